This is an optimization exercise on Yosys and OpenROAD, whose aim is small area, a short achievable clock period and few clock cycles, not a production implementation. At most, simulation tests tie the RTL to the original design; equivalence was not proved. The runs stand in the order in which they began. Some may have run side by side, so a run need not build on the results above it, and the first need not be the original design. Not every run is shown, and edits may drop behaviour that the tests do not exercise. The RTL of runs 2 to 4 and 6 was laid out without a check of its function. Power and IR drop assume default switching activity.

==> design.v <==
module alu(
    input logic [31:0] reg1, reg2,
    input logic [4:0] alu_op,
    output logic [31:0] result
);   
localparam ADD = 5'd0,
           SUB = 5'd1,
           AND = 5'd2,
           OR  = 5'd3,
           XOR = 5'd4,
           SLOG = 5'd5,
           SARI = 5'd6,
           ILTU = 5'd7,
           ILT = 5'd8,  
           EQ  = 5'd9,
           NEQ = 5'd10,
           ADDI= 5'd11,
           ANDI= 5'd12,
           ORI = 5'd13,
           XORI= 5'd14,
           SLOGI= 5'd15,
           SARII= 5'd16,
           ILTUI= 5'd17,
           ILTI = 5'd18,
           EQI = 5'd19,
           NEQI= 5'd20,
           LW = 5'd21,
           SW = 5'd22,
           BT = 5'd23,
           BF = 5'd24,
           JAL = 5'd25,
           JALR = 5'd26,
           LI = 5'd27,
           LUI = 5'd28,
           AUITPC = 5'd29,
           ECALL = 5'd30,
           EBREAK = 5'd31;
    always_comb begin 
            case(alu_op)
                ADD, ADDI,JALR: result = reg1 + reg2;
                SUB: result = reg1 - reg2;
                AND, ANDI: result = reg1 & reg2;
                OR, ORI: result = reg1 | reg2;
                XOR, XORI: result = reg1 ^ reg2;
                SLOG, SLOGI: result = $signed(reg2) > 0 ? $signed(reg1) >> reg2 : $signed(reg1) << ($signed(reg2)*-1);
                SARI, SARII: result = $signed(reg2) > 0 ? $signed(reg1) >>> reg2 : $signed(reg1) <<< ($signed(reg2)*-1);
                ILTU, ILTUI: result = {31'b0, reg1 < reg2};
                ILT, ILTI: result = {31'b0, $signed(reg1) < $signed(reg2)};
                EQI, EQ, BF: result = {31'b0, reg1 == reg2};
                NEQI, NEQ, BT: result = {31'b0, reg1 != reg2};
                default: result = reg1;
            endcase
    end
endmodule
module reg_file (
    input logic clk,
    input logic reset,
    input logic [4:0] rd1_addr,
    input logic [4:0] rd2_addr,
    input logic [4:0] wr_addr,
    input logic [31:0] wr_data,
    input logic write_en,
    output logic [31:0] rd1_data,
    output logic [31:0] rd2_data
);
assign rd1_data = rd1_addr == 0 ? 32'b0 : rd1_addr == wr_addr & write_en ? wr_data : registers[rd1_addr];
assign rd2_data = rd2_addr == 0 ? 32'b0 : rd2_addr == wr_addr & write_en ? wr_data : registers[rd2_addr];
logic [31:0] registers [31:0];
always_ff @(posedge clk or posedge reset) begin
    if (reset) begin
        for (int i = 0; i < 32; i++) begin
            registers[i] <= 32'b0;
        end
    end else if (write_en) begin
        registers[wr_addr] <= wr_data;
    end
end
endmodule
module Branch_Prediction_Unit(
    input logic clk,
    input logic stall,
    input logic halted,
    input logic [4:0] opcode,
    input logic [16:0] branch_target,
    output logic [16:0] predicted_offset,
    output logic [16:0] not_predicted_offset
);
localparam ADD = 5'd0,
           SUB = 5'd1,
           AND = 5'd2,
           OR  = 5'd3,
           XOR = 5'd4,
           SLOG = 5'd5,
           SARI = 5'd6,
           ILTU = 5'd7,
           ILT = 5'd8,  
           EQ  = 5'd9,
           NEQ = 5'd10,
           ADDI= 5'd11,
           ANDI= 5'd12,
           ORI = 5'd13,
           XORI= 5'd14,
           SLOGI= 5'd15,
           SARII= 5'd16,
           ILTUI= 5'd17,
           ILTI = 5'd18,
           EQI = 5'd19,
           NEQI= 5'd20,
           LW = 5'd21,
           SW = 5'd22,
           BT = 5'd23,
           BF = 5'd24,
           JAL = 5'd25,
           JALR = 5'd26,
           LI = 5'd27,
           LUI = 5'd28,
           AUITPC = 5'd29,
           ECALL = 5'd30,
           EBREAK = 5'd31;
logic [16:0] not_predicted_offset_ID;
    always_ff @(posedge clk) begin  
    if (stall | halted) begin
        not_predicted_offset <= not_predicted_offset;
    end else begin
        if (opcode == JAL) begin  
            not_predicted_offset <= not_predicted_offset_ID - branch_target + 17'd1;
        end else begin
            not_predicted_offset <= not_predicted_offset_ID;
        end
    end
end
always_comb begin
    if (opcode == BT || opcode == BF) begin
        if ($signed(branch_target) >= 0) begin  
            predicted_offset = 17'd1;
            not_predicted_offset_ID = branch_target - 17'd2;
        end else begin
            predicted_offset = branch_target;
            not_predicted_offset_ID = 17'd0 - branch_target;
        end
    end else if (opcode == JAL) begin
        predicted_offset = branch_target;
        not_predicted_offset_ID = 17'd0;
    end else begin
        predicted_offset = 17'd1;
        not_predicted_offset_ID = 17'd0;
    end
end
endmodule
module Execute_To_Memory(
    input logic clk,
    input logic reset,
    input logic halted,
    input logic [31:0] alu_result_in,
    input logic [16:0] memaddr_in,
    input logic [4:0] rd_in,
    input logic [4:0] alu_op_in,
    output logic [31:0] alu_result_out,
    output logic [16:0] memaddr_out,
    output logic [4:0] rd_out,
    output logic [4:0] alu_op_out
);
    always_ff @(posedge clk, posedge reset) begin
        if (reset) begin
            alu_result_out <= 32'b0;
            memaddr_out <= 17'b0;
            rd_out <= 5'b0;
            alu_op_out <= 5'b0;
        end else if (!halted) begin
            alu_result_out <= alu_result_in;
            memaddr_out <= memaddr_in;
            rd_out <= rd_in;
            alu_op_out <= alu_op_in;
        end else begin
            alu_result_out <= alu_result_out;
            memaddr_out <= memaddr_out;
            rd_out <= rd_out;
            alu_op_out <= alu_op_out;
        end
    end
endmodule
module Decode_To_Execute(
    input logic clk,
    input logic reset,
    input logic stall,
    input logic flush,
    input logic halted,
    input logic [31:0] operand1_in,
    input logic [31:0] operand2_in,
    input logic [4:0] rd_in,
    input logic [4:0] alu_op_in,
    output logic [31:0] operand1_out,
    output logic [31:0] operand2_out,
    output logic [4:0] alu_op_out,
    output logic [4:0] rd_out
);
    always_ff @(posedge clk,posedge reset) begin
        if (reset) begin
            operand1_out <= 32'b0;
            operand2_out <= 32'b0;
            alu_op_out <= 5'b0;
            rd_out <= 5'b0;
        end else if (flush) begin
            operand1_out <= 32'b0;
            operand2_out <= 32'b0;
            alu_op_out <= 5'b0;
            rd_out <= 5'b0;
        end else if (halted) begin
            operand1_out <= operand1_out;
            operand2_out <= operand2_out;
            alu_op_out <= alu_op_out;
            rd_out <= rd_out;
        end else if (!stall) begin
            operand1_out <= operand1_in;
            operand2_out <= operand2_in;
            alu_op_out <= alu_op_in;
            rd_out <= rd_in;
        end else begin
            operand1_out <= 32'b0;
            operand2_out <= 32'b0;
            alu_op_out <= 5'b0;
            rd_out <= 5'b0;
        end
    end
endmodule
module Hazard_unit(
    input logic clk,
    input logic [4:0] decode_reg1,
    input logic [4:0] decode_reg2,
    input logic [4:0] execute_reg_check,  
    input logic [4:0] memory_reg,
    input logic [4:0] writeback_reg,
    input logic [31:0] memory_data,
    input logic [31:0] writeback_data,
    input logic [4:0] opcode,
    input logic halted,
    output logic hazard1,
    output logic hazard2,
    output logic [31:0] forward_data1,
    output logic [31:0] forward_data2,
    output logic stall
);
localparam ADD = 5'd0,
           SUB = 5'd1,
           AND = 5'd2,
           OR  = 5'd3,
           XOR = 5'd4,
           SLOG = 5'd5,
           SARI = 5'd6,
           ILTU = 5'd7,
           ILT = 5'd8,  
           EQ  = 5'd9,
           NEQ = 5'd10,
           ADDI= 5'd11,
           ANDI= 5'd12,
           ORI = 5'd13,
           XORI= 5'd14,
           SLOGI= 5'd15,
           SARII= 5'd16,
           ILTUI= 5'd17,
           ILTI = 5'd18,
           EQI = 5'd19,
           NEQI= 5'd20,
           LW = 5'd21,
           SW = 5'd22,
           BT = 5'd23,
           BF = 5'd24,
           JAL = 5'd25,
           JALR = 5'd26,
           LI = 5'd27,
           LUI = 5'd28,
           AUITPC = 5'd29,
           ECALL = 5'd30,
           EBREAK = 5'd31;
    logic [4:0] execute_reg1;
    logic [4:0] execute_reg2;
    logic [4:0] mem_opcode;
    logic [4:0] wb_opcode;
    always_ff @(posedge clk) begin
        if(halted) begin
        execute_reg1 <= execute_reg1;
        execute_reg2 <= execute_reg2;
        mem_opcode <= mem_opcode;
        wb_opcode <= wb_opcode;
        end else if(!stall) begin
        execute_reg1 <= decode_reg1;
        execute_reg2 <= decode_reg2;
        mem_opcode <= opcode;
        wb_opcode <= mem_opcode;
        end else begin
        execute_reg1 <= execute_reg1;
        execute_reg2 <= execute_reg2;
        mem_opcode <= opcode;
        wb_opcode <= mem_opcode;
        end
    end
    always_comb begin
        if (memory_reg != 0 && memory_reg == execute_reg1 && mem_opcode != SW && mem_opcode != BT && mem_opcode != BF && mem_opcode != EBREAK) begin
            forward_data1 = memory_data;
            hazard1 = 1'b1;
        end else if (writeback_reg != 0 && writeback_reg == execute_reg1 && wb_opcode != SW && wb_opcode != BT && wb_opcode != BF && wb_opcode != EBREAK) begin
            forward_data1 = writeback_data;
            hazard1 = 1'b1;
        end else begin
            forward_data1 = 32'b0;
            hazard1 = 1'b0;
        end
        if(memory_reg != 0 && memory_reg == execute_reg2 && mem_opcode != SW && mem_opcode != BT && mem_opcode != BF && mem_opcode != EBREAK) begin
            forward_data2 = memory_data;
            hazard2 = 1'b1;
        end else if (writeback_reg != 0 && writeback_reg == execute_reg2 && wb_opcode != SW && wb_opcode != BT && wb_opcode != BF && wb_opcode != EBREAK) begin
            forward_data2 = writeback_data;
            hazard2 = 1'b1;
        end else begin
            forward_data2 = 32'b0;
            hazard2 = 1'b0;
        end
        if(((opcode == LW) | (opcode == LI) | (opcode == LUI)) & 
           ((execute_reg_check == decode_reg1) | (execute_reg_check == decode_reg2))) begin
            stall = 1'b1;
        end else begin
            stall = 1'b0;
        end
    end
endmodule
module pc_mem (
    input logic clk,
    input logic reset,
    input logic flush,
    input logic halted,
    input logic stall,
    input logic [31:0] mem_data,  
    output logic [31:0] read_data
);
    always_ff @(posedge clk or posedge reset) begin
        if (reset) begin
            read_data <= 32'h0000;
        end else if (flush) begin
            read_data <= 32'h0000;
        end else if (!stall & !halted) begin
            read_data <= mem_data;
        end else begin
            read_data <= read_data;
        end
    end
endmodule
module cpu(
    input logic clk,
    input logic reset,
    output logic [12:0] imem_addr,
    input logic [31:0] imem_rdata,
    output logic [16:0] dmem_addr,
    output logic dmem_we,
    output logic [31:0] dmem_wdata,
    input logic [31:0] dmem_rdata,
    output logic halted
);
localparam START_OF_PROGRAM = 13'h0000;
localparam RAM_SIZE = 131072;
localparam PC_SIZE = 8192;   
localparam ADD = 5'd0,
           SUB = 5'd1,
           AND = 5'd2,
           OR  = 5'd3,
           XOR = 5'd4,
           SLOG = 5'd5,
           SARI = 5'd6,
           ILTU = 5'd7,
           ILT = 5'd8,  
           EQ  = 5'd9,
           NEQ = 5'd10,
           ADDI= 5'd11,
           ANDI= 5'd12,
           ORI = 5'd13,
           XORI= 5'd14,
           SLOGI= 5'd15,
           SARII= 5'd16,
           ILTUI= 5'd17,
           ILTI = 5'd18,
           EQI = 5'd19,
           NEQI= 5'd20,
           LW = 5'd21,
           SW = 5'd22,
           BT = 5'd23,
           BF = 5'd24,
           JAL = 5'd25,
           JALR = 5'd26,
           LI = 5'd27,
           LUI = 5'd28,
           AUITPC = 5'd29,
           ECALL = 5'd30,
           EBREAK = 5'd31;
localparam R_TYPE = 5'd10;
logic [12:0] pc;
logic [31:0] instruction;
logic [31:0] operand1;
logic [31:0] operand2;
logic [4:0] alu_op;
logic [4:0] rd;
logic [31:0] alu_result;
logic [16:0] memaddr;
logic [31:0] memdata;
logic [31:0] writeback_data;
logic [31:0] writeback_data_in;
logic [4:0] writeback_regaddr;
logic [4:0] writeback_regaddr_in;
logic [31:0] reg_read_addr1;
logic [31:0] reg_read_addr2;
logic [31:0] reg_read_addr3;
logic write_en_in;
logic write_en;
logic [31:0] operand1_in;
logic [31:0] operand2_in;
logic hazard1;
logic hazard2;
logic [31:0] forward_data1;
logic [31:0] forward_data2;
logic [4:0] mem_alu_op;
logic [31:0] decode_result1;
logic [31:0] decode_result2;
logic stall;
logic flush;
logic [16:0] predicted_offset;
logic [16:0] not_predicted_offset;
logic [12:0] pc_ID;
logic [12:0] pc_EX;
logic debug;
logic [12:0] addr;
logic [31:0] RAM_read_data;
logic [31:0] mem_data_out;
logic [4:0] writeback_op;
    assign addr = flush ? (alu_op == JALR ? alu_result[12:0] : pc - 1 + not_predicted_offset ): pc - 1 + predicted_offset;  
alu alu_inst(
    .reg1(operand1),
    .reg2(operand2),
    .alu_op(alu_op),
    .result(alu_result)
);
reg_file reg_file_inst(
    .clk(clk),
    .reset(reset),
    .write_en(write_en),
    .wr_addr(writeback_regaddr), 
    .wr_data(writeback_data), 
    .rd1_addr(instruction[4:0] != SW  ? instruction[14:10] : instruction[9:5]),  
    .rd2_addr(instruction[19:15]),
    .rd1_data(reg_read_addr1),
    .rd2_data(reg_read_addr2)
);
Hazard_unit hazard_unit_inst(
    .clk(clk),
    .decode_reg1(instruction[4:0] != SW ?instruction[14:10] : instruction[9:5]),  
    .decode_reg2(instruction[4:0] <= R_TYPE ? instruction[19:15] : 5'b0),  
    .execute_reg_check(rd),
    .memory_reg(writeback_regaddr_in),
    .writeback_reg(writeback_regaddr),
    .memory_data(memdata),
    .writeback_data(writeback_data),
    .hazard1(hazard1),
    .hazard2(hazard2),
    .forward_data1(forward_data1),
    .forward_data2(forward_data2),
    .opcode(alu_op),
    .stall(stall),
    .halted(halted)
);
Branch_Prediction_Unit branch_prediction_unit_inst(
    .clk(clk),
    .stall(stall),
    .opcode(instruction[4:0]),
    .branch_target(instruction[31:15]),
    .predicted_offset(predicted_offset),
    .not_predicted_offset(not_predicted_offset),
    .halted(halted)
);
assign imem_addr = addr;
pc_mem pc_mem_inst(
    .clk(clk),
    .reset(reset),
    .flush(flush),
    .halted(halted),
    .stall(stall),
    .mem_data(imem_rdata),
    .read_data(instruction)
);
Decode_To_Execute decode_to_execute_inst(
    .clk(clk),
    .reset(reset),
    .stall(stall),
    .flush(flush),
    .operand1_in(operand1_in), 
    .operand2_in(operand2_in), 
    .rd_in(instruction[9:5]),
    .alu_op_in(instruction[4:0]),  
    .operand1_out(decode_result1),
    .operand2_out(decode_result2),
    .alu_op_out(alu_op),   
    .rd_out(rd),
    .halted(halted)
);
Execute_To_Memory execute_to_memory_inst(
    .clk(clk),
    .reset(reset),
    .alu_result_in(alu_op != JAL && alu_op != JALR ? alu_result : pc_EX), 
    .rd_in(rd),
    .memaddr_in(operand2[16:0]),
    .alu_op_in(alu_op),
    .alu_result_out(memdata), 
    .memaddr_out(memaddr),         
    .rd_out(writeback_regaddr_in),
    .alu_op_out(mem_alu_op),
    .halted(halted)
);
always_ff @(posedge clk, posedge reset) begin
    if (reset) begin
        pc <= START_OF_PROGRAM;
    end else if (flush) begin
        if(alu_op == JALR) begin
            pc <= alu_result[12:0];
        end else begin
            pc <= pc + not_predicted_offset;
        end
    end else if (stall | halted) begin
        pc <= pc;
    end else begin
        pc <= pc + predicted_offset;
    end
end
always_ff @(posedge clk) begin
    if (!stall & !halted) begin
        pc_ID <= addr + 1;  
        pc_EX <= pc_ID;
    end else begin
        pc_ID <= pc_ID;
        pc_EX <= pc_EX;
    end
end
always_comb begin   
    operand2_in = (instruction[4:0] <= R_TYPE ? reg_read_addr2 : (instruction[4:0] == ADDI | instruction[4:0] == ILT | instruction[4:0] == ILTI | instruction[4:0] == SLOG | instruction[4:0] == SLOGI | instruction[4:0] == SARI | instruction[4:0] == SARII | instruction[4:0] == BT | instruction[4:0] == BF | instruction[4:0] == JALR) & instruction[31] == 1 ? {{15{1'b1}},instruction[31:15]} : {{15{1'b0}},instruction[31:15]});
    operand1_in = reg_read_addr1;
end
assign operand1 = hazard1 ? forward_data1 : decode_result1;
assign operand2 = (alu_op == BT | alu_op == BF) ? 32'b0 : hazard2 ? forward_data2 : decode_result2;
always_comb begin
    if(alu_op == JALR) begin
        flush = 1'b1;
    end else if((alu_op == BT | alu_op == BF)) begin
        if(decode_result2[31] ^ alu_result[0]) begin  
            flush = 1'b1;
        end else begin
            flush = 1'b0;
        end
    end else begin
        flush = 1'b0;
    end
end
always_ff @(posedge clk or posedge reset) begin
    if(reset) begin
        debug <= 1'b0;
    end else if (alu_op == EBREAK) begin
        debug <= 1'b1;
    end else begin
        debug <= debug;
    end
end
always_ff @(posedge clk) begin
    writeback_op <= mem_alu_op;
    if(!halted) begin
        write_en <= (mem_alu_op == SW | mem_alu_op == BT | mem_alu_op == BF | mem_alu_op == EBREAK) ? 1'b0 : 1'b1;
        writeback_regaddr <= writeback_regaddr_in;
        if (mem_alu_op == SW) begin
            mem_data_out <= 32'b0;
        end else if(mem_alu_op == LI) begin
            mem_data_out <= {{15{1'b0}},memaddr};
        end else if(mem_alu_op == LUI) begin
            mem_data_out <= {memaddr[14:0],17'b0};
        end else begin
            mem_data_out <= memdata;
        end
    end
    else begin
        write_en <= write_en;
        writeback_regaddr <= writeback_regaddr;
        mem_data_out <= mem_data_out;
        writeback_op <= writeback_op;
    end
end
assign RAM_read_data = dmem_rdata;
assign dmem_addr = memaddr;
assign dmem_wdata = memdata;
assign dmem_we = (mem_alu_op == SW) & !halted;
assign writeback_data = (writeback_op == LW) ? RAM_read_data : mem_data_out;
assign halted = debug;
endmodule
==> run.sh <==
#!/bin/bash
# synth_recipe.tcl (not shown) runs the flow's synth.tcl, then flattens the netlist and writes it again
# the make line also repeats each setting of config.mk as NAME=value (left out here)
make -C /OpenROAD-flow-scripts/flow DESIGN_CONFIG=/design/flow/config.mk WORK_HOME=/design/flow/orfs CLKGATE_MAP_FILE= SYNTH_SCRIPT=/design/flow/synth_recipe.tcl finish
==> config.mk <==
export PLATFORM = sky130hd
export DESIGN_NAME = cpu
export DESIGN_NICKNAME = cpu
export VERILOG_FILES = /design/flow/design.v
export SDC_FILE = /design/flow/constraint.sdc
export NUM_CORES = 4
export LEC_CHECK = 0
export CAP_MARGIN = 20
export CORE_MARGIN = 2
export CORE_UTILIZATION = 30
export PLACE_DENSITY = 0.5
export SLEW_MARGIN = 20
==> constraint.sdc <==
create_clock -name core_clock -period 14.0 [get_ports {clk}]
set_input_delay 2.8000 -clock core_clock [delete_from_list [all_inputs] [get_ports {clk}]]
set_output_delay 2.8000 -clock core_clock [all_outputs]
set_load 0.01 [all_outputs]
==> impl_metrics.tcl, run 1 <==
set metrics [dict create \
    status "finished clean" \
    grt_overflow 0 \
    synth_flop_cell "dfrtp_1" \
    initial_utilization_pct 30.13 \
    wl_met1_mm 168.4 \
    cts_resized 0 \
    clkTransAtPathRegs_ps 60 \
    place_ws_ps 1373 \
    rows 182 \
    portBuffers 129 \
    grt_setup_unrepaired "no" \
    drive_gt1_share_pct 9.960 \
    h-tree-depth 4 \
    ys.warnings.count 9 \
    final_cell_mix "dfrtp_1 (1,169), a21oi_1 (1,027), nor2_1 (911), nand2_1 (843), o21ai_0 (706)" \
    critPathLaunchType "input port" \
    drtAntennaViolNets 0 \
    die_h_um 500.5 \
    relSlewSlack_pct 10.54 \
    worstSkewPairLatency_ps 880 \
    endpoint_kind "output pin" \
    critPathRequiredTime_ps 11200 \
    layout_commonest_cell "dfrtp_1" \
    synth_edf_count 102 \
    drcViolationCount 0 \
    drv_slew 0 \
    crit_type "in2out" \
    wl_met2_mm 167.8 \
    fmax_ghz 0.07840 \
    fp.coreArea_um2 245500 \
    cts_root_buf "clkbuf_16" \
    post_cts_buffers 0 \
    critical_path_arrival_ps 9950 \
    fillers 25140 \
    wl_met3_mm 54.67 \
    finalHoldViolations 0 \
    setup_ws_ps 1245 \
    startpoint "dmem_rdata[0]" \
    fin_skew_ps 54.56 \
    yosysSeqAreaShare_pct 43.76 \
    finalSetupViolCount 0 \
    synth_cell_types 100 \
    cp_num_buf_inv 3 \
    netlist_area_um2 73970 \
    antenna_found_initial 40 \
    grt_usage_pct 32.25 \
    utilization_pct 34.76 \
    critPathMaxStageDelay_ps 640 \
    synth.avg_cell_area_um2 8.710 \
    path_max_fanout 34 \
    cts_hold_buf 0 \
    gp_congestion 0.9606 \
    cp_common_cell "a21oi_1" \
    dieArea_um2 250500 \
    die_w_um 500.5 \
    clock-sinks 1273 \
    period_share_pct 91.11 \
    hold_start "pc_ID[7]$_DFFE_PP_" \
    dr_total_vias 76030 \
    grt_pass1_vias 70930 \
    hold_path_class "reg2reg" \
    cts_buffers 147 \
    crit_family "compound AO/OA/AOI/OAI gates" \
    drtIter0Drc 13030 \
    wirelength_mm 417.1 \
    wire_per_inst_um 35.69 \
    tightest_slew_ps 1339 \
    cts_tree "built" \
    min_period_ps 12750 \
    first_pass_iters 10 \
    synthCells 8492 \
    syn_to_final_growth_pct 15.37 \
    maxCapViolations 0 \
    ys_ff_latch 1273 \
    highest_layer "met5" \
    via_per_inst 6.505 \
    ios 130 \
    grt_max_degree 160 \
    async_flop_share_pct 91.99 \
    cts_buffer_depth 3 \
    grt_first_pass_wirelength_mm 575.2 \
    reg2reg_from "writeback_op[3]$_DFFE_PN_" \
    dp_hpwl_mm 259.3 \
    slowest_stage "clkdlybuf4s50_1" \
    nNetsFinal 8583 \
]
area by class of cell:
type | count | area, µm² | area share [%]
Antenna cell | 24 | 60.06 | 0.07038
Tap cell | 3220 | 4029 | 4.721
Sequential cell | 1273 | 32370 | 37.93
Inverter | 178 | 678.2 | 0.7947
Clock inverter | 59 | 818.3 | 0.9589
Multi-Input combinational cell | 6278 | 39250 | 45.99
Timing Repair Buffer | 455 | 3968 | 4.649
Clock buffer | 201 | 4165 | 4.881
registers in the layout (all words and copies together), names as in the netlist, 17 cells and up:
name and cells:
decode_to_execute_inst.operand1_out 32, reg_file_inst.registers 992, mem_data_out 32, decode_to_execute_inst.operand2_out 32, execute_to_memory_inst.memaddr_out 17, pc_mem_inst.read_data 32, execute_to_memory_inst.alu_result_out 32
per-stage QoR:
step | cell area, µm² | TNS [ps] | instances | hold WS, ps
after floorplan | 73970 | -5819990 | 8492 | 400.3
after global routing | 85280 | 0 | 11670 | 423.0
final | 85340 | 0 | 11690 | 418.3
after detailed placement | 80090 | 0 | 11400 | 406.6
after CTS | 85070 | 0 | 11660 | 419.7
after global placement | 80040 | 0 | 11390 | 402.4
per-layer routing:
| layer | vias up | global-route usage, % |
|---|---|---|
| met5 | - | 0.2894 |
| met4 | 40 | 17.29 |
| met3 | 1421 | 11.20 |
| met2 | 6066 | 44.65 |
| met1 | 37500 | 43.67 |
| li1 | 31000 | - |
synth_stat cells, types with 28 or more instances:
| master | n | area, µm² |
|---|---|---|
| nor2_1 | 985 | 3697 |
| o211ai_1 | 58 | 435.4 |
| xor2_1 | 44 | 385.4 |
| xnor2_1 | 102 | 893.4 |
| buf_1 | 65 | 244.0 |
| o21bai_1 | 41 | 307.8 |
| a22oi_1 | 369 | 2770 |
| a21o_1 | 58 | 435.4 |
| nand2_1 | 853 | 3202 |
| a211oi_1 | 41 | 307.8 |
| a2111oi_0 | 41 | 359.1 |
| dfrtp_1 | 1171 | 29300 |
| ha_1 | 177 | 2215 |
| o31ai_1 | 45 | 337.8 |
| a221oi_1 | 308 | 2698 |
| or3_1 | 31 | 193.9 |
| nand3_1 | 131 | 655.6 |
| mux2_2 | 70 | 788.3 |
| and3_1 | 38 | 237.7 |
| inv_1 | 166 | 623.1 |
| a22o_1 | 225 | 1971 |
| a31oi_1 | 40 | 250.2 |
| clkbuf_1 | 664 | 2492 |
| o22ai_1 | 50 | 312.8 |
| a21oi_1 | 1027 | 5140 |
| o21ai_0 | 707 | 3538 |
| nand4_1 | 158 | 988.5 |
| nor4_1 | 28 | 175.2 |
| nor3_1 | 109 | 545.5 |
| a222oi_1 | 32 | 320.3 |
| edfxtp_1 | 102 | 3063 |
| mux2i_1 | 186 | 1862 |
| nand2b_1 | 28 | 175.2 |
worst paths after layout:
kind                                                                  endpoint  slack, ps  depth (start not counted)
max                                                              imem_addr[12]       1250                         27
min                                                         pc_EX[7]$_DFFE_PP_        420                          0
max reg2reg                decode_to_execute_inst.operand2_out[23]$_DFFE_PP0P_       3930                         26
min reg2reg                                                 pc_EX[7]$_DFFE_PP_        420                          0
max in group asynchronous   execute_to_memory_inst.memaddr_out[12]$_DFFE_PP0N_       8860                          5
min in group asynchronous          reg_file_inst.registers[16][20]$_DFFE_PP0P_       2430                          2
cell families after synthesis:
family / Yosys count / synth area share [%]
AND/OR/NAND/NOR: 2457 / 14.35
multiplexers: 262 / 3.765
AO/OA/AOI/OAI: 3228 / 28.30
buffers and inverters: 941 / 4.907
flip-flops: 1273 / 43.76
adder cells (fa/ha/maj): 184 / 3.184
other: 1 / 0.005070
XOR/XNOR: 146 / 1.729
Testbench counts, summed over its fixed seeds: cycles 54,533.
Power of run 1 is not shown: the default activity estimate is doubtful for this run.
==> run 2: changes to the inputs <==
==> design.v (replaced) <==
module alu (
    input  logic [31:0] a,
    input  logic [31:0] b,
    input  logic        sub,
    input  logic [3:0]  tt,
    input  logic        arith,
    input  logic [1:0]  cmp,
    input  logic [3:0]  fsel,    
    output logic [31:0] result
);
    logic [32:0] s;
    assign s = {1'b0, a} + {1'b0, b ^ {32{sub}}} + {32'b0, sub};
    wire ltu = ~s[32];
    wire lt  = (a[31] ^ b[31]) ? a[31] : s[31];
    wire eq  = (a == b);
    logic cbit;
    always_comb
        case (cmp)
            2'd0: cbit = ltu;
            2'd1: cbit = lt;
            2'd2: cbit = eq;
            default: cbit = ~eq;
        endcase
    logic [31:0] lg;
    always_comb
        for (int i = 0; i < 32; i++) lg[i] = tt[{a[i], b[i]}];
    wire        dl  = b[31];
    wire [4:0]  n   = b[4:0] ^ {5{dl}};            
    wire        big = dl ? ~&b[30:5] : |b[30:5];
    wire        fill = arith & a[31] & ~dl;
    logic [31:0] ar, x, y, yr;
    logic [32:0] y33;
    always_comb
        for (int i = 0; i < 32; i++) ar[i] = a[31 - i];
    assign x = dl ? {1'b0, ar[31:1]} : a;
    assign y33 = $signed({fill, x}) >>> n;
    assign y = y33[31:0];
    always_comb
        for (int i = 0; i < 32; i++) yr[i] = y[31 - i];
    wire [31:0] sh = big ? {32{fill}} : (dl ? yr : y);
    assign result = ({32{fsel[0]}} & s[31:0])
                  | ({32{fsel[1]}} & lg)
                  | ({32{fsel[2]}} & sh)
                  | {31'b0, fsel[3] & cbit};
endmodule
module reg_file (
    input  logic        clk,
    input  logic        reset,
    input  logic [4:0]  ra,
    input  logic [4:0]  rb,
    input  logic [4:0]  wa,
    input  logic [31:0] wd,
    input  logic        we,      
    output logic [31:0] rda,
    output logic [31:0] rdb
);
    logic [31:1][31:0] regs;
    logic [31:1]       vld;
    for (genvar i = 1; i < 32; i++) begin : g_reg
        always_ff @(posedge clk)
            if (we && wa == i) regs[i] <= wd;
        always_ff @(posedge clk or posedge reset)
            if (reset) vld[i] <= 1'b0;
            else if (we && wa == i) vld[i] <= 1'b1;
    end
    wire [31:0][31:0] rr = {regs, 32'b0};
    wire [31:0]       rv = {vld, 1'b0};
    wire hit_a = we && (wa == ra);
    wire hit_b = we && (wa == rb);
    assign rda = hit_a ? wd : (rr[ra] & {32{rv[ra]}});
    assign rdb = hit_b ? wd : (rr[rb] & {32{rv[rb]}});
endmodule
module cpu(
    input  logic        clk,
    input  logic        reset,
    output logic [12:0] imem_addr,
    input  logic [31:0] imem_rdata,
    output logic [16:0] dmem_addr,
    output logic        dmem_we,
    output logic [31:0] dmem_wdata,
    input  logic [31:0] dmem_rdata,
    output logic        halted
);
    localparam logic [4:0] ADD = 5'd0, SUB = 5'd1, AND = 5'd2, OR = 5'd3, XOR = 5'd4,
        SLOG = 5'd5, SARI = 5'd6, ILTU = 5'd7, ILT = 5'd8, EQ = 5'd9, NEQ = 5'd10,
        ADDI = 5'd11, ANDI = 5'd12, ORI = 5'd13, XORI = 5'd14, SLOGI = 5'd15, SARII = 5'd16,
        ILTUI = 5'd17, ILTI = 5'd18, EQI = 5'd19, NEQI = 5'd20, LW = 5'd21, SW = 5'd22,
        BT = 5'd23, BF = 5'd24, JAL = 5'd25, JALR = 5'd26, LI = 5'd27, LUI = 5'd28,
        AUIPC = 5'd29, ECALL = 5'd30, EBREAK = 5'd31;
    logic [12:0] pc;                  
    logic        d_valid;
    logic [31:0] d_ir;
    logic [12:0] d_pc;
    logic [4:0]  d_rb;                
    logic        d_ldok;              
    logic        e_wr;                
    logic        e_br;                
    logic        e_pt;                
    logic        e_bf;                
    logic [12:0] e_alt;               
    logic [4:0]  e_rd;
    logic        e_ld;
    logic        e_fa, e_fb;          
    logic [31:0] e_a, e_b;
    logic        e_sub, e_arith;
    logic [3:0]  e_tt;
    logic [1:0]  e_cmp;
    logic [3:0]  e_fsel;
    logic        w_wr;
    logic [4:0]  w_rd;
    logic [31:0] w_res;
    logic [16:0] ma;
    logic        mwe;
    logic [31:0] mwd;
    logic        halt_r;
    assign imem_addr  = pc;
    assign dmem_addr  = ma;
    assign dmem_we    = mwe;
    assign dmem_wdata = mwd;
    assign halted     = halt_r;
    localparam logic [4:0] R_LAST = NEQ;
    wire [4:0] f_rb = (imem_rdata[4:0] <= R_LAST) ? imem_rdata[19:15] : imem_rdata[9:5];
    wire [4:0]  op   = d_ir[4:0];
    wire [4:0]  rd   = d_ir[9:5];
    wire [4:0]  ra   = d_ir[14:10];
    wire [16:0] imm  = d_ir[31:15];
    wire rtype  = op <= R_LAST;
    wire is_sw  = op == SW;
    wire is_lw  = op == LW;
    wire is_bt  = op == BT;
    wire is_br  = op == BT || op == BF;
    wire is_jal = op == JAL;
    wire is_jr  = op == JALR;
    wire is_eb  = op == EBREAK;
    wire uses_a = op <= NEQI || is_br || is_jr || op == AUIPC || op == ECALL;
    wire writes = op <= LW || (op >= JAL && op <= ECALL);
    wire simm_op = op == ADDI || op == SLOGI || op == SARII || op == ILTI;
    logic [31:0] rda, rdb;
    reg_file rf (
        .clk(clk), .reset(reset),
        .ra(ra), .rb(d_rb),
        .wa(w_rd), .wd(w_res), .we(w_wr),
        .rda(rda), .rdb(rdb)
    );
    wire hz_a = e_wr && e_rd == ra;      
    wire hz_b = e_wr && e_rd == d_rb;    
    wire flush = e_br && (((|w_res) ^ e_bf) ^ e_pt);
    wire neg     = imm[16];
    wire cond_d  = (rda == 32'b0) ^ is_bt;
    wire br_tk   = is_br && (hz_a ? neg : cond_d);
    wire [12:0] tgt_pc = d_pc + imm[12:0];
    wire [12:0] tgt_jr = rda[12:0] + imm[12:0];
    wire [12:0] tgt    = is_jr ? tgt_jr : tgt_pc;
    wire stall = d_valid && (is_eb || (is_jr && hz_a) || (is_sw && hz_b) || (is_lw && !d_ldok));
    wire redir = d_valid && (is_jal || (is_jr && !hz_a) || br_tk);
    wire adv   = d_valid && !stall && !flush;
    logic [31:0] bval;
    always_comb begin
        if (rtype)                    bval = rdb;
        else if (op == LUI)           bval = {imm[14:0], 17'b0};
        else if (is_jal || is_jr)     bval = {19'b0, pc};           
        else if (simm_op)             bval = {{15{imm[16]}}, imm};
        else                          bval = {15'b0, imm};
    end
    logic       c_sub, c_arith;
    logic [3:0] c_tt;
    logic [1:0] c_cmp;
    logic [3:0] c_fsel;
    always_comb begin
        c_sub = 1'b0; c_arith = 1'b0; c_tt = 4'b1010; c_cmp = 2'd0; c_fsel = 4'b0010;
        case (op)
            ADD, ADDI:        c_fsel = 4'b0001;
            SUB:              begin c_fsel = 4'b0001; c_sub = 1'b1; end
            AND, ANDI:        c_tt = 4'b1000;
            OR, ORI:          c_tt = 4'b1110;
            XOR, XORI:        c_tt = 4'b0110;
            SLOG, SLOGI:      c_fsel = 4'b0100;
            SARI, SARII:      begin c_fsel = 4'b0100; c_arith = 1'b1; end
            ILTU, ILTUI:      begin c_fsel = 4'b1000; c_sub = 1'b1; c_cmp = 2'd0; end
            ILT, ILTI:        begin c_fsel = 4'b1000; c_sub = 1'b1; c_cmp = 2'd1; end
            EQ, EQI:          begin c_fsel = 4'b1000; c_cmp = 2'd2; end
            NEQ, NEQI:        begin c_fsel = 4'b1000; c_cmp = 2'd3; end
            LW:               c_fsel = 4'b0000;
            AUIPC, ECALL:     c_tt = 4'b1100;
            default:          c_tt = 4'b1010;    
        endcase
    end
    always_ff @(posedge clk or posedge reset) begin
        if (reset) begin
            pc      <= 13'd0;
            d_valid <= 1'b0;
        end else if (flush) begin
            pc      <= e_alt;
            d_valid <= 1'b0;
        end else if (!stall) begin
            pc      <= redir ? tgt : pc + 13'd1;
            d_valid <= !redir;
        end
    end
    always_ff @(posedge clk) begin
        if (!stall) begin
            d_ir <= imem_rdata;
            d_pc <= pc;
            d_rb <= f_rb;
        end
    end
    wire sel_d = d_valid && (is_sw || (is_lw && !d_ldok));
    always_ff @(posedge clk) begin
        ma     <= sel_d ? imm : imem_rdata[31:15];
        d_ldok <= !sel_d || (d_valid && is_lw);
        mwd    <= rdb;
    end
    always_ff @(posedge clk or posedge reset) begin
        if (reset) begin
            e_wr   <= 1'b0;
            e_br   <= 1'b0;
            mwe    <= 1'b0;
            halt_r <= 1'b0;
        end else begin
            e_wr   <= adv && writes && rd != 5'd0;
            e_br   <= adv && is_br && hz_a;
            mwe    <= adv && is_sw;
            halt_r <= halt_r || (d_valid && is_eb && !flush);
        end
    end
    always_ff @(posedge clk) begin
        e_pt    <= neg;
        e_bf    <= !is_bt;
        e_alt   <= neg ? pc : tgt_pc;
        e_rd    <= rd;
        e_ld    <= is_lw;
        e_fa    <= uses_a && hz_a;
        e_fb    <= rtype && hz_b;
        e_a     <= rda;
        e_b     <= bval;
        e_sub   <= c_sub;
        e_arith <= c_arith;
        e_tt    <= c_tt;
        e_cmp   <= c_cmp;
        e_fsel  <= c_fsel;
    end
    wire [31:0] xa = e_fa ? w_res : e_a;
    wire [31:0] xb = e_fb ? w_res : e_b;
    logic [31:0] alu_res;
    alu alu_i (
        .a(xa), .b(xb), .sub(e_sub), .tt(e_tt), .arith(e_arith), .cmp(e_cmp),
        .fsel(e_fsel), .result(alu_res)
    );
    always_ff @(posedge clk or posedge reset) begin
        if (reset) w_wr <= 1'b0;
        else       w_wr <= e_wr;
    end
    always_ff @(posedge clk) begin
        w_rd  <= e_rd;
        w_res <= e_ld ? dmem_rdata : alu_res;
    end
endmodule
==> run 2 against run 1 <==
  * Still clean
  * Wire length down 42%
  * Via count down 43%
  * Setup slack better by 5800 ps
  * Global-route usage down 10 points
  * Clock skew down 13 ps
  * Critical path depth down 13
  * Fmax up 84%
  * Clock-buffer cell count down 24
  * Non-clock buffer count down 158
==> impl_metrics.tcl, run 2 <==
set metrics [dict create \
    final_cell_mix "edfxtp_1 (1,042), mux4_2 (510), nand2_1 (265), mux2i_1 (258), o21ai_0 (189)" \
    r2r_end "pc[2]$_DFFE_PP0P_" \
    dr_total_vias 43450 \
    post_cts_buffers 0 \
    drtAntennaViolNets 0 \
    synth_edf_count 1042 \
    cts_resized 0 \
    place_ws_ps 7045 \
    synth.avg_cell_area_um2 14.95 \
    yosysSeqAreaShare_pct 56.17 \
    min_period_ps 6928 \
    ys_ff_latch 1277 \
    synth_top_family_by_area "multiplexers" \
    wirelength_mm 243.6 \
    synthMuxAreaShare_pct 24.46 \
    hold_slack_ps 374.8 \
    hold_end "e_rd[0]$_DFF_P_" \
    p_total_mw 11.92 \
    synth_common_cells "edfxtp_1 (1,042), mux4_2 (510), nand2_1 (266)" \
    cp_common_cell "buf_12" \
    grt_setup_unrepaired "no" \
    status "finished clean" \
    ios 130 \
    synth_flop_cell "edfxtp_1" \
    finalSetupViolCount 0 \
    cts_hold_buf 0 \
    hold_start "d_ir[5]$_DFFE_PN_" \
    grt.met1_usage_pct 30.33 \
    cts_buffers 145 \
    tightest_slew_ps 1200 \
    critPathMaxStageDelay_ps 810 \
    cts_buffer_depth 3 \
    synth_cell_types 86 \
    synthXorXnorAreaFrac_pct 1.788 \
    clock-sinks 1277 \
    ys.warnings.count 3 \
    grt_pass1_vias 42460 \
    crit_type "reg2reg" \
    ir_drop_mv 0.1379 \
    p_per_area_nw_per_um2 160.0 \
    period_share_pct 49.49 \
    h-tree-depth 4 \
    syn_to_final_growth_pct 15.42 \
    wire_per_inst_um 32.86 \
    dieArea_um2 218800 \
    cts_root_buf "clkbuf_16" \
    synth_top_area_share_pct 48.49 \
    rows 170 \
    yosys.area_share.simple_pct 5.435 \
    drcViolationCount 0 \
    largest_reg_flops 992 \
    path_cells "buf_12 -> buf_12 -> buf_4 -> mux4_2 -> a22oi_1 -> a21oi_1 -> a31o_2 -> nor4_1 -> o2111ai_1 -> nor4_2 -> o311a_2 -> nand2_1 -> a2111oi_1 -> a311oi_1" \
    critPathRequiredTime_ps 14640 \
    finalHoldViolations 0 \
    synthCells 4317 \
    first_pass_iters 9 \
    synth_compound_area_share_pct 8.370 \
    slowest_stage "nor4_2" \
    path_max_fanout 108 \
    gp_congestion 0.8952 \
    grt_overflow 0 \
    fin_skew_ps 41.20 \
    synthAdderAreaFrac_pct 1.276 \
    maxCapViolations 0 \
    grt_max_degree 128 \
    yosysMostFrequentCell "edfxtp_1" \
    via_per_inst 5.860 \
    fillers 20380 \
    async_flop_share_pct 3.915 \
    reg2reg_depth 14 \
    yosysTopAreaCell "edfxtp_1" \
    dp_hpwl_mm 148.8 \
    initial_utilization_pct 30.13 \
    relSlewSlack_pct 19.46 \
    hold_path_class "reg2reg" \
    fin_setup_tns_ps 0 \
    layout_commonest_cell "edfxtp_1" \
    clkTransAtPathRegs_ps 60 \
    fp.coreArea_um2 214200 \
    grt_util_met2_pct 33.74 \
    regMostFlops "rf.regs" \
    critical_path_arrival_ps 7570 \
    rrSetupSlack_ps 7070 \
    synth.area.top_cells "edfxtp_1 (48%), mux4_2 (18%), dfxtp_1 (5.7%)" \
    use_met3_pct 4.264 \
    fmax_ghz 0.1443 \
    worstSkewPairLatency_ps 830 \
    p_leak_nw 24.89 \
    endpoint_kind "flop" \
    cts_tree "built" \
    critPathLaunchType "flop" \
    grt_first_pass_wirelength_mm 339.4 \
    grt_usage_pct 21.86 \
    antenna_found_initial 18 \
    die_w_um 467.8 \
    regArea_um2 36250 \
    portBuffers 129 \
    die_h_um 467.8 \
    setup_ws_ps 7072 \
    top_usage_layer "met2" \
    netlist_area_um2 64530 \
    nNetsFinal 4579 \
    hold-path-cell-count 0 \
    drv_slew 0 \
    drive_gt1_share_pct 25.52 \
    reg2reg_from "d_ir[10]$_DFFE_PN_" \
    drtIter0Drc 6081 \
    multi_input_area_um2 27010 \
]
[run 2: cell types whose count changed after synthesis, moves of 262 or more]
cell,delta
nor2_1,-797
edfxtp_1,+940
a21oi_1,-874
o21ai_0,-512
a221oi_1,-262
clkbuf_1,-471
nand2_1,-587
dfrtp_1,-1121
mux4_2,+504
a22oi_1,-312
[run 2: cells by family after synthesis]
logic type      count (synthesis)
xor+xnor                      130
flops                        1277
fa+ha+maj                      64
compound gates                801
buf+inv                       369
mux                           920
simple gates                  756
[run 2: worst max-delay path, delay by kind of cell (launching register included)]
kind	cells	cell delay (ps)
mux	1	580
simple gates	3	1650
compound gates	7	1900
buf+inv	3	1850
flops	1	460
[run 2: power by group]
| part | total (mW) | switching (mW) | internal, mW |
|---|---|---|---|
| Combinational | 3.24 | 2.02 | 1.22 |
| Sequential | 4.83 | 0.248 | 4.58 |
| Clock | 3.85 | 1.68 | 2.17 |
| Total | 11.9 | 3.95 | 7.97 |
[run 2: how the worst max path moves through the flow]
stage | startpoint | to | slack, ps | cells past startpoint
3_5_place_dp | d_ir[10]$_DFFE_PN_ | pc[2]$_DFFE_PP0P_ | 7040 | 14
6_report | d_ir[10]$_DFFE_PN_ | pc[2]$_DFFE_PP0P_ | 7070 | 14
2_1_floorplan | d_ir[10]$_DFFE_PN_ | pc[12]$_DFFE_PP0P_ | 9230 | 22
5_1_grt | d_ir[10]$_DFFE_PN_ | pc[2]$_DFFE_PP0P_ | 6650 | 14
3_3_place_gp | d_ir[10]$_DFFE_PN_ | pc[9]$_DFFE_PP0P_ | 7120 | 14
4_1_cts | d_ir[10]$_DFFE_PN_ | pc[2]$_DFFE_PP0P_ | 6990 | 14
[run 2: routing by layer]
metal / part of all wire, % / routed length [µm]
met2: 46 / 111100
met3: 8.4 / 20370
met4: 4.0 / 9818
met1: 42 / 102300
met5: 0.011 / 28
[run 2: final cells by class]
cell class | instances | share of cell area, %
clock inverter | 90 | 1.294
inverter | 57 | 0.2873
antenna | 7 | 0.02352
tap | 2838 | 4.768
timing repair buffer | 297 | 3.545
clock buffer | 177 | 5.144
sequential | 1277 | 48.68
multi-input combinational | 2671 | 36.26
[run 2: per-stage QoR]
stage	instances	cell area (µm²)	util, %
floorplan	4317	64530	-
global placement	7140	69670	32.53
detailed placement	7140	69670	32.53
CTS	7407	74460	34.76
global route	7410	74470	34.77
finish	7414	74480	34.77
==> run 3: changes to the inputs <==
--- a/design.v
+++ b/design.v
@@ -9,7 +9,7 @@
     output logic [31:0] result
 );
     logic [32:0] s;
-    assign s = {1'b0, a} + {1'b0, b ^ {32{sub}}} + {32'b0, sub};
+    ks_add #(.W(32)) add_i (.a(a), .b(b ^ {32{sub}}), .ci(sub), .s(s[31:0]), .co(s[32]));
     wire ltu = ~s[32];
     wire lt  = (a[31] ^ b[31]) ? a[31] : s[31];
     wire eq  = (a == b);
@@ -43,32 +43,88 @@
                   | ({32{fsel[2]}} & sh)
                   | {31'b0, fsel[3] & cbit};
 endmodule
+module ks_add #(parameter int W = 13) (
+    input  logic [W-1:0] a,
+    input  logic [W-1:0] b,
+    input  logic         ci,
+    output logic [W-1:0] s,
+    output logic         co
+);
+    localparam int L = $clog2(W + 1);
+    logic [W:0] g [0:L];
+    logic [W:0] p [0:L];
+    assign g[0][0] = ci;
+    assign p[0][0] = 1'b0;
+    assign g[0][W:1] = a & b;
+    assign p[0][W:1] = a ^ b;
+    for (genvar k = 0; k < L; k++) begin : g_lvl
+        for (genvar i = 0; i <= W; i++) begin : g_bit
+            if (i >= (1 << k)) begin : g_op
+                assign g[k+1][i] = g[k][i] | (p[k][i] & g[k][i - (1 << k)]);
+                assign p[k+1][i] = p[k][i] & p[k][i - (1 << k)];
+            end else begin : g_pass
+                assign g[k+1][i] = g[k][i];
+                assign p[k+1][i] = p[k][i];
+            end
+        end
+    end
+    assign s  = p[0][W:1] ^ g[L][W-1:0];
+    assign co = g[L][W];
+endmodule
 module reg_file (
     input  logic        clk,
     input  logic        reset,
-    input  logic [4:0]  ra,
+    input  logic        hold,    
+    input  logic [4:0]  ra,      
     input  logic [4:0]  rb,
-    input  logic [4:0]  wa,
+    input  logic [4:0]  fra,     
+    input  logic [4:0]  frb0,    
+    input  logic [4:0]  frb1,
+    input  logic        frb_sel,
+    input  logic        pwe,     
+    input  logic [4:0]  pwa,
+    input  logic [4:0]  wa,      
     input  logic [31:0] wd,
-    input  logic        we,      
+    input  logic        we,
     output logic [31:0] rda,
     output logic [31:0] rdb
 );
     logic [31:1][31:0] regs;
     logic [31:1]       vld;
+    logic [31:1]       sa, sb;
+    logic              ha, hb;
     for (genvar i = 1; i < 32; i++) begin : g_reg
+        wire wi = we && wa == i;
         always_ff @(posedge clk)
-            if (we && wa == i) regs[i] <= wd;
+            if (wi) regs[i] <= wd;
         always_ff @(posedge clk or posedge reset)
             if (reset) vld[i] <= 1'b0;
-            else if (we && wa == i) vld[i] <= 1'b1;
-    end
-    wire [31:0][31:0] rr = {regs, 32'b0};
-    wire [31:0]       rv = {vld, 1'b0};
-    wire hit_a = we && (wa == ra);
-    wire hit_b = we && (wa == rb);
-    assign rda = hit_a ? wd : (rr[ra] & {32{rv[ra]}});
-    assign rdb = hit_b ? wd : (rr[rb] & {32{rv[rb]}});
+            else if (wi) vld[i] <= 1'b1;
+        wire ra_i = ra == i, fra_i = fra == i;
+        wire rb_i = rb == i, fb0_i = frb0 == i, fb1_i = frb1 == i;
+        wire fb_i = frb_sel ? fb0_i : fb1_i;
+        always_ff @(posedge clk) begin
+            sa[i] <= (hold ? ra_i : fra_i) && (vld[i] || wi);
+            sb[i] <= (hold ? rb_i : fb_i) && (vld[i] || wi);
+        end
+    end
+    wire ha_d = pwe && pwa == ra, ha_f = pwe && pwa == fra;
+    wire hb_d = pwe && pwa == rb, hb_0 = pwe && pwa == frb0, hb_1 = pwe && pwa == frb1;
+    always_ff @(posedge clk) begin
+        ha <= hold ? ha_d : ha_f;
+        hb <= hold ? hb_d : (frb_sel ? hb_0 : hb_1);
+    end
+    logic [31:0] ora, orb;
+    always_comb begin
+        ora = 32'b0;
+        orb = 32'b0;
+        for (int i = 1; i < 32; i++) begin
+            ora = ora | (regs[i] & {32{sa[i]}});
+            orb = orb | (regs[i] & {32{sb[i]}});
+        end
+    end
+    assign rda = ha ? wd : ora;
+    assign rdb = hb ? wd : orb;
 endmodule
 module cpu(
     input  logic        clk,
@@ -91,6 +147,7 @@
     logic        d_valid;
     logic [31:0] d_ir;
     logic [12:0] d_pc;
+    logic [12:0] d_link;              
     logic [4:0]  d_rb;                
     logic        d_ldok;              
     logic        e_wr;                
@@ -119,7 +176,13 @@
     assign dmem_wdata = mwd;
     assign halted     = halt_r;
     localparam logic [4:0] R_LAST = NEQ;
-    wire [4:0] f_rb = (imem_rdata[4:0] <= R_LAST) ? imem_rdata[19:15] : imem_rdata[9:5];
+    wire       f_rtype = imem_rdata[4:0] <= R_LAST;
+    wire [4:0] f_rb = f_rtype ? imem_rdata[19:15] : imem_rdata[9:5];
+    wire [4:0]  f_op   = imem_rdata[4:0];
+    wire        f_jump = f_op == JAL || ((f_op == BT || f_op == BF) && imem_rdata[31]);
+    logic [12:0] f_tgt;
+    ks_add #(.W(13)) add_f (.a(pc), .b(imem_rdata[27:15]), .ci(1'b0), .s(f_tgt), .co());
+    wire [12:0] pc_inc = pc + 13'd1;
     wire [4:0]  op   = d_ir[4:0];
     wire [4:0]  rd   = d_ir[9:5];
     wire [4:0]  ra   = d_ir[14:10];
@@ -138,7 +201,10 @@
     logic [31:0] rda, rdb;
     reg_file rf (
         .clk(clk), .reset(reset),
-        .ra(ra), .rb(d_rb),
+        .hold(stall), .ra(ra), .rb(d_rb),
+        .fra(imem_rdata[14:10]), .frb0(imem_rdata[19:15]), .frb1(imem_rdata[9:5]),
+        .frb_sel(f_rtype),
+        .pwe(e_wr), .pwa(e_rd),
         .wa(w_rd), .wd(w_res), .we(w_wr),
         .rda(rda), .rdb(rdb)
     );
@@ -147,18 +213,19 @@
     wire flush = e_br && (((|w_res) ^ e_bf) ^ e_pt);
     wire neg     = imm[16];
     wire cond_d  = (rda == 32'b0) ^ is_bt;
-    wire br_tk   = is_br && (hz_a ? neg : cond_d);
-    wire [12:0] tgt_pc = d_pc + imm[12:0];
-    wire [12:0] tgt_jr = rda[12:0] + imm[12:0];
-    wire [12:0] tgt    = is_jr ? tgt_jr : tgt_pc;
+    wire br_fix  = is_br && !hz_a && (cond_d ^ neg);
+    logic [12:0] tgt_pc, tgt_jr;
+    ks_add #(.W(13)) add_p (.a(d_pc), .b(imm[12:0]), .ci(1'b0), .s(tgt_pc), .co());
+    ks_add #(.W(13)) add_j (.a(rda[12:0]), .b(imm[12:0]), .ci(1'b0), .s(tgt_jr), .co());
+    wire [12:0] tgt    = is_jr ? tgt_jr : (neg ? d_link : tgt_pc);
     wire stall = d_valid && (is_eb || (is_jr && hz_a) || (is_sw && hz_b) || (is_lw && !d_ldok));
-    wire redir = d_valid && (is_jal || (is_jr && !hz_a) || br_tk);
+    wire redir = d_valid && ((is_jr && !hz_a) || br_fix);
     wire adv   = d_valid && !stall && !flush;
     logic [31:0] bval;
     always_comb begin
         if (rtype)                    bval = rdb;
         else if (op == LUI)           bval = {imm[14:0], 17'b0};
-        else if (is_jal || is_jr)     bval = {19'b0, pc};           
+        else if (is_jal || is_jr)     bval = {19'b0, d_link};
         else if (simm_op)             bval = {{15{imm[16]}}, imm};
         else                          bval = {15'b0, imm};
     end
@@ -193,7 +260,7 @@
             pc      <= e_alt;
             d_valid <= 1'b0;
         end else if (!stall) begin
-            pc      <= redir ? tgt : pc + 13'd1;
+            pc      <= redir ? tgt : (f_jump ? f_tgt : pc_inc);
             d_valid <= !redir;
         end
     end
@@ -201,6 +268,7 @@
         if (!stall) begin
             d_ir <= imem_rdata;
             d_pc <= pc;
+            d_link <= pc_inc;
             d_rb <= f_rb;
         end
     end
@@ -226,7 +294,7 @@
     always_ff @(posedge clk) begin
         e_pt    <= neg;
         e_bf    <= !is_bt;
-        e_alt   <= neg ? pc : tgt_pc;
+        e_alt   <= neg ? d_link : tgt_pc;
         e_rd    <= rd;
         e_ld    <= is_lw;
         e_fa    <= uses_a && hz_a;
==> flow/run.sh (new file) <==
#!/bin/bash
# Standard layout, with timing repair told to aim for a setup slack margin well above
# the design's (the clock period and constraints stay the design's). Each step's log
# is kept in this folder.
set -euo pipefail
MARGIN=${MARGIN:-10.5}
bash standard.sh synth > synth.log 2>&1
bash standard.sh SETUP_SLACK_MARGIN=$MARGIN finish > layout.log 2>&1
==> standard.sh (new file) <==
#!/bin/bash
# synth_recipe.tcl (not shown) runs the flow's synth.tcl, then flattens the netlist and writes it again
# the make line also repeats each setting of config.mk as NAME=value (left out here)
make -C /OpenROAD-flow-scripts/flow DESIGN_CONFIG=/design/flow/config.mk WORK_HOME=/design/flow/orfs CLKGATE_MAP_FILE= SYNTH_SCRIPT=/design/flow/synth_recipe.tcl "${@:-finish}"
--- a/config.mk
+++ b/config.mk
@@ -5,8 +5,9 @@
 export SDC_FILE = /design/flow/constraint.sdc
 export NUM_CORES = 4
 export LEC_CHECK = 0
+export ABC_CLOCK_PERIOD_IN_PS = 3500
 export CAP_MARGIN = 20
 export CORE_MARGIN = 2
-export CORE_UTILIZATION = 30
-export PLACE_DENSITY = 0.5
+export CORE_UTILIZATION = 45
+export PLACE_DENSITY = 0.6
 export SLEW_MARGIN = 20
removed: run.sh
==> run 3 against run 2 <==
  * Still clean
  * Fmax grew 65%
  * Clock power rose by 2%
  * Sequential share of layout area up 0.39 points
  * Setup slack gained 2700 ps
  * Clock skew up 23 ps
  * Via count up 30%
  * Combinational power increased by 8.6%
  * Critical path type is now in2reg
  * Critical endpoint is now pc[12]$_DFFE_PP0P_
==> impl_metrics.tcl, run 3 <==
set metrics [dict create \
    rrSetupSlack_ps 9810 \
    clkTransAtPathRegs_ps 60 \
    cts_tree "built" \
    worstSkewPairLatency_ps 840 \
    drtIter0Drc 12530 \
    crit_type "in2reg" \
    first_pass_iters 9 \
    rows 136 \
    synth_cell_types 95 \
    drv_slew 0 \
    dieArea_um2 141900 \
    path_depth 14 \
    multi_input_area_um2 25800 \
    antenna_found_initial 19 \
    grt_setup_unrepaired "yes" \
    grt_pass1_vias 51670 \
    cts_buffer_depth 3 \
    cts_buffers 143 \
    synth_edf_count 1055 \
    path_max_fanout 2 \
    critPathLaunchType "input port" \
    h-tree-depth 4 \
    drive_gt1_share_pct 25.42 \
    dr_total_vias 56490 \
    dp_hpwl_mm 177.0 \
    ir_drop_mv 0.1188 \
    fmax_ghz 0.2379 \
    clock-sinks 1354 \
    die_w_um 376.7 \
    cts_root_buf "clkbuf_16" \
    tightest_slew_ps 1340 \
    relSlewSlack_pct 10.46 \
    grt_usage_pct 42.97 \
    min_period_ps 4204 \
    nNetsFinal 5476 \
    synth_flop_cell "edfxtp_1" \
    fin_skew_ps 64.62 \
    via_per_inst 7.770 \
    async_flop_share_pct 3.693 \
    final_cell_mix "edfxtp_1 (1,055), a22o_1 (331), buf_4 (329), a22oi_1 (327), a221oi_1 (295)" \
    fin_area_um2 77770 \
    grt_overflow 0 \
    p_per_area_nw_per_um2 161.3 \
    finalHoldViolations 0 \
    netlist_area_um2 62520 \
    slowest_stage "fa_2" \
    ios 130 \
    regMostFlops "rf.regs" \
    period_share_pct 30.03 \
    portBuffers 129 \
    reg2reg_depth 17 \
    ys.warnings.count 9 \
    synth.avg_cell_area_um2 12.77 \
    wire_per_inst_um 43.41 \
    yosysMostFrequentCell "edfxtp_1" \
    crit_end "pc[12]$_DFFE_PP0P_" \
    ys_ff_latch 1354 \
    synthCells 4897 \
    yosysSeqAreaShare_pct 60.65 \
    crit_family "compound AO/OA/AOI/OAI gates" \
    maxCapViolations 0 \
    r2r_end "pc[12]$_DFFE_PP0P_" \
    path_cells "buf_8 -> ha_4 -> inv_2 -> fa_2 -> nor2b_4 -> o21ai_2 -> a21oi_2 -> nor4_4 -> o31ai_4 -> o41ai_4 -> xnor2_1 -> a21oi_1 -> mux2i_1 -> a221oi_1" \
    synth.area.top_cells "edfxtp_1 (51%), dfxtp_1 (8.0%), a221oi_1 (4.7%)" \
    reg2reg_from "rf.ha$_DFF_P_" \
    fillers 10920 \
    initial_utilization_pct 45.41 \
    die_h_um 376.7 \
    largest_reg_flops 992 \
    cp_num_buf_inv 2 \
    synth_common_cells "edfxtp_1 (1,055), a221oi_1 (338), a22o_1 (331)" \
    wirelength_mm 315.6 \
    cts_hold_buf 0 \
    syn_to_final_growth_pct 24.40 \
    p_leak_nw 27.01 \
    critical_path_arrival_ps 4910 \
    drcViolationCount 0 \
    hold_path_class "reg2reg" \
    critPathMaxStageDelay_ps 370 \
    endpoint_kind "flop" \
    synth_top_area_share_pct 50.67 \
    finalSetupViolCount 0 \
    fp.coreArea_um2 137700 \
    yosysTopAreaCell "edfxtp_1" \
    hold-path-cell-count 0 \
    fin_setup_tns_ps 0 \
    startpoint "imem_rdata[15]" \
    drtAntennaViolNets 0 \
    grt_first_pass_wirelength_mm 420.2 \
    grt_max_degree 62 \
    layout_commonest_cell "edfxtp_1" \
    critPathRequiredTime_ps 14700 \
    hold_slack_ps 368.7 \
    gp_congestion 0.9887 \
    status "finished clean" \
    regArea_um2 38160 \
    dpl_cell_area_um2 66630 \
]
==> run 3: cell count changes after synthesis, sizes merged, moves of 91 or more <==
| cell | delta |
|---|---|
| a22oi | +273 |
| nand4 | +127 |
| nor3 | +98 |
| mux4 | -491 |
| a22o | +263 |
| a221oi | +298 |
| mux2 | -91 |
==> run 3: per-layer routing <==
layer	up-vias	track usage, %	part of all wire, %
met5	-	1.201	0.094
met4	20	27.27	8.9
met3	1761	20.79	18
met2	6251	57.71	39
met1	27530	54.80	34
li1	20930	-	-
==> run 3: cells by family after synthesis <==
| logic type | count (synthesis) | synth area share (%) |
|---|---|---|
| mux | 285 | 5.099 |
| flops | 1354 | 60.65 |
| buf+inv | 455 | 3.278 |
| fa+ha+maj | 77 | 1.577 |
| compound gates | 1660 | 20.08 |
| xor+xnor | 143 | 2.057 |
| simple gates | 923 | 7.259 |
==> run 3: worst min-delay path by stage <==
| stage | endpoint | slack, ps | startpoint |
|---|---|---|---|
| floorplan | e_pt$_DFF_P_ | 350 | d_ir[31]$_DFFE_PN_ |
| global placement | e_rd[3]$_DFF_P_ | 350 | d_ir[8]$_DFFE_PN_ |
| detailed placement | e_rd[2]$_DFF_P_ | 360 | d_ir[7]$_DFFE_PN_ |
| CTS | e_rd[2]$_DFF_P_ | 370 | d_ir[7]$_DFFE_PN_ |
| global route | e_rd[3]$_DFF_P_ | 390 | d_ir[8]$_DFFE_PN_ |
| finish | e_rd[2]$_DFF_P_ | 370 | d_ir[7]$_DFFE_PN_ |
==> run 3: power by group <==
part / total (mW) / switching (mW) / internal [mW]
sequential: 5.11 / 0.304 / 4.81
clock: 3.91 / 1.70 / 2.21
combinational: 3.52 / 2.19 / 1.33
==> run 3: per-stage QoR <==
stage                     std cells  util (%)  setup WS, ps  power [mW]
final                          7270     56.49          9796       12.55
after global routing           7253     56.46          9647       12.80
after CTS                      7159     54.99          9739       12.12
after detailed placement       6690     48.40          8146       7.902
after global placement         6689     48.39          8044       7.900
after floorplan                4897         -          9196       6.715
==> run 3: cell type report <==
cell class,count,share of cell area [%]
antenna,20,0.06435
clock buffer,186,4.912
clock inverter,82,1.197
inverter,137,0.7320
multi-input combinational,3095,33.17
sequential,1354,49.07
tap,1794,2.886
timing repair buffer,600,7.940
timing repair inverter,2,0.02896
==> run 3: timing repair <==
action | in CTS | in global routing
endpoints found under the hold margin | 0 | 0
pin swaps | 105 | 116
endpoints found under the setup margin | 232 | 165
setup buffers | 186 | 89
cloned | 15 | 2
resized for setup | 892 | 243
==> run 4: changes to the inputs <==
--- a/design.v
+++ b/design.v
@@ -1,11 +1,14 @@
 module alu (
     input  logic [31:0] a,
     input  logic [31:0] b,
+    input  logic [4:0]  sa,
     input  logic        sub,
     input  logic [3:0]  tt,
     input  logic        arith,
     input  logic [1:0]  cmp,
     input  logic [3:0]  fsel,    
+    input  logic        ld,
+    input  logic [31:0] ldata,
     output logic [31:0] result
 );
     logic [32:0] s;
@@ -24,24 +27,21 @@
     logic [31:0] lg;
     always_comb
         for (int i = 0; i < 32; i++) lg[i] = tt[{a[i], b[i]}];
-    wire        dl  = b[31];
-    wire [4:0]  n   = b[4:0] ^ {5{dl}};            
-    wire        big = dl ? ~&b[30:5] : |b[30:5];
-    wire        fill = arith & a[31] & ~dl;
-    logic [31:0] ar, x, y, yr;
-    logic [32:0] y33;
-    always_comb
-        for (int i = 0; i < 32; i++) ar[i] = a[31 - i];
-    assign x = dl ? {1'b0, ar[31:1]} : a;
-    assign y33 = $signed({fill, x}) >>> n;
-    assign y = y33[31:0];
-    always_comb
-        for (int i = 0; i < 32; i++) yr[i] = y[31 - i];
-    wire [31:0] sh = big ? {32{fill}} : (dl ? yr : y);
+    wire         dl   = b[31];
+    wire         big  = dl ? ~&b[30:5] : |b[30:5];
+    wire         fill = arith & a[31] & ~dl;
+    wire [63:0]  v    = dl ? {a, 32'b0} : {{32{fill}}, a};
+    wire [47:0]  t16  = sa[4] ? v[63:16]  : v[47:0];
+    wire [39:0]  t8   = sa[3] ? t16[47:8] : t16[39:0];
+    wire [35:0]  t4   = sa[2] ? t8[39:4]  : t8[35:0];
+    wire [33:0]  t2   = sa[1] ? t4[35:2]  : t4[33:0];
+    wire [31:0]  t1   = sa[0] ? t2[33:1]  : t2[31:0];
+    wire [31:0]  sh   = big ? {32{fill}} : t1;
     assign result = ({32{fsel[0]}} & s[31:0])
                   | ({32{fsel[1]}} & lg)
                   | ({32{fsel[2]}} & sh)
-                  | {31'b0, fsel[3] & cbit};
+                  | {31'b0, fsel[3] & cbit}
+                  | ({32{ld}} & ldata);
 endmodule
 module ks_add #(parameter int W = 13) (
     input  logic [W-1:0] a,
@@ -103,9 +103,10 @@
         wire ra_i = ra == i, fra_i = fra == i;
         wire rb_i = rb == i, fb0_i = frb0 == i, fb1_i = frb1 == i;
         wire fb_i = frb_sel ? fb0_i : fb1_i;
+        wire nw_i = !(pwe && pwa == i);
         always_ff @(posedge clk) begin
-            sa[i] <= (hold ? ra_i : fra_i) && (vld[i] || wi);
-            sb[i] <= (hold ? rb_i : fb_i) && (vld[i] || wi);
+            sa[i] <= (hold ? ra_i : fra_i) && (vld[i] || wi) && nw_i;
+            sb[i] <= (hold ? rb_i : fb_i) && (vld[i] || wi) && nw_i;
         end
     end
     wire ha_d = pwe && pwa == ra, ha_f = pwe && pwa == fra;
@@ -123,8 +124,8 @@
             orb = orb | (regs[i] & {32{sb[i]}});
         end
     end
-    assign rda = ha ? wd : ora;
-    assign rdb = hb ? wd : orb;
+    assign rda = ora | (wd & {32{ha}});
+    assign rdb = orb | (wd & {32{hb}});
 endmodule
 module cpu(
     input  logic        clk,
@@ -147,7 +148,6 @@
     logic        d_valid;
     logic [31:0] d_ir;
     logic [12:0] d_pc;
-    logic [12:0] d_link;              
     logic [4:0]  d_rb;                
     logic        d_ldok;              
     logic        e_wr;                
@@ -157,8 +157,8 @@
     logic [12:0] e_alt;               
     logic [4:0]  e_rd;
     logic        e_ld;
-    logic        e_fa, e_fb;          
     logic [31:0] e_a, e_b;
+    logic [4:0]  e_sa;                
     logic        e_sub, e_arith;
     logic [3:0]  e_tt;
     logic [1:0]  e_cmp;
@@ -170,7 +170,8 @@
     logic        mwe;
     logic [31:0] mwd;
     logic        halt_r;
-    assign imem_addr  = pc;
+    logic [12:0] pc_o;
+    assign imem_addr  = pc_o;
     assign dmem_addr  = ma;
     assign dmem_we    = mwe;
     assign dmem_wdata = mwd;
@@ -198,7 +199,11 @@
     wire uses_a = op <= NEQI || is_br || is_jr || op == AUIPC || op == ECALL;
     wire writes = op <= LW || (op >= JAL && op <= ECALL);
     wire simm_op = op == ADDI || op == SLOGI || op == SARII || op == ILTI;
+    wire is_sh   = op == SLOG || op == SARI || op == SLOGI || op == SARII;
     logic [31:0] rda, rdb;
+    logic [31:0] res;                 
+    assign res = alu_res;
+    logic [31:0] alu_res;
     reg_file rf (
         .clk(clk), .reset(reset),
         .hold(stall), .ra(ra), .rb(d_rb),
@@ -212,13 +217,20 @@
     wire hz_b = e_wr && e_rd == d_rb;    
     wire flush = e_br && (((|w_res) ^ e_bf) ^ e_pt);
     wire neg     = imm[16];
-    wire cond_d  = (rda == 32'b0) ^ is_bt;
-    wire br_fix  = is_br && !hz_a && (cond_d ^ neg);
+    wire [12:0] d_link = d_pc + 13'd1;
+    wire [31:0] zb = e_b ^ {32{e_sub}};
+    wire [31:0] zp = e_a ^ zb;
+    wire [31:0] zk = {e_a[30:0] | zb[30:0], e_sub};
+    wire zero_e  = &(zp ~^ zk);
+    wire hz_br   = hz_a && !e_fsel[0];   
+    wire zero_a  = hz_a ? zero_e : (rda == 32'b0);
+    wire cond_d  = zero_a ^ is_bt;
+    wire br_fix  = is_br && !hz_br && (cond_d ^ neg);
     logic [12:0] tgt_pc, tgt_jr;
     ks_add #(.W(13)) add_p (.a(d_pc), .b(imm[12:0]), .ci(1'b0), .s(tgt_pc), .co());
     ks_add #(.W(13)) add_j (.a(rda[12:0]), .b(imm[12:0]), .ci(1'b0), .s(tgt_jr), .co());
     wire [12:0] tgt    = is_jr ? tgt_jr : (neg ? d_link : tgt_pc);
-    wire stall = d_valid && (is_eb || (is_jr && hz_a) || (is_sw && hz_b) || (is_lw && !d_ldok));
+    wire stall = d_valid && (is_eb || (is_jr && hz_a) || (is_lw && !d_ldok));
     wire redir = d_valid && ((is_jr && !hz_a) || br_fix);
     wire adv   = d_valid && !stall && !flush;
     logic [31:0] bval;
@@ -265,10 +277,14 @@
         end
     end
     always_ff @(posedge clk) begin
+        if (reset)       pc_o <= 13'd0;
+        else if (flush)  pc_o <= e_alt;
+        else if (!stall) pc_o <= redir ? tgt : (f_jump ? f_tgt : pc_inc);
+    end
+    always_ff @(posedge clk) begin
         if (!stall) begin
             d_ir <= imem_rdata;
             d_pc <= pc;
-            d_link <= pc_inc;
             d_rb <= f_rb;
         end
     end
@@ -276,7 +292,7 @@
     always_ff @(posedge clk) begin
         ma     <= sel_d ? imm : imem_rdata[31:15];
         d_ldok <= !sel_d || (d_valid && is_lw);
-        mwd    <= rdb;
+        mwd    <= hz_b ? res : rdb;
     end
     always_ff @(posedge clk or posedge reset) begin
         if (reset) begin
@@ -286,7 +302,7 @@
             halt_r <= 1'b0;
         end else begin
             e_wr   <= adv && writes && rd != 5'd0;
-            e_br   <= adv && is_br && hz_a;
+            e_br   <= adv && is_br && hz_br;
             mwe    <= adv && is_sw;
             halt_r <= halt_r || (d_valid && is_eb && !flush);
         end
@@ -297,21 +313,17 @@
         e_alt   <= neg ? d_link : tgt_pc;
         e_rd    <= rd;
         e_ld    <= is_lw;
-        e_fa    <= uses_a && hz_a;
-        e_fb    <= rtype && hz_b;
-        e_a     <= rda;
-        e_b     <= bval;
+        e_a     <= (uses_a && hz_a) ? res : rda;
+        e_b     <= (rtype && hz_b) ? res : bval;
+        e_sa    <= is_sh ? ((rtype && hz_b) ? res[4:0] : bval[4:0]) : 5'b0;
         e_sub   <= c_sub;
         e_arith <= c_arith;
         e_tt    <= c_tt;
         e_cmp   <= c_cmp;
         e_fsel  <= c_fsel;
     end
-    wire [31:0] xa = e_fa ? w_res : e_a;
-    wire [31:0] xb = e_fb ? w_res : e_b;
-    logic [31:0] alu_res;
     alu alu_i (
-        .a(xa), .b(xb), .sub(e_sub), .tt(e_tt), .arith(e_arith), .cmp(e_cmp),
+        .a(e_a), .b(e_b), .sa(e_sa), .ld(e_ld), .ldata(dmem_rdata), .sub(e_sub), .tt(e_tt), .arith(e_arith), .cmp(e_cmp),
         .fsel(e_fsel), .result(alu_res)
     );
     always_ff @(posedge clk or posedge reset) begin
@@ -320,6 +332,6 @@
     end
     always_ff @(posedge clk) begin
         w_rd  <= e_rd;
-        w_res <= e_ld ? dmem_rdata : alu_res;
+        w_res <= res;
     end
 endmodule
--- a/flow/run.sh
+++ b/flow/run.sh
@@ -3,6 +3,6 @@
 # the design's (the clock period and constraints stay the design's). Each step's log
 # is kept in this folder.
 set -euo pipefail
-MARGIN=${MARGIN:-10.5}
+MARGIN=${MARGIN:-9.8}
 bash standard.sh synth > synth.log 2>&1
 bash standard.sh SETUP_SLACK_MARGIN=$MARGIN finish > layout.log 2>&1
==> config.mk (replaced) <==
export PLATFORM = sky130hd
export DESIGN_NAME = cpu
export DESIGN_NICKNAME = cpu
export VERILOG_FILES = /design/flow/design.v
export SDC_FILE = /design/flow/constraint.sdc
export NUM_CORES = 4
export LEC_CHECK = 0
export CAP_MARGIN = 20
export CORE_MARGIN = 2
export CORE_UTILIZATION = 40
export CTS_BUF_LIST = sky130_fd_sc_hd__clkbuf_4 sky130_fd_sc_hd__clkbuf_8 sky130_fd_sc_hd__clkbuf_16
export PLACE_DENSITY = 0.55
export SLEW_MARGIN = 20
export SYNTH_HIERARCHICAL = 1
==> run 4 against run 3 <==
  * Critical path depth shrank 8
  * Die area grew 16%
  * Register-to-register slack lost 40 ps
  * Non-clock buffer count shrank 186
  * Power shrank 2.4%
  * Cell count grew 5.2%
  * Sequential cell count grew 3
  * Setup slack lost 31 ps
  * Synthesized cell count grew 4.7%
  * Global-route usage shrank 5.0 points
  * Clock skew shrank 24 ps
  * Critical endpoint is now e_b[17]$_DFF_P_
  * Largest power group unchanged
==> impl_metrics.tcl, run 4 <==
set metrics [dict create \
    synthCells 5125 \
    regMostFlops "rf.regs" \
    via_per_inst 7.418 \
    critPathMaxStageDelay_ps 800 \
    multi_input_area_um2 26080 \
    tightest_slew_ps 1186 \
    fin_area_um2 75980 \
    drv_slew 0 \
    ys.warnings.count 18 \
    p_leak_nw 25.66 \
    rows 147 \
    nNetsFinal 5528 \
    critPathLaunchType "input port" \
    path_cells "clkdlybuf4s50_1 -> a222oi_1 -> o21ai_1 -> mux2_4 -> nor2_1 -> a21oi_1" \
    hold_slack_ps 366.0 \
    fillers 14350 \
    utilization_pct 47.38 \
    portBuffers 129 \
    endpoint_kind "flop" \
    h-tree-depth 4 \
    fin_skew_ps 40.26 \
    critical_path_arrival_ps 4910 \
    grt_setup_unrepaired "yes" \
    layout_commonest_cell "edfxtp_1" \
    gp_congestion 0.9993 \
    min_period_ps 4234 \
    antenna_found_initial 16 \
    crit_type "in2reg" \
    worstSkewPairLatency_ps 820 \
    ios 130 \
    fin_setup_tns_ps 0 \
    ir_drop_mv 0.1133 \
    relSlewSlack_pct 20.90 \
    grt_max_degree 66 \
    initial_utilization_pct 40.21 \
    period_share_pct 30.24 \
    dp_hpwl_mm 187.5 \
    drtAntennaViolNets 0 \
    fp.coreArea_um2 160400 \
    finalHoldViolations 0 \
    path_max_fanout 3 \
    syn_to_final_growth_pct 17.81 \
    die_w_um 405.5 \
    final_cell_mix "edfxtp_1 (1,042), a22oi_1 (1,041), nand4_1 (302), buf_4 (223), nand2_1 (162)" \
    dpl_cell_area_um2 69060 \
    status "finished clean" \
    grt_overflow 0 \
    largest_reg_flops 992 \
    p_per_area_nw_per_um2 161.1 \
    clock-sinks 1357 \
    hold_path_class "reg2reg" \
    fmax_ghz 0.2362 \
    cts_buffer_depth 3 \
    wirelength_mm 323.8 \
    regArea_um2 38050 \
    drcViolationCount 0 \
    cts_root_buf "clkbuf_16" \
    maxCapViolations 0 \
    die_h_um 405.5 \
    clkTransAtPathRegs_ps 60 \
    cts_tree "built" \
    finalSetupViolCount 0 \
    drive_gt1_share_pct 21.35 \
    first_pass_iters 15 \
    grt_first_pass_wirelength_mm 431.3 \
    grt_pass1_vias 52630 \
    drtIter0Drc 12430 \
    dieArea_um2 164500 \
    netlist_area_um2 64490 \
    critPathRequiredTime_ps 14680 \
    wire_per_inst_um 42.34 \
    cts_buffers 147 \
    dr_total_vias 56730 \
    slowest_stage "a222oi_1" \
    grt_usage_pct 37.95 \
    synth.avg_cell_area_um2 12.58 \
]
## run 4: changes by cell type in the layout (fill, tap and decap cells not counted), sizes merged, moves of 57 or more
cell,change
mux2i,-151
a221oi,-331
mux2,+58
nand4,+152
a22o,-324
nand3,-57
a22oi,+717
xor2,+66
o21ai,-72
buf,-221
or4,+65
inv,-60
## run 4: layout make-up
type | instances | area share [%]
inverter | 76 | 0.3804
multi-input combinational | 3352 | 34.33
tap | 2160 | 3.557
antenna | 13 | 0.04281
sequential | 1357 | 50.07
timing repair buffer | 414 | 5.090
clock inverter | 81 | 1.135
clock buffer | 195 | 5.396
## run 4: worst paths after layout
kind / from / to / slack (ps) / cells past startpoint
max: dmem_rdata[17] / e_b[17]$_DFF_P_ / 9770 / 6
max in group asynchronous: reset / halt_r$_DFF_PP0_ / 11050 / 2
max reg2reg: rf.sa[8]$_DFF_P_ / pc[1]$_DFFE_PP0P_ / 9770 / 14
min in group asynchronous: reset / w_wr$_DFF_PP0_ / 2470 / 2
min reg2reg: d_ir[8]$_DFFE_PN_ / e_rd[3]$_DFF_P_ / 370 / 0
min: d_ir[8]$_DFFE_PN_ / e_rd[3]$_DFF_P_ / 370 / 0
## run 4: power breakdown
group,switching (mW),total [mW],leakage [nW],internal [mW]
clock network,1.76,4.05,2.48,2.30
registers,0.360,5.15,12.4,4.79
logic,1.91,3.04,10.8,1.12
## run 4: per-layer routing
layer  share of wire (%)  up-vias  GRT usage (%)
li1                    -    21450              -
met1                  34    27720          45.86
met2                  42     5766          55.41
met3                  15     1778          15.65
met4                 8.8       18          25.23
met5               0.054        -              0
## run 4: timing repair
item,CTS,global route
gates cloned,2,4
pin swaps,31,45
resized for setup,376,190
hold endpoints to repair,0,0
endpoints found under the setup margin,260,140
setup buffers,36,46
hold buffers,0,0
## run 4: worst max-delay path: cells and delay by family
kind | cells | cell delay (ps)
compound gates | 3 | 1180
buf+inv | 1 | 440
mux | 1 | 390
simple gates | 1 | 100
## run 4: metrics by stage
stage / total power [mW] / cells / setup slack, ps
5_1_grt: 12.55 / 7635 / 9740
2_1_floorplan: 6.755 / 5135 / 9562
4_1_cts: 11.99 / 7585 / 9777
3_5_place_dp: 7.952 / 7271 / 8301
3_3_place_gp: 7.954 / 7271 / 8260
6_report: 12.24 / 7648 / 9766
==> run 5: changes to the inputs <==
--- a/design.v
+++ b/design.v
@@ -50,7 +50,8 @@
     output logic [W-1:0] s,
     output logic         co
 );
-    localparam int L = $clog2(W + 1);
+    localparam int L = (W + 1 <= 2) ? 1 : (W + 1 <= 4) ? 2 : (W + 1 <= 8) ? 3 :
+                       (W + 1 <= 16) ? 4 : (W + 1 <= 32) ? 5 : 6;    
     logic [W:0] g [0:L];
     logic [W:0] p [0:L];
     assign g[0][0] = ci;
@@ -148,13 +149,8 @@
     logic        d_valid;
     logic [31:0] d_ir;
     logic [12:0] d_pc;
-    logic [4:0]  d_rb;                
     logic        d_ldok;              
     logic        e_wr;                
-    logic        e_br;                
-    logic        e_pt;                
-    logic        e_bf;                
-    logic [12:0] e_alt;               
     logic [4:0]  e_rd;
     logic        e_ld;
     logic [31:0] e_a, e_b;
@@ -178,7 +174,6 @@
     assign halted     = halt_r;
     localparam logic [4:0] R_LAST = NEQ;
     wire       f_rtype = imem_rdata[4:0] <= R_LAST;
-    wire [4:0] f_rb = f_rtype ? imem_rdata[19:15] : imem_rdata[9:5];
     wire [4:0]  f_op   = imem_rdata[4:0];
     wire        f_jump = f_op == JAL || ((f_op == BT || f_op == BF) && imem_rdata[31]);
     logic [12:0] f_tgt;
@@ -214,8 +209,8 @@
         .rda(rda), .rdb(rdb)
     );
     wire hz_a = e_wr && e_rd == ra;      
+    wire [4:0] d_rb = rtype ? d_ir[19:15] : rd;    
     wire hz_b = e_wr && e_rd == d_rb;    
-    wire flush = e_br && (((|w_res) ^ e_bf) ^ e_pt);
     wire neg     = imm[16];
     wire [12:0] d_link = d_pc + 13'd1;
     wire [31:0] zb = e_b ^ {32{e_sub}};
@@ -230,9 +225,9 @@
     ks_add #(.W(13)) add_p (.a(d_pc), .b(imm[12:0]), .ci(1'b0), .s(tgt_pc), .co());
     ks_add #(.W(13)) add_j (.a(rda[12:0]), .b(imm[12:0]), .ci(1'b0), .s(tgt_jr), .co());
     wire [12:0] tgt    = is_jr ? tgt_jr : (neg ? d_link : tgt_pc);
-    wire stall = d_valid && (is_eb || (is_jr && hz_a) || (is_lw && !d_ldok));
+    wire stall = d_valid && (is_eb || (is_jr && hz_a) || (is_br && hz_br) || (is_lw && !d_ldok));
     wire redir = d_valid && ((is_jr && !hz_a) || br_fix);
-    wire adv   = d_valid && !stall && !flush;
+    wire adv   = d_valid && !stall;
     logic [31:0] bval;
     always_comb begin
         if (rtype)                    bval = rdb;
@@ -268,9 +263,6 @@
         if (reset) begin
             pc      <= 13'd0;
             d_valid <= 1'b0;
-        end else if (flush) begin
-            pc      <= e_alt;
-            d_valid <= 1'b0;
         end else if (!stall) begin
             pc      <= redir ? tgt : (f_jump ? f_tgt : pc_inc);
             d_valid <= !redir;
@@ -278,14 +270,12 @@
     end
     always_ff @(posedge clk) begin
         if (reset)       pc_o <= 13'd0;
-        else if (flush)  pc_o <= e_alt;
         else if (!stall) pc_o <= redir ? tgt : (f_jump ? f_tgt : pc_inc);
     end
     always_ff @(posedge clk) begin
         if (!stall) begin
             d_ir <= imem_rdata;
             d_pc <= pc;
-            d_rb <= f_rb;
         end
     end
     wire sel_d = d_valid && (is_sw || (is_lw && !d_ldok));
@@ -297,20 +287,15 @@
     always_ff @(posedge clk or posedge reset) begin
         if (reset) begin
             e_wr   <= 1'b0;
-            e_br   <= 1'b0;
             mwe    <= 1'b0;
             halt_r <= 1'b0;
         end else begin
             e_wr   <= adv && writes && rd != 5'd0;
-            e_br   <= adv && is_br && hz_br;
             mwe    <= adv && is_sw;
-            halt_r <= halt_r || (d_valid && is_eb && !flush);
+            halt_r <= halt_r || (d_valid && is_eb);
         end
     end
     always_ff @(posedge clk) begin
-        e_pt    <= neg;
-        e_bf    <= !is_bt;
-        e_alt   <= neg ? d_link : tgt_pc;
         e_rd    <= rd;
         e_ld    <= is_lw;
         e_a     <= (uses_a && hz_a) ? res : rda;
==> run 5 against run 4 <==
  * Highest routed layer unchanged
  * Clock skew is 0.84 ps lower
  * Fmax down 0.55%
  * Still clean on timing, DRC and antenna
  * Clock-buffer cell count fell by 16
==> impl_metrics.tcl, run 5 <==
set metrics [dict create \
    ios 130 \
    reg2reg_from "rf.sa[4]$_DFF_P_" \
    first_pass_iters 12 \
    path_max_fanout 3 \
    cts_buffers 145 \
    fin_setup_tns_ps 0 \
    fmax_ghz 0.2349 \
    clkTransAtPathRegs_ps 60 \
    regMostFlops "rf.regs" \
    clock-sinks 1336 \
    grt_setup_unrepaired "yes" \
    rrSetupSlack_ps 9750 \
    cts_root_buf "clkbuf_16" \
    dieArea_um2 163500 \
    largest_reg_flops 992 \
    antenna_found_initial 24 \
    cts_buffer_depth 3 \
    die_w_um 404.4 \
    hold_slack_ps 399.2 \
    seqPwrFrac_pct 41.7 \
    min_period_ps 4258 \
    critPathRequiredTime_ps 14680 \
    gp_congestion 1.010 \
    tightest_slew_ps 1227 \
    hold_start "d_ir[9]$_DFFE_PN_" \
    hold_path_class "reg2reg" \
    fp.coreArea_um2 158700 \
    rows 146 \
    p_per_area_nw_per_um2 162.9 \
    fillers 13970 \
    startpoint "dmem_rdata[12]" \
    p_sw_mw 4.085 \
    synthCells 5111 \
    drv_slew 0 \
    endpoint_kind "flop" \
    status "finished clean" \
    netlist_area_um2 64120 \
    combinationalPowerShare_pct 25.2 \
    via_per_inst 7.522 \
    p_sw_share_pct 33.14 \
    dr_total_vias 56640 \
    pwr-share-clk_pct 33.1 \
    nNetsFinal 5506 \
    cts_hold_buf 0 \
    p_leak_nw 25.36 \
    die_h_um 404.4 \
    r2r_end "pc_o[9]$_SDFFE_PP0N_" \
    crit_end "e_b[12]$_DFF_P_" \
    syn_to_final_growth_pct 18.04 \
    grt_max_degree 66 \
    grt_overflow 0 \
    final_cell_mix "edfxtp_1 (1,037), a22oi_1 (1,032), nand4_1 (308), buf_4 (221), nand2_1 (159)" \
    finalSetupViolCount 0 \
    layout_commonest_cell "edfxtp_1" \
    fin_skew_ps 39.41 \
    grt_usage_pct 38.19 \
    finalHoldViolations 0 \
    drtIter0Drc 12260 \
    wirelength_mm 324.1 \
    place_ws_ps 8191 \
    internal-power_mw 8.240 \
    crit_type "in2reg" \
    synth.avg_cell_area_um2 12.55 \
    grt_pass1_vias 53120 \
    drive_gt1_share_pct 21.07 \
    reg2reg_depth 13 \
    h-tree-depth 4 \
    wire_per_inst_um 43.04 \
    dp_hpwl_mm 184.6 \
    maxCapViolations 0 \
    critPathLaunchType "input port" \
    grt_first_pass_wirelength_mm 433.5 \
    critical_path_arrival_ps 4940 \
    portBuffers 129 \
    drtAntennaViolNets 0 \
    ys.warnings.count 18 \
    cts_tree "built" \
    setup_ws_ps 9742 \
    drcViolationCount 0 \
    relSlewSlack_pct 18.19 \
    initial_utilization_pct 40.39 \
    ir_drop_mv 0.1114 \
    worstSkewPairLatency_ps 830 \
    period_share_pct 30.41 \
]
[run 5: cell count changes in the layout (fill, tap and decap cells not counted), sizes merged, moves of 10 or more]
cell     change
a21oi       -26
a211oi      +21
mux2        -18
clkbuf      -17
a2bb2oi     +15
dfxtp       -15
buf         -14
nor2        -13
clkinv      +12
mux2i       -12
a22oi       -10
[run 5: power by group through the flow]
stage | sequential (mW) | clock (mW) | combinational [mW]
3_3_place_gp | 5.20 | 0 | 2.78
2_1_floorplan | 5.09 | 0 | 1.64
4_1_cts | 5.12 | 4.09 | 2.86
6_report | 5.14 | 4.08 | 3.10
5_1_grt | 5.15 | 4.25 | 3.23
3_5_place_dp | 5.19 | 0 | 2.78
[run 5: stage by stage]
stage | power (mW) | std cells | util [%] | cell area [µm²]
after floorplan | 6.732 | 5121 | - | 64340
after global placement | 7.978 | 7168 | 43.17 | 68520
after detailed placement | 7.971 | 7168 | 43.18 | 68540
after CTS | 12.07 | 7467 | 46.91 | 74470
after global routing | 12.63 | 7527 | 47.67 | 75680
final | 12.33 | 7530 | 47.68 | 75680
[run 5: worst max-delay path: stages]
cell and delay, ps:
clkdlybuf4s50_1 400, a222oi_1 650, o31ai_1 290, mux2_2 460, a221o_1 320
[run 5: area by class of cell]
class / instances / area [µm²] / share of cell area [%]
Multi-Input combinational cell: 3363 / 26480 / 34.98
Clock inverter: 92 / 1067 / 1.410
Antenna cell: 9 / 22.52 / 0.02976
Clock buffer: 179 / 4004 / 5.290
Timing Repair Buffer: 405 / 3710 / 4.902
Sequential cell: 1336 / 37530 / 49.58
Inverter: 74 / 284.0 / 0.3753
Tap cell: 2072 / 2592 / 3.425
[run 5: layer usage]
metal | global-route usage [%] | vias up | part of all wire [%]
li1 | - | 21440 | -
met5 | 1.219 | - | 0.17
met3 | 16.31 | 1871 | 16
met2 | 55.67 | 6079 | 41
met4 | 24.41 | 20 | 8.6
met1 | 46.14 | 27240 | 34
[run 5: worst min-delay path by stage]
stage	endpoint	cells past startpoint
final	e_rd[4]$_DFF_P_	0
after global routing	e_rd[4]$_DFF_P_	0
after CTS	e_rd[4]$_DFF_P_	0
after detailed placement	e_rd[4]$_DFF_P_	0
after global placement	e_rd[4]$_DFF_P_	0
after floorplan	e_rd[4]$_DFF_P_	0
[run 5: repair_timing]
item / CTS / global route
buffers inserted: 26 / 49
cloned: 2 / 5
gates resized for setup: 401 / 187
setup endpoints to repair: 277 / 131
pin swaps: 27 / 42
Testbench counts for the RTL of run 5, summed over its fixed seeds: cycles 49,418.
==> run 6: changes to the inputs <==
--- a/design.v
+++ b/design.v
@@ -300,7 +300,7 @@
         e_ld    <= is_lw;
         e_a     <= (uses_a && hz_a) ? res : rda;
         e_b     <= (rtype && hz_b) ? res : bval;
-        e_sa    <= is_sh ? ((rtype && hz_b) ? res[4:0] : bval[4:0]) : 5'b0;
+        e_sa    <= (rtype && hz_b) ? res[4:0] : (is_sh ? bval[4:0] : 5'b0);
         e_sub   <= c_sub;
         e_arith <= c_arith;
         e_tt    <= c_tt;
--- a/config.mk
+++ b/config.mk
@@ -8,7 +8,8 @@
 export CAP_MARGIN = 20
 export CORE_MARGIN = 2
 export CORE_UTILIZATION = 40
-export CTS_BUF_LIST = sky130_fd_sc_hd__clkbuf_4 sky130_fd_sc_hd__clkbuf_8 sky130_fd_sc_hd__clkbuf_16
+export CTS_CLUSTER_DIAMETER = 150
+export CTS_CLUSTER_SIZE = 20
 export PLACE_DENSITY = 0.55
 export SLEW_MARGIN = 20
 export SYNTH_HIERARCHICAL = 1
==> run 6 against run 5 <==
  * Register-to-register slack improved by 40 ps
  * Critical path depth increased by 9
  * Via count decreased by 0.93%
  * Critical endpoint is now pc_o[12]$_SDFFE_PP0N_
  * Largest power group unchanged
==> impl_metrics.tcl, run 6 <==
set metrics [dict create \
    critPathRequiredTime_ps 14680 \
    die_h_um 406.2 \
    wirelength_mm 319.1 \
    cts_hold_buf 0 \
    grt_setup_unrepaired "yes" \
    grt_usage_pct 37.48 \
    finalHoldViolations 0 \
    hold_path_class "reg2reg" \
    fin_area_um2 72660 \
    cts_root_buf "clkbuf_16" \
    cts_buffers 77 \
    portBuffers 129 \
    final_cell_mix "a22oi_1 (1,047), edfxtp_1 (1,037), nand4_1 (300), nand2_1 (169), buf_4 (168)" \
    fin_skew_ps 56.56 \
    fillers 14540 \
    cts_buffer_depth 3 \
    clkTransAtPathRegs_ps 90 \
    utilization_pct 45.25 \
    finalSetupViolCount 0 \
    netlist_area_um2 64710 \
    via_per_inst 7.485 \
    grt_first_pass_wirelength_mm 428.2 \
    dpl_cell_area_um2 68870 \
    grt_overflow 0 \
    worstSkewPairLatency_ps 750 \
    ir_drop_mv 0.1035 \
    synth.avg_cell_area_um2 12.43 \
    critical_path_arrival_ps 4880 \
    largest_reg_flops 992 \
    tightest_slew_ps 1286 \
    endpoint_kind "flop" \
    regMostFlops "rf.regs" \
    ios 130 \
    syn_to_final_growth_pct 12.28 \
    drtAntennaViolNets 0 \
    initial_utilization_pct 40.30 \
    h-tree-depth 3 \
    fin_setup_tns_ps 0 \
    min_period_ps 4206 \
    slowest_stage "or4_4" \
    gp_congestion 1.001 \
    dieArea_um2 165000 \
    period_share_pct 30.05 \
    fmax_ghz 0.2377 \
    first_pass_iters 13 \
    dr_total_vias 56110 \
    maxCapViolations 0 \
    clock-sinks 1336 \
    status "finished clean" \
    reg2reg_from "rf.sa[31]$_DFF_P_" \
    grt_pass1_vias 51820 \
    drcViolationCount 0 \
    layout_commonest_cell "a22oi_1" \
    drtIter0Drc 11420 \
    drive_gt1_share_pct 16.22 \
    synthCells 5206 \
    rows 147 \
    relSlewSlack_pct 13.78 \
    die_w_um 406.2 \
    startpoint "rf.sa[31]$_DFF_P_" \
    hold-path-cell-count 0 \
    crit_type "reg2reg" \
    cp_common_cell "a21o_1" \
    antenna_found_initial 13 \
    path_cells "buf_6 -> a22oi_1 -> nand4_1 -> or4_4 -> ha_2 -> a21o_1 -> a21o_1 -> a211o_1 -> and2_0 -> a311oi_2 -> a21oi_1 -> and3_1 -> o31a_1 -> o2bb2ai_1" \
    hold_start "d_ir[6]$_DFFE_PN_" \
    fp.coreArea_um2 160600 \
    critPathLaunchType "flop" \
    p_per_area_nw_per_um2 146.5 \
    path_max_fanout 24 \
    cts_tree "built" \
    p_leak_nw 23.61 \
    grt_max_degree 68 \
    critPathMaxStageDelay_ps 610 \
    dp_hpwl_mm 178.2 \
    wire_per_inst_um 42.57 \
    reg2reg_depth 14 \
    ys.warnings.count 18 \
    drv_slew 0 \
    nNetsFinal 5444 \
]
run 6: worst paths after layout:
kind / end / slack, ps
max: pc_o[12]$_SDFFE_PP0N_ / 9790
min: e_rd[1]$_DFF_P_ / 420
max reg2reg: pc_o[12]$_SDFFE_PP0N_ / 9790
min reg2reg: e_rd[1]$_DFF_P_ / 420
max in group asynchronous: rf.vld[19]$_DFFE_PP0P_ / 10930
min in group asynchronous: d_valid$_DFFE_PP0N_ / 2700
run 6: area by class of cell:
type | count | area, µm² | share of cell area (%)
clock buffer | 130 | 2147 | 2.955
timing repair buffer | 339 | 3162 | 4.352
timing repair inverter | 1 | 5.005 | 0.006888
sequential | 1336 | 37580 | 51.72
tap | 2160 | 2703 | 3.720
clock inverter | 7 | 131.4 | 0.1808
antenna | 16 | 40.04 | 0.05511
multi-input combinational | 3432 | 26600 | 36.60
inverter | 76 | 296.5 | 0.4081
run 6: timing repair:
action | 4_1_cts | 5_1_grt
buffers inserted | 11 | 29
pin swaps | 9 | 36
hold endpoints to repair | 0 | 0
setup endpoints to repair | 214 | 141
cloned | 2 | 1
gates resized for setup | 239 | 202
run 6: stage by stage:
step | cells | setup slack [ps] | hold slack, ps | power, mW
after detailed placement | 7301 | 8727 | 397.7 | 7.997
after global placement | 7301 | 8693 | 412.8 | 7.999
final | 7497 | 9794 | 420.2 | 10.64
after CTS | 7451 | 9701 | 420.5 | 10.39
after global routing | 7482 | 9707 | 438.7 | 10.92
after floorplan | 5216 | 9578 | 356.5 | 6.746
run 6: report_power, final:
part	switching, mW	internal, mW	leakage [nW]
registers	0.433	4.71	12.2
clock network	1.38	1.07	1.08
logic	1.91	1.14	10.3
total	3.73	6.91	23.6
run 6: per-layer routing:
| layer | share of wire [%] | global-route usage (%) | vias up |
|---|---|---|---|
| met4 | 8.2 | 23.27 | 6 |
| li1 | - | - | 21450 |
| met3 | 15 | 14.32 | 1558 |
| met5 | 0.012 | 0 | - |
| met2 | 41 | 54.11 | 5434 |
| met1 | 35 | 47.19 | 27660 |
run 6: critical path: cells and delay by family (launching register included):
family,cells,cell delay [ps]
AOI/OAI and AO/OA,8,1760
adders and majority gates,1,380
buffers and inverters,1,330
DFF,1,470
and+or+nand+nor,4,1180
==> run 7: changes to the inputs <==
--- a/design.v
+++ b/design.v
@@ -167,11 +167,12 @@
     logic [31:0] mwd;
     logic        halt_r;
     logic [12:0] pc_o;
+    logic        halt_o;              
     assign imem_addr  = pc_o;
     assign dmem_addr  = ma;
     assign dmem_we    = mwe;
     assign dmem_wdata = mwd;
-    assign halted     = halt_r;
+    assign halted     = halt_o;
     localparam logic [4:0] R_LAST = NEQ;
     wire       f_rtype = imem_rdata[4:0] <= R_LAST;
     wire [4:0]  f_op   = imem_rdata[4:0];
@@ -269,6 +270,10 @@
         end
     end
     always_ff @(posedge clk) begin
+        if (reset) halt_o <= 1'b0;
+        else       halt_o <= halt_r || (d_valid && is_eb);
+    end
+    always_ff @(posedge clk) begin
         if (reset)       pc_o <= 13'd0;
         else if (!stall) pc_o <= redir ? tgt : (f_jump ? f_tgt : pc_inc);
     end
--- a/flow/run.sh
+++ b/flow/run.sh
@@ -3,6 +3,6 @@
 # the design's (the clock period and constraints stay the design's). Each step's log
 # is kept in this folder.
 set -euo pipefail
-MARGIN=${MARGIN:-9.8}
+MARGIN=${MARGIN:-10.0}
 bash standard.sh synth > synth.log 2>&1
 bash standard.sh SETUP_SLACK_MARGIN=$MARGIN finish > layout.log 2>&1
==> run 7 against run 6 <==
  * Area after synthesis rose by 0.29%
  * Power rose by 3.6%
  * Sequential cell count rose by 1
  * Fmax rose by 2.1%
  * First-iteration DRC count rose by 6.9%
  * Die area rose by 0.28%
  * Synthesized cell count rose by 0.25%
  * Via count rose by 1.9%
  * Critical path depth fell by 1
  * Clock skew rose by 3.9 ps
  * Largest power group unchanged
==> impl_metrics.tcl, run 7 <==
set metrics [dict create \
    status "finished clean" \
    syn_to_final_growth_pct 16.91 \
    p_per_area_nw_per_um2 145.3 \
    top_usage_layer "met2" \
    internal-power_mw 7.125 \
    critPathRequiredTime_ps 14650 \
    dp.cells 7324 \
    hold_start "d_ir[8]$_DFFE_PN_" \
    fillers 14380 \
    portBuffers 129 \
    place_ws_ps 8662 \
    critical_path_arrival_ps 4770 \
    dieArea_um2 165500 \
    wirelength_mm 329.5 \
    path_max_fanout 32 \
    largest_reg_flops 992 \
    startpoint "rf.sa[17]$_DFF_P_" \
    grt_setup_unrepaired "yes" \
    finalSetupViolCount 0 \
    grt.met1_usage_pct 47.40 \
    worstSkewPairLatency_ps 750 \
    synth.avg_cell_area_um2 12.43 \
    cts_root_buf "clkbuf_16" \
    maxCapViolations 0 \
    p_sw_mw 3.902 \
    crit_end "pc[8]$_DFFE_PP0N_" \
    ys.warnings.count 18 \
    ir_drop_mv 0.1209 \
    wire_per_inst_um 43.01 \
    die_w_um 406.8 \
    layout.cells.non_filler 7661 \
    antenna_found_initial 21 \
    fin_setup_tns_ps 0 \
    gp_congestion 0.9956 \
    final_cell_mix "edfxtp_1 (1,037), a22oi_1 (989), nand4_1 (305), buf_4 (268), nand2_1 (158)" \
    drtIter0Drc 12210 \
    dr_total_vias 57160 \
    dp_hpwl_mm 179.1 \
    die_h_um 406.8 \
    fin_skew_ps 60.44 \
    tightest_slew_ps 1327 \
    combinationalPowerShare_pct 30.6 \
    cts_hold_buf 0 \
    seqPwrFrac_pct 47.1 \
    critPathLaunchType "flop" \
    grt_overflow 0 \
    first_pass_iters 9 \
    use_met3_pct 13.54 \
    fp.coreArea_um2 160800 \
    grt_usage_pct 37.60 \
    setup_ws_ps 9881 \
    cts_buffer_depth 3 \
    relSlewSlack_pct 11.53 \
    ios 130 \
    period_share_pct 29.42 \
    drtAntennaViolNets 0 \
    reg2reg_depth 13 \
    drcViolationCount 0 \
    min_period_ps 4119 \
    regMostFlops "rf.regs" \
    cts_tree "built" \
    finalHoldViolations 0 \
    netlist_area_um2 64890 \
    grt_pass1_vias 52050 \
    synthCells 5219 \
    clkTransAtPathRegs_ps 100 \
    r2r_end "pc[8]$_DFFE_PP0N_" \
    crit_type "reg2reg" \
    hold_path_class "reg2reg" \
    drv_slew 0 \
    rows 147 \
    utilization_pct 47.20 \
    rrSetupSlack_ps 9880 \
    endpoint_kind "flop" \
    initial_utilization_pct 40.37 \
    p_leak_nw 24.84 \
    p_sw_share_pct 35.39 \
    via_per_inst 7.461 \
    grt_max_degree 66 \
    cts_buffers 77 \
    reg2reg_from "rf.sa[17]$_DFF_P_" \
    layout_commonest_cell "edfxtp_1" \
    nNetsFinal 5611 \
    grt_util_met2_pct 55.51 \
    grt_first_pass_wirelength_mm 432.0 \
    fmax_ghz 0.2428 \
    drive_gt1_share_pct 22.83 \
    clock-sinks 1337 \
    h-tree-depth 3 \
    pwr-share-clk_pct 22.3 \
]
==> run 7: how the worst min path moves through the flow <==
stage	end	slack (ps)	depth (start not counted)
2_1_floorplan	e_rd[3]$_DFF_P_	360	0
3_3_place_gp	e_rd[3]$_DFF_P_	410	0
3_5_place_dp	e_rd[3]$_DFF_P_	410	0
4_1_cts	e_rd[3]$_DFF_P_	430	0
5_1_grt	e_rd[3]$_DFF_P_	440	0
6_report	e_rd[3]$_DFF_P_	440	0
==> run 7: layer usage <==
metal  routed length (µm)  part of all wire (%)
met1               113500                    34
met5                  283                 0.086
met2               138300                    42
met3                50900                    15
met4                26530                   8.0
==> run 7: stage by stage <==
stage | instance area (µm²) | hold slack [ps] | power, mW
final | 75870 | 437.1 | 11.03
after global routing | 75840 | 442.7 | 11.30
after CTS | 73070 | 426.7 | 10.64
after detailed placement | 69270 | 407.6 | 8.115
after global placement | 69270 | 406.0 | 8.110
after floorplan | 65240 | 357.9 | 6.830
==> run 7: power groups by stage <==
stage	logic, mW	clock network (mW)	registers [mW]
2_1_floorplan	1.72	0	5.11
3_3_place_gp	2.87	0	5.24
3_5_place_dp	2.88	0	5.23
4_1_cts	3.02	2.45	5.17
5_1_grt	3.51	2.58	5.21
6_report	3.37	2.46	5.20
==> run 7: what timing repair did <==
| action | in CTS | in global routing |
|---|---|---|
| pin swaps | 48 | 110 |
| hold endpoints to repair | 0 | 0 |
| endpoints found under the setup margin | 262 | 210 |
| gates cloned | 2 | 16 |
| setup buffers | 57 | 112 |
| gates resized for setup | 637 | 314 |
==> run 7: worst max-delay path, cell delays in order, from the launching register on <==
cell and delay [ps]:
dfxtp_2 340, buf_12 170, a22oi_1 290, nand4_1 120, or4_4 700, buf_6 180, nor4_4 200, nand4_1 240
buf_4 200, or2_4 250, a221o_2 420, o211ai_4 210, nand2_1 270, o221ai_1 290
==> run 7: area by class of cell <==
type	instances	area (µm²)	area share, %
Inverter	75	290.3	0.3826
Tap cell	2160	2703	3.562
Multi-Input combinational cell	3451	27870	36.73
Sequential cell	1337	37680	49.66
Antenna cell	16	40.04	0.05277
Clock inverter	7	123.9	0.1633
Timing Repair Buffer	488	5030	6.629
Clock buffer	127	2136	2.815
Testbench counts for the RTL of run 7, summed over its fixed seeds: cycles 49,418.
==> run 8: changes to the inputs <==
--- a/design.v
+++ b/design.v
@@ -148,7 +148,8 @@
     logic [12:0] pc;                  
     logic        d_valid;
     logic [31:0] d_ir;
-    logic [12:0] d_pc;
+    logic [12:0] d_link;              
+    logic [12:0] d_tgt;               
     logic        d_ldok;              
     logic        e_wr;                
     logic [4:0]  e_rd;
@@ -213,7 +214,6 @@
     wire [4:0] d_rb = rtype ? d_ir[19:15] : rd;    
     wire hz_b = e_wr && e_rd == d_rb;    
     wire neg     = imm[16];
-    wire [12:0] d_link = d_pc + 13'd1;
     wire [31:0] zb = e_b ^ {32{e_sub}};
     wire [31:0] zp = e_a ^ zb;
     wire [31:0] zk = {e_a[30:0] | zb[30:0], e_sub};
@@ -222,10 +222,9 @@
     wire zero_a  = hz_a ? zero_e : (rda == 32'b0);
     wire cond_d  = zero_a ^ is_bt;
     wire br_fix  = is_br && !hz_br && (cond_d ^ neg);
-    logic [12:0] tgt_pc, tgt_jr;
-    ks_add #(.W(13)) add_p (.a(d_pc), .b(imm[12:0]), .ci(1'b0), .s(tgt_pc), .co());
+    logic [12:0] tgt_jr;
     ks_add #(.W(13)) add_j (.a(rda[12:0]), .b(imm[12:0]), .ci(1'b0), .s(tgt_jr), .co());
-    wire [12:0] tgt    = is_jr ? tgt_jr : (neg ? d_link : tgt_pc);
+    wire [12:0] tgt    = is_jr ? tgt_jr : (neg ? d_link : d_tgt);
     wire stall = d_valid && (is_eb || (is_jr && hz_a) || (is_br && hz_br) || (is_lw && !d_ldok));
     wire redir = d_valid && ((is_jr && !hz_a) || br_fix);
     wire adv   = d_valid && !stall;
@@ -280,7 +279,8 @@
     always_ff @(posedge clk) begin
         if (!stall) begin
             d_ir <= imem_rdata;
-            d_pc <= pc;
+            d_link <= pc_inc;
+            d_tgt  <= f_tgt;
         end
     end
     wire sel_d = d_valid && (is_sw || (is_lw && !d_ldok));
==> run 8 against run 7 <==
  * Still clean on timing, DRC and antenna
  * Cell count down 4.9%
  * Non-clock buffer count is 88 lower
  * Sequential power up 2%
  * Wire length is 5.0% lower
  * Clock-buffer cell count increased by 8
  * Largest power group unchanged
==> impl_metrics.tcl, run 8 <==
set metrics [dict create \
    finalHoldViolations 0 \
    grt_first_pass_wirelength_mm 417.1 \
    ios 130 \
    p_per_area_nw_per_um2 147.2 \
    cts_buffers 77 \
    min_period_ps 4144 \
    h-tree-depth 3 \
    critPathRequiredTime_ps 14610 \
    drtAntennaViolNets 0 \
    ir_drop_mv 0.08977 \
    cts_root_buf "clkbuf_16" \
    path_max_fanout 2 \
    gp_congestion 0.9526 \
    syn_to_final_growth_pct 14.75 \
    antenna_found_initial 18 \
    drcViolationCount 0 \
    ys.warnings.count 18 \
    critical_path_arrival_ps 4760 \
    largest_reg_flops 992 \
    fin_skew_ps 66.28 \
    setup_ws_ps 9856 \
    synthCells 4996 \
    fmax_ghz 0.2413 \
    utilization_pct 46.26 \
    dr_total_vias 54660 \
    grt_overflow 0 \
    finalSetupViolCount 0 \
    hold_slack_ps 410.7 \
    grt_setup_unrepaired "yes" \
    grt_max_degree 75 \
    crit_type "in2reg" \
    grt_usage_pct 36.67 \
    drv_slew 0 \
    period_share_pct 29.60 \
    clkTransAtPathRegs_ps 90 \
    cts_hold_buf 0 \
    wire_per_inst_um 42.99 \
    netlist_area_um2 63930 \
    relSlewSlack_pct 19.64 \
    regMostFlops "rf.regs" \
    maxCapViolations 0 \
    dieArea_um2 163000 \
    drive_gt1_share_pct 21.61 \
    clock-sinks 1350 \
    fin_area_um2 73360 \
    critPathLaunchType "input port" \
    layout_commonest_cell "edfxtp_1" \
    status "finished clean" \
    final_cell_mix "edfxtp_1 (1,050), a22oi_1 (1,023), nand4_1 (298), buf_4 (217), nand2_1 (145)" \
    layout.cells.non_filler 7282 \
    fp.coreArea_um2 158600 \
    grt_pass1_vias 50770 \
    dp_hpwl_mm 168.2 \
    synth.avg_cell_area_um2 12.80 \
    worstSkewPairLatency_ps 770 \
    via_per_inst 7.506 \
    first_pass_iters 12 \
    wirelength_mm 313.0 \
    dp.cells 7008 \
    nNetsFinal 5298 \
    place_ws_ps 8547 \
    die_h_um 403.8 \
    die_w_um 403.8 \
    hold_path_class "reg2reg" \
    p_total_mw 10.80 \
    initial_utilization_pct 40.32 \
    fin_setup_tns_ps 0 \
    portBuffers 129 \
    tightest_slew_ps 1205 \
    rows 146 \
    endpoint_kind "flop" \
    cts_buffer_depth 3 \
    dpl_cell_area_um2 68230 \
    p_leak_nw 24.08 \
    drtIter0Drc 11240 \
    cts_tree "built" \
]
run 8: cell types whose count changed in the layout (fill, tap and decap cells not counted), sizes merged, moves of 22 or more:
cell / previous run / this run
buf: 414 / 340
a211oi: 80 / 34
xnor2: 141 / 97
a21oi: 141 / 108
mux2i: 42 / 73
xor2: 77 / 102
nor2: 153 / 131
o211ai: 43 / 21
run 8: repair_timing:
action	CTS	global route
setup buffers	51	61
endpoints found under the setup margin	278	190
resized for setup	593	257
gates cloned	3	2
pin swaps	59	84
run 8: layout make-up:
class,count,area [µm²]
Fill cell,14110,85200
Sequential cell,1350,38070
Multi-Input combinational cell,3234,26320
Timing Repair Buffer,400,3771
Tap cell,2072,2592
Clock buffer,135,2155
Inverter,69,264.0
Clock inverter,8,153.9
Antenna cell,14,35.03
run 8: path summary, 6_finish.rpt:
check | from | to | slack [ps] | cells past startpoint
min in group asynchronous | reset | d_valid$_DFFE_PP0N_ | 2640 | 2
hold reg to reg | d_ir[8]$_DFFE_PN_ | e_rd[3]$_DFF_P_ | 410 | 0
max in group asynchronous | reset | pc[8]$_DFFE_PP0N_ | 10770 | 3
hold / removal | d_ir[8]$_DFFE_PN_ | e_rd[3]$_DFF_P_ | 410 | 0
setup / recovery | imem_rdata[15] | pc_o[9]$_SDFFE_PP0N_ | 9860 | 9
setup reg to reg | rf.sa[1]$_DFF_P_ | pc_o[9]$_SDFFE_PP0N_ | 9890 | 13
run 8: metal layers:
layer / vias to the layer above / global-route usage (%) / share of wire, %
li1: 20760 / - / -
met1: 26960 / 44.82 / 34
met2: 5320 / 54.84 / 43
met3: 1608 / 12.85 / 15
met4: 12 / 24.03 / 8.6
met5: - / 0.4758 / 0.058
run 8: critical path, cell delays in order:
cell	delay, ps
buf_8	100
fa_2	380
a211oi_4	240
o211ai_1	160
a31o_2	290
a21oi_4	130
xnor2_2	140
mux2i_1	130
a2111oi_1	390
run 8: report_power, final:
group / leakage (nW) / switching, mW / internal (mW)
clock network: 1.09 / 1.43 / 1.07
registers: 12.3 / 0.481 / 4.81
logic: 10.7 / 1.79 / 1.22
total: 24.1 / 3.70 / 7.10
Testbench counts for the RTL of run 8, summed over its fixed seeds: cycles 49,418.
==> run 9: changes to the inputs <==
--- a/design.v
+++ b/design.v
@@ -225,7 +225,8 @@
     logic [12:0] tgt_jr;
     ks_add #(.W(13)) add_j (.a(rda[12:0]), .b(imm[12:0]), .ci(1'b0), .s(tgt_jr), .co());
     wire [12:0] tgt    = is_jr ? tgt_jr : (neg ? d_link : d_tgt);
-    wire stall = d_valid && (is_eb || (is_jr && hz_a) || (is_br && hz_br) || (is_lw && !d_ldok));
+    wire stall = d_valid && (is_eb || (is_jr && hz_a) || (is_br && hz_br) || (is_sw && hz_b) ||
+                             (is_lw && !d_ldok));
     wire redir = d_valid && ((is_jr && !hz_a) || br_fix);
     wire adv   = d_valid && !stall;
     logic [31:0] bval;
@@ -287,7 +288,7 @@
     always_ff @(posedge clk) begin
         ma     <= sel_d ? imm : imem_rdata[31:15];
         d_ldok <= !sel_d || (d_valid && is_lw);
-        mwd    <= hz_b ? res : rdb;
+        mwd    <= rdb;
     end
     always_ff @(posedge clk or posedge reset) begin
         if (reset) begin
--- a/config.mk
+++ b/config.mk
@@ -7,9 +7,9 @@
 export LEC_CHECK = 0
 export CAP_MARGIN = 20
 export CORE_MARGIN = 2
-export CORE_UTILIZATION = 40
+export CORE_UTILIZATION = 35
 export CTS_CLUSTER_DIAMETER = 150
 export CTS_CLUSTER_SIZE = 20
-export PLACE_DENSITY = 0.55
+export PLACE_DENSITY = 0.5
 export SLEW_MARGIN = 20
 export SYNTH_HIERARCHICAL = 1
==> run 9 against run 8 <==
  * Clock power hardly changed
  * Core utilization is 3.9 points lower
  * Clock skew is 13 ps lower
  * Critical endpoint is now pc_o[8]$_SDFFE_PP0N_
  * Hold slack better by 63 ps
  * Die area is 14% higher
  * Area after synthesis is 0.29% lower
  * Via count is 2.8% higher
==> impl_metrics.tcl, run 9 <==
set metrics [dict create \
    rows 156 \
    wirelength_mm 340.6 \
    cts_buffer_depth 3 \
    drtIter0Drc 10950 \
    grt_first_pass_wirelength_mm 449.5 \
    finalSetupViolCount 0 \
    drcViolationCount 0 \
    clock-sinks 1350 \
    critPathRequiredTime_ps 14630 \
    cts_buffers 77 \
    grt_max_degree 65 \
    clkTransAtPathRegs_ps 90 \
    pwr-share-clk_pct 22.8 \
    p_per_area_nw_per_um2 143.8 \
    drive_gt1_share_pct 25.62 \
    p_sw_mw 3.843 \
    p_leak_nw 25.28 \
    layout.cells.non_filler 7789 \
    critPathLaunchType "flop" \
    finalHoldViolations 0 \
    dieArea_um2 185500 \
    fin_skew_ps 53.03 \
    hold_slack_ps 474.0 \
    hold_path_class "reg2reg" \
    die_w_um 430.8 \
    grt_usage_pct 35.09 \
    initial_utilization_pct 35.23 \
    fillers 16610 \
    regMostFlops "rf.regs" \
    fin_setup_tns_ps 0 \
    ys.warnings.count 18 \
    seqPwrFrac_pct 47.4 \
    synthCells 4990 \
    endpoint_kind "flop" \
    cts_tree "built" \
    h-tree-depth 3 \
    gp_congestion 0.9856 \
    dp.cells 7348 \
    worstSkewPairLatency_ps 750 \
    dr_total_vias 56170 \
    fmax_ghz 0.2361 \
    die_h_um 430.8 \
    status "finished clean" \
    portBuffers 129 \
    reg2reg_depth 15 \
    via_per_inst 7.211 \
    hold-path-cell-count 0 \
    place_ws_ps 8217 \
    setup_ws_ps 9765 \
    grt_setup_unrepaired "yes" \
    final_cell_mix "edfxtp_1 (1,050), a22oi_1 (999), buf_4 (348), nand4_1 (288), nand2_1 (153)" \
    netlist_area_um2 63740 \
    combinationalPowerShare_pct 29.8 \
    period_share_pct 30.25 \
    layout_commonest_cell "edfxtp_1" \
    ios 130 \
    drv_slew 0 \
    critical_path_arrival_ps 4870 \
    grt_overflow 0 \
    nNetsFinal 5502 \
    fin_area_um2 76630 \
    min_period_ps 4235 \
    antenna_found_initial 15 \
    dp_hpwl_mm 189.6 \
    first_pass_iters 12 \
    cts_hold_buf 0 \
    drtAntennaViolNets 0 \
    path_max_fanout 7 \
    cts_root_buf "clkbuf_16" \
    largest_reg_flops 992 \
    dpl_cell_area_um2 68680 \
    syn_to_final_growth_pct 20.22 \
    p_total_mw 11.02 \
    wire_per_inst_um 43.73 \
    utilization_pct 42.35 \
    ir_drop_mv 0.1018 \
    relSlewSlack_pct 18.50 \
    internal-power_mw 7.176 \
    maxCapViolations 0 \
    grt_pass1_vias 51810 \
    crit_type "reg2reg" \
    synth.avg_cell_area_um2 12.77 \
    p_sw_share_pct 34.88 \
    fp.coreArea_um2 180900 \
    tightest_slew_ps 1223 \
]
[run 9: routing by layer]
metal / GRT usage, % / share of wire (%) / wire [µm] / vias to the layer above
li1: - / - / - / 21180
met1: 42.58 / 34 / 117500 / 27720
met2: 51.36 / 42 / 141800 / 5550
met3: 13.86 / 15 / 50340 / 1698
met4: 23.31 / 9.0 / 30670 / 12
met5: 0.6245 / 0.081 / 277 / -
[run 9: final timing paths]
kind / startpoint / endpoint / slack, ps
worst max-delay path: rf.sa[3]$_DFF_P_ / pc_o[8]$_SDFFE_PP0N_ / 9770
worst min-delay path: d_ir[5]$_DFFE_PN_ / e_rd[0]$_DFF_P_ / 470
worst max register to register: rf.sa[3]$_DFF_P_ / pc_o[8]$_SDFFE_PP0N_ / 9770
worst min register to register: d_ir[5]$_DFFE_PN_ / e_rd[0]$_DFF_P_ / 470
max in group asynchronous: reset / rf.vld[8]$_DFFE_PP0P_ / 10910
min in group asynchronous: reset / w_wr$_DFF_PP0_ / 2690
[run 9: final cells by class]
type                            instances  area (µm²)  share of cell area [%]
Inverter                               69       270.3                  0.3527
Timing Repair Buffer                  608        6406                   8.360
Sequential cell                      1350       38020                   49.62
Clock inverter                          6       102.6                  0.1339
Timing Repair inverter                  1       7.507                0.009797
Multi-Input combinational cell       3230       26610                   34.73
Clock buffer                          138        2198                   2.869
Tap cell                             2370        2965                   3.870
Antenna cell                           17       42.54                 0.05552
[run 9: what timing repair did]
item / 4_1_cts / 5_1_grt
resized for setup: 750 / 290
buffers inserted: 177 / 82
cloned: 16 / 5
pin swaps: 79 / 120
setup endpoints to repair: 290 / 166
[run 9: power by group through the flow]
stage	clock (mW)	sequential, mW	combinational (mW)
finish	2.51	5.22	3.28
global route	2.63	5.24	3.39
CTS	2.51	5.20	2.91
detailed placement	0	5.27	2.71
global placement	0	5.28	2.71
floorplan	0	5.18	1.51
[run 9: worst max-delay path, cell delays in order, from the launching register on]
cell and delay [ps]:
dfxtp_4 360, buf_12 140, buf_16 140, a22oi_1 200, nand4_1 120, or4_4 610
nor4_4 460, nand4_1 440, a211o_1 450, o311a_1 150, o21ba_4 230, o21ai_4 220
buf_6 150, nor2_4 50, buf_12 150, a221oi_2 240
Testbench counts for the RTL of run 9, summed over its fixed seeds: cycles 49,465.
==> run 10: changes to the inputs <==
--- a/design.v
+++ b/design.v
@@ -225,8 +225,7 @@
     logic [12:0] tgt_jr;
     ks_add #(.W(13)) add_j (.a(rda[12:0]), .b(imm[12:0]), .ci(1'b0), .s(tgt_jr), .co());
     wire [12:0] tgt    = is_jr ? tgt_jr : (neg ? d_link : d_tgt);
-    wire stall = d_valid && (is_eb || (is_jr && hz_a) || (is_br && hz_br) || (is_sw && hz_b) ||
-                             (is_lw && !d_ldok));
+    wire stall = d_valid && (is_eb || (is_jr && hz_a) || (is_br && hz_br) || (is_lw && !d_ldok));
     wire redir = d_valid && ((is_jr && !hz_a) || br_fix);
     wire adv   = d_valid && !stall;
     logic [31:0] bval;
@@ -288,7 +287,7 @@
     always_ff @(posedge clk) begin
         ma     <= sel_d ? imm : imem_rdata[31:15];
         d_ldok <= !sel_d || (d_valid && is_lw);
-        mwd    <= rdb;
+        mwd    <= hz_b ? res : rdb;
     end
     always_ff @(posedge clk or posedge reset) begin
         if (reset) begin
--- a/flow/run.sh
+++ b/flow/run.sh
@@ -3,6 +3,6 @@
 # the design's (the clock period and constraints stay the design's). Each step's log
 # is kept in this folder.
 set -euo pipefail
-MARGIN=${MARGIN:-10.0}
+MARGIN=${MARGIN:-9.7}
 bash standard.sh synth > synth.log 2>&1
 bash standard.sh SETUP_SLACK_MARGIN=$MARGIN finish > layout.log 2>&1
--- a/config.mk
+++ b/config.mk
@@ -7,9 +7,9 @@
 export LEC_CHECK = 0
 export CAP_MARGIN = 20
 export CORE_MARGIN = 2
-export CORE_UTILIZATION = 35
+export CORE_UTILIZATION = 40
 export CTS_CLUSTER_DIAMETER = 150
 export CTS_CLUSTER_SIZE = 20
-export PLACE_DENSITY = 0.5
+export PLACE_DENSITY = 0.55
 export SLEW_MARGIN = 20
 export SYNTH_HIERARCHICAL = 1
==> run 10 against run 9 <==
  * Core utilization grew 2.6 points
  * Combinational power shrank 17%
  * Sequential power grew 0.8%
  * Via count shrank 3.3%
  * Sequential share of layout area grew 3.7 points
  * Non-clock buffer count shrank 289
  * Sequential cell count is the same
  * Clock power is essentially flat
  * Global-route usage grew 2.0 points
  * Largest cell class unchanged
  * Highest routed layer unchanged
==> impl_metrics.tcl, run 10 <==
set metrics [dict create \
    multi_input_area_um2 25210 \
    ios 130 \
    largest_reg_flops 992 \
    wirelength_mm 312.5 \
    clkTransAtPathRegs_ps 100 \
    fp.coreArea_um2 158600 \
    critPathLaunchType "input port" \
    regArea_um2 37950 \
    syn_to_final_growth_pct 11.39 \
    period_share_pct 31.27 \
    synthCells 4996 \
    cts_buffers 77 \
    drtAntennaViolNets 0 \
    use_met3_pct 13.50 \
    grt_util_met2_pct 54.47 \
    initial_utilization_pct 40.32 \
    top_usage_layer "met2" \
    finalHoldViolations 0 \
    p_per_area_nw_per_um2 147.0 \
    die_h_um 403.8 \
    drcViolationCount 0 \
    grt_usage_pct 37.11 \
    cts_tree "built" \
    rrSetupSlack_ps 9660 \
    drtIter0Drc 11430 \
    status "finished clean" \
    final_cell_mix "edfxtp_1 (1,050), a22oi_1 (1,039), nand4_1 (298), buf_4 (166), nand2_1 (159)" \
    ys.warnings.count 18 \
    cts_buffer_depth 3 \
    grt_max_degree 65 \
    netlist_area_um2 63930 \
    hold_end "e_rd[1]$_DFF_P_" \
    die_w_um 403.8 \
    grt_first_pass_wirelength_mm 420.1 \
    dr_total_vias 54330 \
    crit_type "in2reg" \
    hold_path_class "reg2reg" \
    ir_drop_mv 0.1013 \
    fin_skew_ps 106.1 \
    wire_per_inst_um 43.40 \
    hold-path-cell-count 0 \
    regMostFlops "rf.regs" \
    path_cells "clkdlybuf4s50_1 -> a222oi_1 -> o31ai_1 -> buf_4 -> mux2_4 -> o2bb2ai_1" \
    gp_congestion 0.9941 \
    grt_setup_unrepaired "no" \
    critical_path_arrival_ps 5040 \
    setup_ws_ps 9622 \
    endpoint_kind "flop" \
    antenna_found_initial 20 \
    grt_overflow 0 \
    portBuffers 129 \
    r2r_end "pc_o[12]$_SDFFE_PP0N_" \
    dp_hpwl_mm 168.2 \
    reg2reg_depth 13 \
    p_leak_nw 23.34 \
    utilization_pct 44.91 \
    grt.met1_usage_pct 45.94 \
    grt_pass1_vias 50690 \
    dieArea_um2 163000 \
    rows 146 \
    h-tree-depth 3 \
    synth.avg_cell_area_um2 12.80 \
    slowest_stage "a222oi_1" \
    layout_commonest_cell "edfxtp_1" \
    tightest_slew_ps 1205 \
    nNetsFinal 5217 \
    first_pass_iters 14 \
    path_max_fanout 3 \
    min_period_ps 4378 \
    fmax_ghz 0.2284 \
    hold_start "d_ir[6]$_DFFE_PN_" \
    relSlewSlack_pct 18.85 \
    critPathRequiredTime_ps 14660 \
    layout.cells.non_filler 7201 \
    maxCapViolations 0 \
    drv_slew 0 \
    finalSetupViolCount 0 \
    hold_slack_ps 413.1 \
    drive_gt1_share_pct 15.29 \
    fillers 14350 \
    reg2reg_from "rf.sa[3]$_DFF_P_" \
    clock-sinks 1350 \
    dp.cells 7012 \
    via_per_inst 7.545 \
    critPathMaxStageDelay_ps 810 \
    cts_root_buf "clkbuf_16" \
    place_ws_ps 8373 \
    worstSkewPairLatency_ps 790 \
    fin_setup_tns_ps 0 \
]
-- run 10: per-stage QoR --
step | power (mW) | area, µm²
floorplan | 6.650 | 64070
global placement | 7.843 | 68000
detailed placement | 7.847 | 68010
CTS | 10.27 | 70650
global route | 10.73 | 71170
finish | 10.47 | 71210
-- run 10: worst max path at each step --
stage                     slack [ps]                     to  cells past startpoint         startpoint
after CTS                       9620  pc_o[11]$_SDFFE_PP0N_                     13   rf.sa[3]$_DFF_P_
after detailed placement        8370      rf.sb[11]$_DFF_P_                      7      imem_rdata[2]
final                           9620        e_b[12]$_DFF_P_                      6     dmem_rdata[12]
after global routing            9660  pc_o[12]$_SDFFE_PP0N_                     13  rf.sa[30]$_DFF_P_
after global placement          8450      rf.sb[11]$_DFF_P_                      8      imem_rdata[0]
after floorplan                 9430  pc_o[12]$_SDFFE_PP0N_                      8     imem_rdata[24]
-- run 10: cell type report --
cell class / instances / area share (%)
clock buffers: 132 / 2.996
repair buffers: 319 / 3.960
diodes: 16 / 0.05623
well taps: 2072 / 3.641
clock inverters: 9 / 0.2741
multi-input cells: 3234 / 35.41
inverters: 69 / 0.3743
flip-flops and latches: 1350 / 53.29
-- run 10: report_power, final --
part / total (mW) / internal (mW) / switching, mW
Sequential: 5.26 / 4.80 / 0.461
Clock: 2.49 / 1.07 / 1.42
Combinational: 2.72 / 1.01 / 1.71
-- run 10: worst max-delay path, delay by kind of cell --
| family | cells | cell delay, ps |
|---|---|---|
| AO/OA/AOI/OAI | 3 | 1180 |
| multiplexers | 1 | 370 |
| buffers and inverters | 2 | 690 |
-- run 10: per-layer routing --
layer / vias to the layer above / wire length (µm)
li1: 20580 / -
met1: 26570 / 107000
met2: 5551 / 131200
met3: 1610 / 47570
met4: 19 / 26310
met5: - / 483
-- run 10: what timing repair did --
| item | 4_1_cts | 5_1_grt |
|---|---|---|
| hold buffers | 0 | 0 |
| setup endpoints to repair | 236 | 98 |
| pin swaps | 17 | 20 |
| gates cloned | 3 | 0 |
| buffers inserted | 10 | 18 |
| gates resized for setup | 155 | 96 |
Testbench counts for the RTL of run 10, summed over its fixed seeds: cycles 49,418.
==> run 11: changes to the inputs <==
--- a/design.v
+++ b/design.v
@@ -225,7 +225,8 @@
     logic [12:0] tgt_jr;
     ks_add #(.W(13)) add_j (.a(rda[12:0]), .b(imm[12:0]), .ci(1'b0), .s(tgt_jr), .co());
     wire [12:0] tgt    = is_jr ? tgt_jr : (neg ? d_link : d_tgt);
-    wire stall = d_valid && (is_eb || (is_jr && hz_a) || (is_br && hz_br) || (is_lw && !d_ldok));
+    wire stall = d_valid && (is_eb || (is_jr && hz_a) || (is_br && hz_br) || (is_sw && hz_b) ||
+                             (is_lw && !d_ldok));
     wire redir = d_valid && ((is_jr && !hz_a) || br_fix);
     wire adv   = d_valid && !stall;
     logic [31:0] bval;
@@ -287,7 +288,7 @@
     always_ff @(posedge clk) begin
         ma     <= sel_d ? imm : imem_rdata[31:15];
         d_ldok <= !sel_d || (d_valid && is_lw);
-        mwd    <= hz_b ? res : rdb;
+        mwd    <= rdb;
     end
     always_ff @(posedge clk or posedge reset) begin
         if (reset) begin
--- a/flow/run.sh
+++ b/flow/run.sh
@@ -3,6 +3,6 @@
 # the design's (the clock period and constraints stay the design's). Each step's log
 # is kept in this folder.
 set -euo pipefail
-MARGIN=${MARGIN:-9.7}
+MARGIN=${MARGIN:-9.8}
 bash standard.sh synth > synth.log 2>&1
 bash standard.sh SETUP_SLACK_MARGIN=$MARGIN finish > layout.log 2>&1
==> run 11 against run 10 <==
  * Sequential share of layout area decreased by 0.94 points
  * Area after synthesis decreased by 0.29%
  * Still clean
  * Global-route usage increased by 0.75 points
  * Die area decreased by 0.29%
  * Sequential power decreased by 0.8%
  * Synthesized cell count decreased by 0.12%
  * Core utilization increased by 0.89 points
  * Register-to-register slack about the same
  * Sequential cell count unchanged
  * Setup slack improved by 29 ps
  * Wire length increased by 2.3%
==> impl_metrics.tcl, run 11 <==
set metrics [dict create \
    status "finished clean" \
    crit_type "reg2reg" \
    critPathRequiredTime_ps 14630 \
    critPathLaunchType "flop" \
    largest_reg_flops 992 \
    critical_path_arrival_ps 4980 \
    via_per_inst 7.551 \
    p_per_area_nw_per_um2 146.7 \
    finalSetupViolCount 0 \
    min_period_ps 4349 \
    tightest_slew_ps 1260 \
    cts_hold_buf 0 \
    grt_pass1_vias 51000 \
    netlist_area_um2 63740 \
    worstSkewPairLatency_ps 730 \
    cts_root_buf "clkbuf_16" \
    rows 146 \
    ys.warnings.count 18 \
    drtAntennaViolNets 0 \
    h-tree-depth 3 \
    fin_setup_tns_ps 0 \
    ios 130 \
    fin_skew_ps 55.42 \
    regMostFlops "rf.regs" \
    initial_utilization_pct 40.25 \
    drive_gt1_share_pct 17.92 \
    grt_overflow 0 \
    antenna_found_initial 24 \
    fmax_ghz 0.2299 \
    drcViolationCount 0 \
    syn_to_final_growth_pct 13.81 \
    first_pass_iters 14 \
    hold_path_class "reg2reg" \
    portBuffers 129 \
    cts_tree "built" \
    cts_buffers 79 \
    p_leak_nw 23.83 \
    layout_commonest_cell "edfxtp_1" \
    fillers 14180 \
    final_cell_mix "edfxtp_1 (1,050), a22oi_1 (1,026), nand4_1 (288), buf_4 (224), nand2_1 (165)" \
    dp_hpwl_mm 178.2 \
    path_max_fanout 32 \
    synthCells 4990 \
    hold_slack_ps 416.7 \
    wirelength_mm 319.8 \
    grt_max_degree 65 \
    dr_total_vias 55020 \
    gp_congestion 0.9837 \
    fin_area_um2 72540 \
    fp.coreArea_um2 158400 \
    drtIter0Drc 12850 \
    ir_drop_mv 0.09480 \
    drv_slew 0 \
    endpoint_kind "flop" \
    dieArea_um2 162600 \
    maxCapViolations 0 \
    nNetsFinal 5302 \
    grt_first_pass_wirelength_mm 426.9 \
    relSlewSlack_pct 16.01 \
    dpl_cell_area_um2 67920 \
    period_share_pct 31.06 \
    die_w_um 403.2 \
    die_h_um 403.2 \
    grt_usage_pct 37.86 \
    finalHoldViolations 0 \
    wire_per_inst_um 43.89 \
    clkTransAtPathRegs_ps 100 \
    synth.avg_cell_area_um2 12.77 \
    clock-sinks 1350 \
    grt_setup_unrepaired "yes" \
    cts_buffer_depth 3 \
]
-- run 11: final timing paths --
path                              startpoint               endpoint  slack [ps]  cells after the start
setup / recovery           rf.sa[22]$_DFF_P_   pc_o[1]$_SDFFE_PP0N_        9650                     12
hold / removal             d_ir[5]$_DFFE_PN_        e_rd[0]$_DFF_P_         420                      0
setup reg to reg           rf.sa[22]$_DFF_P_   pc_o[1]$_SDFFE_PP0N_        9650                     12
hold reg to reg            d_ir[5]$_DFFE_PN_        e_rd[0]$_DFF_P_         420                      0
max in group asynchronous              reset  rf.vld[2]$_DFFE_PP0P_       10950                      3
min in group asynchronous              reset      pc[1]$_DFFE_PP0N_        2700                      3
-- run 11: stage by stage --
stage                     util [%]  std cells  setup WS, ps  total power, mW
after global routing         45.79       7275          9702            10.90
after global placement       42.88       7021          8605            7.907
after floorplan                  -       4998          9566            6.684
final                        45.80       7286          9651            10.64
after detailed placement     42.88       7021          8575            7.906
after CTS                    45.13       7210          9790            10.40
-- run 11: layer usage --
| metal | track usage, % | part of all wire (%) | routed length [µm] |
|---|---|---|---|
| met1 | 46.17 | 34 | 108300 |
| met2 | 54.61 | 41 | 131200 |
| met3 | 15.75 | 16 | 51380 |
| met4 | 25.26 | 8.9 | 28550 |
| met5 | 1.011 | 0.13 | 404 |
-- run 11: layout make-up --
type,count,area (µm²),area share [%]
diodes,14,35.03,0.04829
clock buffers,135,2208,3.044
clock inverters,9,138.9,0.1914
inverters,69,262.8,0.3622
multi-input cells,3230,25430,35.06
flip-flops and latches,1350,37980,52.35
well taps,2072,2592,3.574
repair buffers,407,3894,5.367
-- run 11: what timing repair did --
| item | CTS | global route |
|---|---|---|
| setup endpoints to repair | 258 | 121 |
| resized for setup | 313 | 146 |
| gates cloned | 5 | 0 |
| pin swaps | 30 | 40 |
| buffers inserted | 40 | 62 |
-- run 11: power by group --
| part | switching (mW) | total [mW] | internal [mW] |
|---|---|---|---|
| combinational | 1.82 | 2.90 | 1.08 |
| sequential | 0.421 | 5.22 | 4.80 |
| clock | 1.42 | 2.52 | 1.10 |
| total | 3.66 | 10.6 | 6.99 |
-- run 11: worst max-delay path: stages, from the launching register on --
cell,delay [ps]
dfxtp_2,330
buf_6,270
a22oi_1,290
nand4_1,140
or4_4,660
nor4_2,310
nand4_1,440
a211o_1,480
o31ai_4,340
o21ai_4,150
buf_6,190
or3_1,410
o2111a_1,160
Testbench counts for the RTL of run 11, summed over its fixed seeds: cycles 49,465.
==> run 12: changes to the inputs <==
--- a/design.v
+++ b/design.v
@@ -225,8 +225,7 @@
     logic [12:0] tgt_jr;
     ks_add #(.W(13)) add_j (.a(rda[12:0]), .b(imm[12:0]), .ci(1'b0), .s(tgt_jr), .co());
     wire [12:0] tgt    = is_jr ? tgt_jr : (neg ? d_link : d_tgt);
-    wire stall = d_valid && (is_eb || (is_jr && hz_a) || (is_br && hz_br) || (is_sw && hz_b) ||
-                             (is_lw && !d_ldok));
+    wire stall = d_valid && (is_eb || (is_jr && hz_a) || (is_br && hz_br) || (is_lw && !d_ldok));
     wire redir = d_valid && ((is_jr && !hz_a) || br_fix);
     wire adv   = d_valid && !stall;
     logic [31:0] bval;
@@ -288,7 +287,7 @@
     always_ff @(posedge clk) begin
         ma     <= sel_d ? imm : imem_rdata[31:15];
         d_ldok <= !sel_d || (d_valid && is_lw);
-        mwd    <= rdb;
+        mwd    <= hz_b ? res : rdb;
     end
     always_ff @(posedge clk or posedge reset) begin
         if (reset) begin
--- a/flow/run.sh
+++ b/flow/run.sh
@@ -3,6 +3,6 @@
 # the design's (the clock period and constraints stay the design's). Each step's log
 # is kept in this folder.
 set -euo pipefail
-MARGIN=${MARGIN:-9.8}
+MARGIN=${MARGIN:-10.0}
 bash standard.sh synth > synth.log 2>&1
 bash standard.sh SETUP_SLACK_MARGIN=$MARGIN finish > layout.log 2>&1
--- a/config.mk
+++ b/config.mk
@@ -10,6 +10,6 @@
 export CORE_UTILIZATION = 40
 export CTS_CLUSTER_DIAMETER = 150
 export CTS_CLUSTER_SIZE = 20
-export PLACE_DENSITY = 0.55
+export PLACE_DENSITY = 0.62
 export SLEW_MARGIN = 20
 export SYNTH_HIERARCHICAL = 1
==> run 12 against run 11 <==
  * Design area rose by 1.1%
  * Critical endpoint is now e_b[16]$_DFF_P_
  * Power rose by 1.5%
  * Wire length shrank 3.7%
  * Area after synthesis rose by 0.29%
  * Non-clock buffer count shrank 22
  * Cell count is 0.30% lower
  * Critical path depth fell by 7
  * Combinational power increased by 3%
  * First-iteration DRC count decreased by 4.7%
  * Hold slack worse by 1.1 ps
  * Largest power group unchanged
  * Global-route usage decreased by 1.8 points
==> impl_metrics.tcl, run 12 <==
set metrics [dict create \
    first_pass_iters 12 \
    utilization_pct 46.24 \
    wl_met1_mm 100.6 \
    layout_commonest_cell "edfxtp_1" \
    die_w_um 403.8 \
    finalHoldViolations 0 \
    highest_layer "met5" \
    worstSkewPairLatency_ps 760 \
    relSlewSlack_pct 16.84 \
    maxCapViolations 0 \
    ir_drop_mv 0.1114 \
    fmax_ghz 0.2398 \
    hold_path_class "reg2reg" \
    cts_buffer_depth 3 \
    portBuffers 129 \
    fillers 14010 \
    grt_setup_unrepaired "yes" \
    cts_buffers 77 \
    hold-path-cell-count 0 \
    fin_setup_tns_ps 0 \
    clock-sinks 1350 \
    ys.warnings.count 18 \
    clkTransAtPathRegs_ps 100 \
    initial_utilization_pct 40.32 \
    grt_first_pass_wirelength_mm 412.4 \
    period_share_pct 29.79 \
    tightest_slew_ps 1247 \
    ios 130 \
    layout.cells.non_filler 7264 \
    dieArea_um2 163000 \
    regMostFlops "rf.regs" \
    critical_path_arrival_ps 4820 \
    final_cell_mix "edfxtp_1 (1,050), a22oi_1 (1,033), nand4_1 (298), buf_4 (198), nand2_1 (146)" \
    drtIter0Drc 12240 \
    grt_max_degree 66 \
    synth.avg_cell_area_um2 12.80 \
    largest_reg_flops 992 \
    drive_gt1_share_pct 21.90 \
    rrSetupSlack_ps 9850 \
    critPathRequiredTime_ps 14650 \
    dp.cells 6998 \
    drcViolationCount 0 \
    grt_overflow 0 \
    syn_to_final_growth_pct 14.70 \
    finalSetupViolCount 0 \
    die_h_um 403.8 \
    multi_input_area_um2 26360 \
    endpoint_kind "flop" \
    p_per_area_nw_per_um2 147.4 \
    fin_skew_ps 81.16 \
    regArea_um2 38110 \
    grt_usage_pct 36.10 \
    wl_met2_mm 125.1 \
    crit_type "in2reg" \
    p_leak_nw 23.95 \
    gp_congestion 1.029 \
    wire_per_inst_um 42.39 \
    fp.coreArea_um2 158600 \
    dr_total_vias 55270 \
    cts_root_buf "clkbuf_16" \
    critPathLaunchType "input port" \
    wl_met3_mm 54.49 \
    synthCells 4996 \
    place_ws_ps 8566 \
    wirelength_mm 307.9 \
    via_per_inst 7.609 \
    h-tree-depth 3 \
    antenna_found_initial 19 \
    rows 146 \
    setup_ws_ps 9829 \
    status "finished clean" \
    dp_hpwl_mm 165.5 \
    drtAntennaViolNets 0 \
    netlist_area_um2 63930 \
    min_period_ps 4171 \
    cts_tree "built" \
    nNetsFinal 5286 \
    reg2reg_depth 13 \
    path_max_fanout 2 \
    grt_pass1_vias 51220 \
    drv_slew 0 \
    p_total_mw 10.81 \
]
run 12: routing by layer:
layer / up-vias / global-route usage (%)
met4: 22 / 23.93
li1: 20720 / -
met2: 6111 / 51.12
met5: - / 0.6839
met1: 26710 / 43.97
met3: 1712 / 16.47
run 12: final cells by class:
class | instances | share of cell area (%)
inverter | 69 | 0.3652
sequential | 1350 | 51.97
timing repair buffer | 385 | 5.003
antenna | 15 | 0.05119
clock inverter | 8 | 0.2082
tap | 2072 | 3.536
timing repair inverter | 1 | 0.006825
clock buffer | 128 | 2.918
multi-input combinational | 3236 | 35.95
run 12: through the flow:
stage / cell area (µm²) / hold slack (ps)
floorplan: 64320 / 355.0
global route: 73290 / 429.8
CTS: 71570 / 411.2
global placement: 68160 / 385.1
finish: 73330 / 415.6
detailed placement: 68180 / 393.7
run 12: power breakdown:
group	switching [mW]	internal, mW	leakage (nW)
combinational	1.78	1.22	10.5
sequential	0.543	4.81	12.3
clock	1.39	1.07	1.09
total	3.71	7.10	23.9
run 12: what timing repair did:
item,CTS,global route
setup buffers,48,61
gates resized for setup,584,269
cloned,4,1
endpoints found under the setup margin,282,196
hold buffers,0,0
pin swaps,44,82
run 12: path summary, 6_finish.rpt:
check / startpoint / endpoint
min in group asynchronous: reset / pc[3]$_DFFE_PP0N_
setup reg to reg: e_sub$_DFF_P_ / e_b[16]$_DFF_P_
hold / removal: d_ir[9]$_DFFE_PN_ / e_rd[4]$_DFF_P_
setup / recovery: dmem_rdata[16] / e_b[16]$_DFF_P_
hold reg to reg: d_ir[9]$_DFFE_PN_ / e_rd[4]$_DFF_P_
max in group asynchronous: reset / e_wr$_DFF_PP0_
run 12: critical path: stages:
cell and delay (ps):
clkbuf_2 110, a222oi_1 1040, o21ai_1 280, mux2_4 400, a21o_1 180
Testbench counts for the RTL of run 12, summed over its fixed seeds: cycles 49,418.

static timing again, ports no longer ideal:
Ports are ideal in the flow. The routed layouts listed here were re-timed in OpenROAD.
Step 1: set_driving_cell puts a clkbuf_16 on clk and a buf_2 on each other input, an assumption about the parent block.
Step 2 adds t to the input delays and takes it off the output delays; t is the mean of the earliest and latest rising clock arrival at the registers after step 1. Input paths then give back, and output paths get back, about the clock's delay inside the block.
a / b / c = ideal / step 1 / step 2; a / b = the first two.
run	shift t [ns]	slack for setup (ns)	worst setup path after step 2	clock arrival spread, ns	slew at the worst register clock pin (ns)
run 1	0.941	1.245 / 1.215 / 1.215	input to output	0.063 / 0.063	0.07 / 0.07
run 2	0.891	7.072 / 7.072 / 7.072	register to register	0.052 / 0.052	0.07 / 0.07
run 3	0.881	9.796 / 9.720 / 8.944	input to register	0.067 / 0.068	0.07 / 0.07
run 4	0.893	9.766 / 9.748 / 8.934	input to register	0.065 / 0.065	0.07 / 0.07
run 5	0.879	9.742 / 9.745 / 8.921	input to register	0.056 / 0.057	0.08 / 0.08
run 6	0.807	9.794 / 9.725 / 9.023	input to register	0.056 / 0.056	0.10 / 0.10
run 7	0.806	9.881 / 9.848 / 9.181	input to register	0.061 / 0.061	0.10 / 0.10
run 8	0.824	9.856 / 9.829 / 9.061	input to register	0.068 / 0.068	0.12 / 0.12
run 9	0.803	9.765 / 9.765 / 9.067	input to register	0.068 / 0.067	0.10 / 0.10
run 10	0.820	9.622 / 9.596 / 8.856	input to register	0.107 / 0.107	0.10 / 0.10
run 11	0.792	9.651 / 9.651 / 9.036	input to register	0.068 / 0.068	0.10 / 0.10
run 12	0.795	9.829 / 9.847 / 9.080	input to register	0.085 / 0.084	0.11 / 0.11
After both steps setup and hold are still met in every run listed. The setup slack of run 3, which loses most, moves by -0.076 ns with the drivers and by -0.852 ns with both steps.
